This is an optimization exercise on Yosys and OpenROAD, whose aim is small area, not a production implementation. In this exercise RTL edits were held to simulation tests only and were not proved equivalent to the original. Order is by start time. A run may have started before the one above it ended, and the first run may already hold edits. Not every run is shown, and edits may drop behaviour that the tests do not exercise. No activity file was given, so power comes from the tool's default toggle rates.

`design/flow/design.v`:
```
`timescale 1ns / 1ps
module temp_monitor(
    input         CLK100MHZ,         
    input         reset,             
    input         enable,            
    input  [12:0] manualSwitch,
    input         TMP_SDA_in,        
    output        TMP_SDA_out,       
    output        TMP_SDA_oe,        
    output        TMP_SCL,           
    output [6:0]  CA,                
    output [7:0]  AN,                
    output        dp,
    output        R,G,B,
    output [15:0] LED                
    );
    localparam [4:0] DASH  = 5'd16;
    localparam [4:0] BLANK = 5'd31;
    reg  [14:0] lfsr;
    wire        lz    = (lfsr[13:0] == 14'd0);
    wire        lzero = lz & ~lfsr[14];
    always @(posedge CLK100MHZ or posedge reset)
        if (reset) lfsr <= 15'd0;
        else       lfsr <= {lfsr[13:0], lfsr[14] ^ lfsr[13] ^ lz};
    reg  [2:0] pdig;                         
    wire [2:0] dig = pdig + {2'b00, lzero};   
    reg        started;
    always @(posedge CLK100MHZ or posedge reset)
        if (reset) begin
            pdig    <= 3'd7;
            started <= 1'b0;
        end else begin
            pdig    <= dig;
            started <= 1'b1;
        end
    localparam [8:0] PRE_FIRST = 9'd401;
    localparam [8:0] PRE_LAST  = 9'd456;
    reg  [8:0] pre;
    wire       tick = (pre == PRE_LAST);
    always @(posedge CLK100MHZ or posedge reset)
        if (reset) pre <= PRE_FIRST;
        else       pre <= {pre[7:0], ~(pre[8] ^ pre[4] ^ tick)};
    reg [2:0] sub;
    reg [6:0] ph;
    wire sub_end = (sub == 3'd4);
    always @(posedge CLK100MHZ or posedge reset)
        if (reset) begin
            sub <= 3'd0;
            ph  <= 7'd0;
        end else if (tick) begin
            sub <= sub_end ? 3'd0 : sub + 3'd1;
            if (sub_end)
                ph <= (ph == 7'd111) ? 7'd0 : ph + 7'd1;
        end
    assign TMP_SCL = ph[1];
    wire nack = (ph >= 7'd106);
    assign TMP_SDA_oe = (ph < 7'd34) | (ph >= 7'd70 && ph < 7'd74) | nack;
    reg obit;
    always @(*) begin
        if (ph[6])
            obit = ph[5];
        else if (ph == 7'd0)
            obit = 1'b1;
        else if (ph < 7'd3)
            obit = 1'b0;
        else if (ph < 7'd7)
            obit = 1'b1;
        else if (ph < 7'd15)
            obit = 1'b0;
        else if (ph < 7'd19)
            obit = 1'b1;
        else if (ph < 7'd23)
            obit = 1'b0;
        else
            obit = 1'b1;
    end
    assign TMP_SDA_out = obit;
    wire sample = tick & sub_end & (ph[1:0] == 2'b01) & (ph >= 7'd41) & (ph <= 7'd93) & (ph != 7'd73);
    reg [12:0] shreg;
    always @(posedge CLK100MHZ)
        if (sample) shreg <= {shreg[11:0], TMP_SDA_in};
    reg [12:0] T;
    reg        valid;
    wire       load = tick & nack;
    always @(posedge CLK100MHZ)
        if (load) T <= shreg;
    always @(posedge CLK100MHZ or posedge reset)
        if (reset)     valid <= 1'b0;
        else if (load) valid <= 1'b1;
    wire [12:0] V = ({13{enable & valid}} & T) | ({13{~enable}} & manualSwitch);
    assign LED = {V, 3'b000};
    reg [6:0] rc;
    reg       rgb;
    always @(posedge CLK100MHZ or posedge reset)
        if (reset) rc <= 7'd0;
        else       rc <= (rc == 7'd100) ? 7'd0 : rc + 7'd1;
    wire [7:0] TI = T[11:4];
    wire gt30  = (TI > 8'd30);
    wire hold  = ~valid | (~T[12] & ((TI == 8'd0) | (TI == 8'd30)));
    wire level = T[12] ? (rc < 7'd25) : gt30 ? (rc != 7'd100) : (rc < 7'd50);
    always @(posedge CLK100MHZ or posedge reset)
        if (reset)      rgb <= 1'b0;
        else if (!hold) rgb <= level;
    assign R = rgb;
    assign G = rgb;
    assign B = rgb;
    wire [4:0] code;
    tm_digit_code u_code(.enable(enable), .V(V), .dig(dig), .code(code));
    reg [4:0] ncode;
    always @(posedge CLK100MHZ or posedge reset)
        if (reset) ncode <= 5'd0;
        else       ncode <= ~code;
    wire [4:0] rcode = ~ncode;
    reg [6:0] seg;
    always @(*) begin
        case (rcode)
            5'd0 : seg = 7'b1000000;
            5'd1 : seg = 7'b1111001;
            5'd2 : seg = 7'b0100100;
            5'd3 : seg = 7'b0110000;
            5'd4 : seg = 7'b0011001;
            5'd5 : seg = 7'b0010010;
            5'd6 : seg = 7'b0000010;
            5'd7 : seg = 7'b1111000;
            5'd8 : seg = 7'b0000000;
            5'd9 : seg = 7'b0011000;
            5'd10: seg = 7'b0001000;
            5'd11: seg = 7'b0000011;
            5'd12: seg = 7'b1000110;
            5'd13: seg = 7'b0100001;
            5'd14: seg = 7'b0000110;
            5'd15: seg = 7'b0001110;
            5'd16: seg = 7'b0111111;
            default: seg = 7'b1111111;
        endcase
    end
    assign CA = seg;
    assign AN[0] = ~(pdig == 3'd0);
    assign AN[1] = ~(pdig == 3'd1);
    assign AN[2] = ~(pdig == 3'd2);
    assign AN[3] = ~(pdig == 3'd3);
    assign AN[4] = ~(pdig == 3'd4);
    assign AN[5] = ~(pdig == 3'd5);
    assign AN[6] = ~(started & pdig[2] & pdig[1]);
    assign AN[7] = 1'b1;
    assign dp    = ~(pdig == 3'd4);
endmodule
module tm_digit_code(
    input             enable,
    input      [12:0] V,
    input      [2:0]  dig,
    output reg [4:0]  code
    );
    localparam [4:0] DASH  = 5'd16;
    localparam [4:0] BLANK = 5'd31;
    wire        s   = V[12];
    wire [11:0] below;
    assign below[0] = 1'b0;
    genvar gi;
    generate for (gi = 1; gi < 12; gi = gi + 1) begin : g_neg
        assign below[gi] = below[gi-1] | V[gi-1];
    end endgenerate
    wire [11:0] mag = V[11:0] ^ ({12{s}} & below);
    wire [7:0]  I   = mag[11:4];
    wire [3:0]  F   = mag[3:0];
    wire [4:0] q;
    wire [2:0] r0, r1, r2, r3, r4;
    assign q[4] = I[7] & (I[6] | I[5]);
    assign r0 = {I[7] & ~I[6] & ~I[5], I[6] & (~I[7] | I[5]), (~I[7] & I[5]) | (I[7] & I[6] & ~I[5])};
    m5 s1(r0, I[4], q[3], r1);
    m5 s2(r1, I[3], q[2], r2);
    m5 s3(r2, I[2], q[1], r3);
    m5 s4(r3, I[1], q[0], r4);
    wire [3:0] r = {r4, I[0]};
    wire        ge100 = (q >= 5'd10);
    wire        ge10  = (q != 5'd0);
    wire [1:0]  hun   = {q >= 5'd20, ge100 & (q < 5'd20)};
    wire [3:0]  ten   = q - ((q >= 5'd20) ? 5'd20 : ge100 ? 5'd10 : 5'd0);
    reg [3:0] f1, f2, f3;
    always @(*) begin
        case (F[1:0])
            2'd0: f1 = 4'd0;
            2'd1: f1 = 4'd2;
            2'd2: f1 = 4'd5;
            default: f1 = 4'd7;
        endcase
        case (F[2:0])
            3'd0: f2 = 4'd0;
            3'd1: f2 = 4'd6;
            3'd2: f2 = 4'd2;
            3'd3: f2 = 4'd8;
            3'd4: f2 = 4'd5;
            3'd5: f2 = 4'd1;
            3'd6: f2 = 4'd7;
            default: f2 = 4'd3;
        endcase
        case (F)
            4'd0, 4'd1:   f3 = 4'd0;
            4'd2, 4'd3:   f3 = 4'd1;
            4'd4:         f3 = 4'd2;
            4'd5, 4'd6:   f3 = 4'd3;
            4'd7:         f3 = 4'd4;
            4'd8, 4'd9:   f3 = 4'd5;
            4'd10, 4'd11: f3 = 4'd6;
            4'd12:        f3 = 4'd7;
            4'd13, 4'd14: f3 = 4'd8;
            default:      f3 = 4'd9;
        endcase
    end
    always @(*) begin
        case (dig)
            3'd0: code = F[0] ? 5'd5 : 5'd0;
            3'd1: code = {1'b0, f1};
            3'd2: code = {1'b0, f2};
            3'd3: code = {1'b0, f3};
            3'd4: code = {1'b0, r};
            3'd5: code = enable ? q : ge10 ? {1'b0, ten} : (s ? DASH : BLANK);
            3'd6: code = enable ? (s ? DASH : BLANK) :
                         ge100 ? {3'b000, hun} : ((ge10 & s) ? DASH : BLANK);
            default: code = (~enable & s & ge100) ? DASH : BLANK;
        endcase
    end
endmodule
module m5(input [2:0] r, input b, output q, output [2:0] ro);
    assign q     = r[2] | (r[1] & (r[0] | b));
    assign ro[2] = (r[1] & ~r[0] & ~b) | (r[2] & b);
    assign ro[1] = (~r[1] & r[0]) | (r[1] & r[0] & b) | (r[2] & ~b);
    assign ro[0] = (~r[2] & ~r[1] & b) | (r[1] & r[0] & ~b) | (r[2] & ~b);
endmodule
```
`design/flow/run.sh`:
```
#!/bin/bash
# synth_recipe.tcl (not shown) runs the flow's synth.tcl, then flattens the netlist and writes it again
# the make line also repeats each setting of config.mk as NAME=value (left out here)
make -C /OpenROAD-flow-scripts/flow DESIGN_CONFIG=/design/flow/config.mk WORK_HOME=/design/flow/orfs CLKGATE_MAP_FILE= SYNTH_SCRIPT=/design/flow/synth_recipe.tcl finish
```
`design/flow/config.mk`:
```
export PLATFORM = sky130hd
export DESIGN_NAME = temp_monitor
export DESIGN_NICKNAME = temp_monitor
export VERILOG_FILES = /design/flow/design.v
export SDC_FILE = /design/flow/constraint.sdc
export NUM_CORES = 4
export LEC_CHECK = 0
export CAP_MARGIN = 20
export CORE_MARGIN = 2
export CORE_UTILIZATION = 40
export SLEW_MARGIN = 20
```
`design/flow/constraint.sdc`:
```
create_clock -name core_clock -period 10.0 [get_ports {CLK100MHZ}]
set_input_delay 2.0000 -clock core_clock [delete_from_list [all_inputs] [get_ports {CLK100MHZ}]]
set_output_delay 2.0000 -clock core_clock [all_outputs]
set_load 0.01 [all_outputs]
```
==> out/results.tsv, run 1 <==
metric	value	unit
syn-instance-count	560	
ys_warn_count	2	
clock_sinks	78	
synth_top_cell_area_share	0.214	
grt_max_degree	53	
p_total	865	uW
synthArstFlopShare	0.667	
synth_area	5260	um2
path_max_fanout	20	
core	12700	um2
grt.busiest_layer	met2	
critPathSlowestCell	clkdlybuf4s50_1	
hp-class	flop to flop	
finalHoldViolCount	0	
htreeDepth	3	
drive_gt1_frac	0.0883	
io_buffer_count	50	
clock-skew-final	7.84	ps
cp-end-kind	flop	
row_count	41	
fin_nets	633	
die_x	119	um
synth_common_cells	nor2_1 (52), dfrtp_1 (45), nand2_1 (40)	
die_height	119	um
grtUsageTotal	0.182	
fillers	1239	
postPlaceCellArea	5820	um2
critical_path_class	input port to flop	
ys_top_cells_by_area	dfrtp_1 (21%), edfxtp_1 (15%), ha_1 (4.8%)	
clockBufferDepth	2	
synth-seq-cells	78	
fin_area	6130	um2
worst-path-buf-inv	3	
grt_pass1_vias	4231	
ctsResizeCount	0	
grt_pass1_wl	20900	um
io_pins	55	
p_per_area	141	nW/um2
grt_overflow	0	
cts_hold_buf	0	
drtIter0Drc	360	
yosysMostFrequentCell	nor2_1	
first_pass_iters	5	
met3_usage	0.0367	
cts_tree	done	
vias_per_cell	5.72	
place_hpwl	9580	um
status	no timing/DRC/antenna violations	
cp.arrival	7480	ps
ir_worst_vdd	0.0859	mV
start_util	0.413	
wire_per_inst	16.2	um
rsz0062_at_grt	no	
stdcell_count	772	
slew_headroom	0.334	
maxCapViolCount	0	
crit_family	compound AO/OA/AOI/OAI gates	
die_area	14100	um2
remaining_drc_errors	0	
syn_avg_cell_area	9.39	um2
drv_slew	0	
holdWs	369	ps
setup_viol	0	
multi_input_area	2900	um2
tightest_slew	995	ps
fmax	138	MHz
timing.setup.tns	0	ps
finalCriticalPeriod	7260	ps
yosys_most_used_dff	dfrtp_1	
yosysSeqAreaShare	0.397	
path_cells	clkdlybuf4s50_1, inv_1, a22oi_1, inv_1, mux2i_1, a31oi_1, o311ai_1, o32ai_4, a2bb2oi_1, o31ai_1, nand2_1, ha_1, fa_1, mux2i_1, a21o_1, o41ai_1	
synth_edf_count	26	
use_met1	0.242	
antenna_cells	0	
seq_area	2090	um2
placed_cells	756	
ys_types	85	
use_met2	0.286	
cts.clk_slew.worst_paths	60	ps
synth_area_leader_cell	dfrtp_1	
cts_buffers	9	
cts_setup_buffers	0	
via_count	4413	
ant_nets	0	
antenna_found_initial	0	
routed_wl	12500	um
gp_congestion	0.892	
clock_latency	330	ps
syn2layout_area_growth	16.5	%
worstSetupStartpointType	input port	
timing.final.crit_share	0.726	
cp_data_required_time	10220	ps
clockRootBuffer	clkbuf_16	
cpPeakStageDelay	890	ps
leakage	0.00240	uW
## kinds of logic (layout without fill, tap and decap cells)
group	after synthesis	count (layout)	share of synthesized area
compound gates	170	170	0.233
fa+ha+maj	21	21	0.0514
other cells	2	5	0.00143
mux	9	9	0.0176
simple gates	192	192	0.190
xor+xnor	28	28	0.0545
buf+inv	60	97	0.0545
flops	78	78	0.397
## flip-flops by register name (all words and copies together), names as in the netlist
| register | cells |
|---|---|
| lfsr | 15 |
| valid | 1 |
| pdig | 3 |
| ph | 7 |
| sub | 3 |
| rc | 7 |
| shreg | 13 |
| rgb | 1 |
| pre | 9 |
| T | 13 |
| started | 1 |
| ncode | 5 |
## worst register-to-register path: stages (launching register included)
cell and delay, ps:
edfxtp_1 480, and2_1 250, a32o_2 330, or3_1 500, or3_4 460, xnor2_2 290
a311oi_1 140, o32ai_4 510, a2bb2oi_1 190, o31ai_1 470, nand2_1 150, ha_1 240
fa_1 480, mux2i_1 70, a21o_1 200, o41ai_1 220
## metrics by stage
| step | util | setup slack [ps] |
|---|---|---|
| final | 0.482 | 2740 |
| after floorplan | - | 3900 |
| after detailed placement | 0.458 | 2500 |
| after CTS | 0.481 | 2820 |
| after global routing | 0.482 | 2220 |
| after global placement | 0.458 | 2620 |
## worst paths after layout
check,endpoint,cells past startpoint,slack [ps],from
max,ncode[2],16,2740,enable
min,pre[8],0,370,pre[7]
max reg2reg,ncode[2],15,4930,T[12]
min reg2reg,pre[8],0,370,pre[7]
max in group asynchronous,lfsr[2],2,7360,reset
min in group asynchronous,ph[0],2,2140,reset
## routing by layer
metal,wire (um),up-vias,share of wire
met3,746,29,0.060
met2,5760,148,0.46
li1,-,2166,-
met1,5650,2070,0.45
met4,331,0,0.026
met5,0,-,0
## final cells by class
class,instances,share of cell area
Multi-Input combinational cell,425,0.473
Sequential cell,78,0.341
Timing Repair Buffer,52,0.0841
Clock buffer,12,0.0402
Tap cell,172,0.0351
Inverter,29,0.0180
Clock inverter,4,0.00878
## where the power goes
part / leakage, uW / internal (uW) / total [uW] / switching (uW)
clock network: 0.000148 / 202 / 321 / 120
registers: 0.000870 / 330 / 333 / 2.67
logic: 0.00138 / 88.5 / 211 / 122
## placed cells by master (no fill, tap or decap), drive strengths merged, types with 8 or more instances in the layout
cell           Yosys  final
a211oi             8      8
clkdlybuf4s50      0     50
or3               11     11
dfrtp             45     45
nand2             40     40
nand3             22     22
clkbuf            17     12
edfxtp            26     26
a21oi             26     26
o21ai             38     38
xnor2             24     24
ha                20     20
a22oi              9      9
a22o               8      8
nor3              21     21
nor2              53     53
inv               28     29
nand4              8      8
==> run 2, diff against run 1 <==
--- a/design/flow/config.mk
+++ b/design/flow/config.mk
@@ -7,5 +7,5 @@
 export LEC_CHECK = 0
 export CAP_MARGIN = 20
 export CORE_MARGIN = 2
-export CORE_UTILIZATION = 40
+export CORE_UTILIZATION = 70
 export SLEW_MARGIN = 20
==> out/results.tsv, run 2 <==
metric	value	unit	change
status	no timing/DRC/antenna violations		
cts_setup_buffers	0		unchanged
critPathSlowestCell	clkdlybuf4s50_1		
ys_warn_count	2		unchanged
tightest_slew	1030	ps	+31.2 ps
synth_edf_count	26		unchanged
fillers	440		-64%
hp-class	flop to flop		
grt_pass1_wl	22700	um	+8.6%
cp.arrival	7600	ps	+120 ps
layout_common_cells	nor2_1 (51), clkdlybuf4s50_1 (50), dfrtp_1 (45), nand2_1 (40), o21ai_0 (38)		
largest_register_ff_count	15		unchanged
use_met1	0.448		+0.207
grt_max_degree	53		unchanged
cts_hold_buf	0		unchanged
p_int	514	uW	-17%
ant_nets	0		unchanged
regMostFlops	lfsr		
ir_worst_vdd	0.138	mV	+61%
syn_avg_cell_area	9.39	um2	unchanged
core	7250	um2	-43%
drtIter0Drc	452		+26%
clock_latency	350	ps	+20 ps
cp-end-kind	flop		
die_x	90.7	um	-24%
synth_area_leader_cell	dfrtp_1		
crit_family	compound AO/OA/AOI/OAI gates		
cpPeakStageDelay	920	ps	+30 ps
row_count	31		-24%
holdWs	372	ps	+2.88 ps
place_hpwl	9870	um	+3.0%
finalHoldViolCount	0		unchanged
drv_slew	0		unchanged
layout_commonest_cell	nor2_1		
critical_path_class	input port to flop		
cts_tree	done		
use_met2	0.586		+0.300
p_comb_frac	0.280		+0.036
power_frac_seq	0.439		+0.054
grt_overflow	0		unchanged
first_pass_iters	6		+1
antenna_found_initial	0		unchanged
grt_pass1_vias	4393		+3.8%
start_util	0.725		+0.312
routed_wl	14000	um	+12%
remaining_drc_errors	0		unchanged
met3_usage	0.0543		+0.0176
die_area	8220	um2	-42%
gp_congestion	1.00		+12%
slew_headroom	0.313		-0.0209
drive_gt1_frac	0.0885		+0.000147
maxCapViolCount	0		unchanged
htreeDepth	3		unchanged
timing.setup.tns	0	ps	unchanged
cts.clk_slew.worst_paths	80	ps	+20 ps
cts_buffers	9		unchanged
ys_top_cells_by_area	dfrtp_1 (21%), edfxtp_1 (15%), ha_1 (4.8%)		
reg_top3	lfsr (15), T (13), shreg (13)		
syn-instance-count	560		unchanged
clock_sinks	78		unchanged
setup_viol	0		unchanged
rsz0062_at_grt	no		
fin_nets	632		-0.16%
io_buffer_count	50		unchanged
clockRootBuffer	clkbuf_8		
cp_data_required_time	10220	ps	about the same
switching_share	0.321		+0.0375
clockBufferDepth	2		unchanged
synthArstFlopShare	0.667		unchanged
synth_common_cells	nor2_1 (52), dfrtp_1 (45), nand2_1 (40)		
path_max_fanout	20		unchanged
vias_per_cell	6.87		+20%
switchingPower	243	uW	-0.84%
grt.busiest_layer	met2		
finalCriticalPeriod	7380	ps	+124 ps
yosys_most_used_dff	dfrtp_1		
yosysMostFrequentCell	nor2_1		
worstSetupStartpointType	input port		
io_pins	55		unchanged
via_count	4796		+8.7%
die_height	90.7	um	-24%
clock-skew-final	9.25	ps	+1.41 ps
path_cells	clkdlybuf4s50_1, inv_1, a22oi_1, inv_1, mux2i_1, a31oi_1, o311ai_1, o32ai_4, a2bb2oi_1, o31ai_1, nand2_1, ha_1, fa_1, mux2i_1, a21o_1, o41ai_1		
synth_top_cell_area_share	0.214		unchanged
synth-seq-cells	78		unchanged
timing.final.crit_share	0.738		+0.0124
p_per_area	128	nW/um2	-9.1%
syn2layout_area_growth	12.2	%	
fmax	135	MHz	-1.7%
worst-path-buf-inv	3		unchanged
grtUsageTotal	0.344		+0.162
ys_types	85		unchanged
synth_area	5260	um2	unchanged
leakage	0.00234	uW	-2.6%
yosysSeqAreaShare	0.397		unchanged
ctsResizeCount	0		unchanged
antenna_cells	0		unchanged
power.share.clock	0.282		-0.090
wire_per_inst	20.1	um	+24%
-- run 2: cell counts after synthesis --
No cell type changed its count.
-- run 2: worst reg2reg max path, cell delays in order, from the launching register on --
cell       delay [ps]
edfxtp_1          510
and2_1            280
a32o_2            350
nor3_2            620
a211oi_1          160
a31oi_1           460
o311ai_1          250
o32ai_4           450
a2bb2oi_1         190
o31ai_1           470
nand2_1           140
ha_1              220
fa_1              480
mux2i_1            70
a21o_1            200
o41ai_1           300
-- run 2: kinds of logic (layout without fill, tap and decap cells) --
| group | after synthesis | after routing | share of synthesized area |
|---|---|---|---|
| XOR/XNOR | 28 | 28 | 0.0545 |
| buffers and inverters | 60 | 96 | 0.0545 |
| AO/OA/AOI/OAI | 170 | 170 | 0.233 |
| adder cells (fa/ha/maj) | 21 | 21 | 0.0514 |
| other | 2 | 5 | 0.00143 |
| flip-flops | 78 | 78 | 0.397 |
| multiplexers | 9 | 9 | 0.0176 |
| AND/OR/NAND/NOR | 192 | 192 | 0.190 |
-- run 2: final timing paths --
path                            startpoint        to  slack (ps)  cells past startpoint
max in group asynchronous            reset   lfsr[4]        7320                      2
worst max-delay path                enable  ncode[2]        2620                     16
min in group asynchronous            reset     ph[6]        2170                      2
worst min-delay path                pre[7]    pre[8]         370                      0
worst min register to register      pre[7]    pre[8]         370                      0
worst max register to register       T[12]  ncode[2]        4750                     15
-- run 2: power groups by stage --
stage | Combinational [uW] | Sequential [uW] | Clock, uW
floorplan | 157 | 337 | 0
global placement | 200 | 338 | 0
detailed placement | 205 | 339 | 0
CTS | 207 | 332 | 215
global route | 227 | 332 | 229
finish | 212 | 332 | 213
-- run 2: final cells by class --
cell class | instances | area (um2) | share of cell area
Multi-Input combinational cell | 425 | 2900 | 0.491
Sequential cell | 78 | 2090 | 0.354
Timing Repair Buffer | 51 | 508 | 0.0861
Clock buffer | 11 | 141 | 0.0240
Tap cell | 99 | 124 | 0.0210
Inverter | 29 | 110 | 0.0187
Clock inverter | 5 | 32.5 | 0.00551
-- run 2: per-layer routing --
metal | vias up | routed length [um]
met5 | - | 0
met4 | 0 | 399
met3 | 47 | 1120
met2 | 312 | 7170
met1 | 2285 | 5350
li1 | 2152 | -
-- run 2: through the flow --
stage / std cells / cell area, um2 / setup slack, ps / util / total power (uW)
after detailed placement: 682 / 5730 / 2540 / 0.789 / 543
after floorplan: 563 / 5270 / 3900 / - / 495
final: 698 / 5900 / 2620 / 0.814 / 757
after global placement: 682 / 5730 / 2700 / 0.789 / 539
after global routing: 698 / 5900 / 2420 / 0.814 / 788
after CTS: 698 / 5900 / 2820 / 0.813 / 754
==> run 3, diff against run 2 <==
--- a/design/flow/config.mk
+++ b/design/flow/config.mk
@@ -5,7 +5,11 @@
 export SDC_FILE = /design/flow/constraint.sdc
 export NUM_CORES = 4
 export LEC_CHECK = 0
+export ABC_AREA = 1
 export CAP_MARGIN = 20
 export CORE_MARGIN = 2
-export CORE_UTILIZATION = 70
+export CORE_UTILIZATION = 85
+export CTS_BUF_LIST = sky130_fd_sc_hd__clkbuf_2
+export CTS_CLUSTER_SIZE = 20
+export PLACE_DENSITY_LB_ADDON = 0.05
 export SLEW_MARGIN = 20
==> out/results.tsv, run 3 <==
metric	value	unit	change
synth_area	4930	um2	-6.3%
synth_area_leader_cell	dfrtp_1		
die_height	80.2	um	-12%
ys_types	51		-40%
yosys_most_used_dff	dfrtp_1		
lastStage	global placement without I/O		
synth_edf_count	26		unchanged
start_util	0.890		+0.165
ys_warn_count	2		unchanged
syn-instance-count	599		+7.0%
yosysMostFrequentCell	nand2_1		
syn_avg_cell_area	8.23	um2	-12%
status	stopped before the end		
ys_top_cells_by_area	dfrtp_1 (23%), edfxtp_1 (16%), nand2_1 (8.6%)		
synth_top_cell_area_share	0.228		+0.0143
row_count	27		-13%
synthArstFlopShare	0.667		unchanged
yosysSeqAreaShare	0.424		+0.0266
die_x	80.2	um	-12%
synth-seq-cells	78		unchanged
stop_error	[ERROR FLW-0024] Place density exceeds 1.0 (current PLACE_DENSITY_LB_ADDON =  0.05). Please check if the value of  PLACE_DENSITY_LB_ADDON is between 0 and 0.99.		
synth_common_cells	nand2_1 (113), inv_1 (77), nor2_1 (50)		
## run 3: changes by cell type after synthesis, sizes merged, moves of 8 or more
cell    delta
a211oi     -8
a22oi      -9
clkbuf    -16
xnor2     -24
nor3       -8
inv       +55
nand3     +31
a22o       -8
or3       -11
nand2    +107
## run 3: logic make-up after synthesis
group / count (synthesis) / share of synthesized area
other: 2 / 0.00152
adders and majority gates: 21 / 0.0548
DFF: 78 / 0.424
buffers and inverters: 97 / 0.0832
AOI/OAI and AO/OA: 90 / 0.114
and+or+nand+nor: 302 / 0.301
xor gates and xnor gates: 9 / 0.0213
==> run 4, diff against run 3 <==
--- a/design/flow/config.mk
+++ b/design/flow/config.mk
@@ -8,8 +8,8 @@
 export ABC_AREA = 1
 export CAP_MARGIN = 20
 export CORE_MARGIN = 2
-export CORE_UTILIZATION = 85
-export CTS_BUF_LIST = sky130_fd_sc_hd__clkbuf_2
-export CTS_CLUSTER_SIZE = 20
-export PLACE_DENSITY_LB_ADDON = 0.05
+export CORE_UTILIZATION = 78
+export CTS_BUF_LIST = sky130_fd_sc_hd__clkbuf_8
+export CTS_CLUSTER_SIZE = 15
+export PLACE_DENSITY = 0.9
 export SLEW_MARGIN = 20
==> out/results.tsv, run 4 <==
metric	value	unit	change
min-delay-start	lfsr[6]		
regMostFlops	lfsr		
yosysSeqAreaShare	0.424		unchanged
die_x	83.5	um	+4.2%
critPathSlowestCell	clkdlybuf4s50_1		
cp.arrival	7460	ps	
htreeDepth	3		
ys_types	51		unchanged
ctsResizeCount	0		
worstSetupStartpointType	input port		
antenna_cells	0		
grt_pass1_wl	28300	um	
layout_common_cells	nand2_1 (113), inv_1 (76), clkdlybuf4s50_1 (50), nor2_1 (49), nand3_1 (46)		
clockBufferDepth	2		
critical_path_class	input port to flop		
met3_usage	0.192		
drtIter0Drc	1333		
cp_data_required_time	10250	ps	
crit_top_cell	nand2_2		
rr_worst_depth	30		
tightest_slew	1010	ps	
first_pass_iters	15		
holdPathEnd	lfsr[7]		
reg_top3	lfsr (15), T (13), shreg (13)		
clock-skew-final	14.6	ps	
grt_max_degree	53		
cpPeakStageDelay	980	ps	
cts_hold_buf	0		
fin_util	0.941		
rr_endpoint	ncode[3]		
largest_register_ff_count	15		
syn2layout_area_growth	15.0	%	
yosysMostFrequentCell	nand2_1		
cts_setup_buffers	0		
grtUsageTotal	0.523		
remaining_drc_errors	0		
use_met1	0.570		
antenna_found_initial	0		
synth_top_cell_area_share	0.228		unchanged
path_max_fanout	16		
syn_avg_cell_area	8.23	um2	unchanged
core	6030	um2	
cts_tree	done		
cts_buffers	9		
setup_viol	0		
fin_nets	688		
finalCriticalPeriod	7200	ps	
grt_pass1_vias	5459		
gp_congestion	0.970		
fillers	175		
io_buffer_count	50		
ir_worst_vdd	0.166	mV	
fin_area	5670	um2	
fmax	139	MHz	
routed_wl	18800	um	
holdWs	392	ps	
via_count	5652		
postPlaceCellArea	5440	um2	
yosys_most_used_dff	dfrtp_1		
wire_per_inst	25.8	um	
cts.clk_slew.worst_paths	90	ps	
synth_area_leader_cell	dfrtp_1		
synth_common_cells	nand2_1 (113), inv_1 (77), nor2_1 (50)		
hp-class	flop to flop		
synthArstFlopShare	0.667		unchanged
rrSetupSlack	5270	ps	
worstReg2RegStart	valid		
ys_warn_count	2		unchanged
finalHoldViolCount	0		
cp-end-kind	flop		
grt.busiest_layer	met2		
p_per_area	143	nW/um2	
rsz0062_at_grt	no		
clock_latency	370	ps	
die_area	6970	um2	
timing.setup.tns	0	ps	
place_hpwl	9910	um	
die_height	83.5	um	+4.2%
clockRootBuffer	clkbuf_8		
synth_area	4930	um2	unchanged
syn-instance-count	599		unchanged
maxCapViolCount	0		
leakage	0.00258	uW	
ant_nets	0		
start_util	0.818		-0.0717
status	no timing/DRC/antenna violations		
row_count	28		+3.7%
ys_top_cells_by_area	dfrtp_1 (23%), edfxtp_1 (16%), nand2_1 (8.6%)		
io_pins	55		
slew_headroom	0.324		
vias_per_cell	7.74		
timing.final.crit_share	0.720		
synth-seq-cells	78		unchanged
synth_edf_count	26		unchanged
grt_overflow	0		
use_met2	0.808		
whs_path_depth	0		
clock_sinks	78		
drive_gt1_frac	0.142		
drv_slew	0		
layout_commonest_cell	nand2_1		
[run 4: how the worst max path moves through the flow]
stage,startpoint,to,slack [ps],cells after the start
2_1_floorplan,enable,ncode[3],4830,31
3_3_place_gp,enable,ncode[3],3570,32
3_5_place_dp,enable,ncode[3],3310,32
4_1_cts,enable,ncode[3],3290,32
5_1_grt,enable,ncode[3],2700,32
6_report,enable,ncode[3],2800,32
[run 4: area by class of cell]
class,instances,area [um2],area share
flip-flops and latches,78,2090,0.369
repair buffers,50,500,0.0883
well taps,75,93.8,0.0165
clock inverters,7,103,0.0181
inverters,84,317,0.0558
clock buffers,9,124,0.0218
multi-input cells,427,2440,0.431
[run 4: logic make-up (layout without fill, tap and decap cells)]
group,count (synthesis),count (layout),share of synthesized area
other cells,2,5,0.00152
simple gates,302,302,0.301
fa+ha+maj,21,21,0.0548
flops,78,78,0.424
compound gates,90,90,0.114
xor+xnor,9,9,0.0213
buf+inv,97,150,0.0832
[run 4: critical path, delay by kind of cell]
family,cells,cell delay (ps)
adder cells (fa/ha/maj),2,600
AO/OA/AOI/OAI,1,200
AND/OR/NAND/NOR,21,2540
XOR/XNOR,1,360
buffers and inverters,7,1750
[run 4: metrics by stage]
step,power [uW],setup slack [ps],cells
global placement,498,3570,714
finish,812,2800,730
detailed placement,506,3310,714
floorplan,464,4830,602
CTS,784,3290,730
global route,828,2700,730
[run 4: layer usage]
layer,share of wire,vias up
met5,0,-
met4,0.13,0
met3,0.15,310
met2,0.42,787
met1,0.30,2465
li1,-,2090
[run 4: power by group]
part	total, uW	switching [uW]	internal (uW)	leakage (uW)
Combinational	194	131	62.8	0.00159
Clock	286	141	145	0.000117
Sequential	331	2.17	329	0.000870
==> run 5, diff against run 4 <==
==> design/flow/flow/run.sh (new file) <==
#!/bin/bash
# Own layout flow: the standard synthesis, then its combinational logic is
# re-mapped with a stronger ABC script (registers untouched), then the standard
# ORFS layout with the smallest buffer on the ports.
set -euo pipefail
W=$(pwd)
PLAT=$FLOW_HOME/platforms/$FLOW_PLATFORM
LIB=$PLAT/lib/sky130_fd_sc_hd__tt_025C_1v80.lib
RES=$W/orfs/results/$FLOW_PLATFORM/temp_monitor/base

# 1. standard synthesis (reference registers and names)
bash standard.sh synth > $W/log_1_standard_synth.txt 2>&1
cp $RES/1_2_yosys.v $W/std_1_2_yosys.v

# 2. re-map the combinational logic
python3 flow/cellmap.py $LIB > $W/cellmap.v
cat > $W/resyn.ys <<EOS
read_verilog $W/cellmap.v
read_liberty -lib -ignore_redef $LIB
read_verilog $W/std_1_2_yosys.v
hierarchy -top $FLOW_TOP
flatten
opt -purge
techmap
opt -fast -purge
read_liberty -lib -overwrite $LIB
abc -script $W/flow/resyn.abc -liberty $LIB -dont_use *probe* -dont_use *lpflow*
splitnets
opt_clean -purge
hilomap -singleton -hicell sky130_fd_sc_hd__conb_1 HI -locell sky130_fd_sc_hd__conb_1 LO
insbuf -buf sky130_fd_sc_hd__buf_1 A X
check -assert -mapped
tee -o $W/resyn_stat.txt stat -liberty $LIB
write_verilog -noattr -nohex -nodec $W/resyn.v
EOS
yosys -s $W/resyn.ys > $W/log_2_resyn.txt 2>&1
cp $W/resyn.v $RES/1_2_yosys.v
rm -f $RES/1_synth.odb $RES/1_synth.sdc

# 3. standard layout from the re-mapped netlist
export BUFFER_PORTS_ARGS="-buffer_cell sky130_fd_sc_hd__buf_1"
bash standard.sh > $W/log_3_layout.txt 2>&1
==> design/flow/flow/cellmap.py (new file) <==
#!/usr/bin/env python3
"""Write Verilog models (assign statements) of the combinational sky130hd cells."""
import re, sys
lib = sys.argv[1]
cells = {}
cell = None; pin = None; depth = 0; seq = set(); tri = set(); dirs = {}
for line in open(lib):
    m = re.match(r'\s*cell\s*\(\s*"?(\w+)"?\s*\)', line)
    if m:
        cell = m.group(1); cells[cell] = {}; dirs[cell] = {}; continue
    if cell is None: continue
    if re.match(r'\s*(ff|latch|statetable)\s*\(', line): seq.add(cell)
    if 'three_state' in line: tri.add(cell)
    m = re.match(r'\s*pin\s*\(\s*"?(\w+)"?\s*\)', line)
    if m: pin = m.group(1); continue
    m = re.match(r'\s*direction\s*:\s*"?(\w+)"?', line)
    if m and pin: dirs[cell][pin] = m.group(1)
    m = re.match(r'\s*function\s*:\s*"([^"]*)"', line)
    if m and pin: cells[cell][pin] = m.group(1)
out = []
for c, fs in cells.items():
    if c in seq or c in tri or not fs: continue
    ins = [p for p, d in dirs[c].items() if d == 'input']
    outs = [p for p in fs if dirs[c].get(p) == 'output']
    if not outs: continue
    out.append('module %s(%s);' % (c, ', '.join(ins + outs)))
    for p in ins: out.append('  input %s;' % p)
    for p in outs:
        out.append('  output %s;' % p)
        out.append('  assign %s = %s;' % (p, fs[p].replace('!', '~')))
    out.append('endmodule')
print('\n'.join(out))
==> design/flow/flow/resyn.abc (new file) <==
&get -n
&deepsyn -T 60
&put
dch -f
map -a
topo
==> design/flow/standard.sh (new file) <==
#!/bin/bash
# synth_recipe.tcl (not shown) runs the flow's synth.tcl, then flattens the netlist and writes it again
# the make line also repeats each setting of config.mk as NAME=value (left out here)
make -C /OpenROAD-flow-scripts/flow DESIGN_CONFIG=/design/flow/config.mk WORK_HOME=/design/flow/orfs CLKGATE_MAP_FILE= SYNTH_SCRIPT=/design/flow/synth_recipe.tcl "${@:-finish}"
--- a/design/flow/config.mk
+++ b/design/flow/config.mk
@@ -8,8 +8,5 @@
 export ABC_AREA = 1
 export CAP_MARGIN = 20
 export CORE_MARGIN = 2
-export CORE_UTILIZATION = 78
-export CTS_BUF_LIST = sky130_fd_sc_hd__clkbuf_8
-export CTS_CLUSTER_SIZE = 15
-export PLACE_DENSITY = 0.9
+export CORE_UTILIZATION = 70
 export SLEW_MARGIN = 20
removed: design/flow/run.sh
==> out/results.tsv, run 5 <==
metric	value	unit	change
status	no timing/DRC/antenna violations		
crit_top_cell	nor2_1		
critical_path_class	input port to flop		
timing.setup.tns	0	ps	unchanged
leakage	0.00172	uW	-33%
io_buffer_count	50		unchanged
ir_worst_vdd	0.144	mV	-13%
rr_worst_depth	46		+53%
clock_latency	360	ps	about the same
reg_top3	lfsr (15), T (13), shreg (13)		
timing.final.crit_share	0.888		+0.168
finalHoldViolCount	0		unchanged
use_met1	0.386		-0.185
finalCriticalPeriod	8880	ps	+1680 ps
start_util	0.735		-0.0828
vias_per_cell	5.75		-26%
syn-instance-count	517		-14%
rrSetupSlack	2710	ps	-2560 ps
hp-class	flop to flop		
cpPeakStageDelay	330	ps	-650 ps
use_met2	0.522		-0.286
antenna_found_initial	0		unchanged
clockRootBuffer	clkbuf_8		
whs_path_depth	0		unchanged
p_total	619	uW	-24%
cp.arrival	9140	ps	+1680 ps
drtIter0Drc	227		-83%
grt.busiest_layer	met2		
htreeDepth	3		unchanged
clock_sinks	78		unchanged
via_count	3601		-36%
syn_avg_cell_area	7.93	um2	-3.7%
tightest_slew	983	ps	-27.3 ps
layout_commonest_cell	nor2_1		
grt_max_degree	53		unchanged
cts_tree	done		
largest_register_ff_count	15		unchanged
cts_buffers	9		unchanged
antenna_cells	0		unchanged
ys_warn_count	2		unchanged
row_count	27		-3.6%
first_pass_iters	5		-10
clock-skew-final	10.3	ps	-4.33 ps
pre_cts_slack	588	ps	-2730 ps
regMostFlops	lfsr		
ant_nets	0		unchanged
synth_area	4100	um2	-17%
clockBufferDepth	2		unchanged
maxCapViolCount	0		unchanged
die_x	80.5	um	-3.6%
wire_per_inst	14.6	um	-43%
place_hpwl	6920	um	-30%
grtUsageTotal	0.315		-0.208
layout_setup_ws	1120	ps	-1680 ps
grt_overflow	0		unchanged
rsz0062_at_grt	no		
p_per_area	139	nW/um2	-2.9%
drv_slew	0		unchanged
remaining_drc_errors	0		unchanged
met3_usage	0.0764		-0.115
routed_wl	9150	um	-51%
drive_gt1_frac	0.0487		-0.0932
path_max_fanout	16		unchanged
grt_pass1_vias	3443		-37%
die_height	80.5	um	-3.6%
critPathSlowestCell	o21ai_0		
layout_common_cells	nor2_1 (94), clkinv_1 (81), nand2_1 (70), buf_1 (50), dfrtp_1 (45)		
grt_pass1_wl	15400	um	-46%
die_area	6480	um2	-7.0%
fillers	383		+120%
fmax	113	MHz	-19%
cts_setup_buffers	0		unchanged
worstSetupStartpointType	input port		
cp_data_required_time	10260	ps	about the same
core	5570	um2	-7.5%
io_pins	55		unchanged
syn2layout_area_growth	8.58	%	
setup_viol	0		unchanged
cp-end-kind	flop		
fin_nets	566		-18%
cts.clk_slew.worst_paths	80	ps	about the same
slew_headroom	0.342		+0.0183
gp_congestion	0.924		-4.8%
## run 5: cell types whose count changed in the layout (fill, tap and decap cells not counted), moves of 27 or more
cell	previous run	this run
nor2_1	49	94
clkdlybuf4s50_1	50	0
clkinv_1	1	81
buf_1	0	50
nand3_1	46	19
inv_1	76	0
nand2_2	31	0
nand2_1	113	70
## run 5: area by class of cell
cell class                      instances  area, um2  area share
Multi-Input combinational cell        328       1600       0.360
Tap cell                               72       90.1      0.0202
Timing Repair Buffer                   51        195      0.0439
Sequential cell                        78       2090       0.470
Clock buffer                           11        131      0.0295
Clock inverter                          5       33.8     0.00759
Inverter                               81        305      0.0686
## run 5: worst max-delay path: cells and delay by family
family / cells / cell delay, ps
compound gates: 14 / 2720
simple gates: 22 / 2700
buf+inv: 10 / 1500
xor+xnor: 1 / 230
## run 5: timing repair
item	in CTS	in global routing
resized for setup	0	4
endpoints found under the setup margin	0	5
hold buffers	0	0
## run 5: path summary, 6_finish.rpt
kind                             start        to
worst max-delay path            enable  ncode[2]
worst min-delay path            pre[7]    pre[8]
worst max register to register   valid  ncode[2]
worst min register to register  pre[7]    pre[8]
max in group asynchronous        reset    sub[2]
min in group asynchronous        reset  lfsr[13]
## run 5: metal layers
| layer | vias up | part of all wire |
|---|---|---|
| met3 | 30 | 0.062 |
| met4 | 0 | 0.031 |
| met1 | 1661 | 0.42 |
| li1 | 1758 | - |
| met5 | - | 0 |
| met2 | 152 | 0.49 |
## run 5: stage by stage
| stage | area [um2] | hold slack [ps] | cells | utilization |
|---|---|---|---|---|
| after global placement | 4270 | 355 | 610 | 0.766 |
| final | 4450 | 375 | 626 | 0.798 |
| after global routing | 4450 | 380 | 626 | 0.798 |
| after detailed placement | 4270 | 362 | 610 | 0.766 |
| after floorplan | 4110 | 345 | 520 | - |
| after CTS | 4440 | 374 | 626 | 0.796 |
## run 5: where the power goes
part	total, uW	leakage (uW)	internal, uW	switching (uW)
clock	202	0.0000779	90.3	112
combinational	86.1	0.000771	25.5	60.6
sequential	330	0.000870	329	1.24
==> run 6, diff against run 5 <==
--- a/design/flow/design.v
+++ b/design/flow/design.v
@@ -75,29 +75,35 @@
             obit = 1'b1;
     end
     assign TMP_SDA_out = obit;
-    wire sample = tick & sub_end & (ph[1:0] == 2'b01) & (ph >= 7'd41) & (ph <= 7'd93) & (ph != 7'd73);
-    reg [12:0] shreg;
+    wire step_end = tick & sub_end;
+    wire sample   = step_end & (ph[1:0] == 2'b01) & (ph >= 7'd41) & (ph <= 7'd89) & (ph != 7'd73);
+    wire sample_l = step_end & (ph == 7'd93);
+    reg [12:0] ring;
     always @(posedge CLK100MHZ)
-        if (sample) shreg <= {shreg[11:0], TMP_SDA_in};
+        ring <= {ring[11:0], sample ? TMP_SDA_in : ring[12]};
+    reg lsb3;
+    always @(posedge CLK100MHZ)
+        if (sample_l) lsb3 <= TMP_SDA_in;
     reg [12:0] T;
     reg        valid;
-    wire       load = tick & nack;
+    wire       load = tick & (sub == 3'd0) & (ph == 7'd106);
     always @(posedge CLK100MHZ)
-        if (load) T <= shreg;
+        if (load) T <= {ring[1], ring[11], ring[8], ring[5], ring[2], ring[12], ring[9],
+                        ring[6], ring[0], ring[10], ring[7], ring[4], lsb3};
     always @(posedge CLK100MHZ or posedge reset)
         if (reset)     valid <= 1'b0;
         else if (load) valid <= 1'b1;
     wire [12:0] V = ({13{enable & valid}} & T) | ({13{~enable}} & manualSwitch);
     assign LED = {V, 3'b000};
-    reg [6:0] rc;
+    reg [6:0] rc;    
     reg       rgb;
     always @(posedge CLK100MHZ or posedge reset)
-        if (reset) rc <= 7'd0;
-        else       rc <= (rc == 7'd100) ? 7'd0 : rc + 7'd1;
+        if (reset) rc <= 7'd100;
+        else       rc <= (rc == 7'd0) ? 7'd100 : rc - 7'd1;
     wire [7:0] TI = T[11:4];
     wire gt30  = (TI > 8'd30);
     wire hold  = ~valid | (~T[12] & ((TI == 8'd0) | (TI == 8'd30)));
-    wire level = T[12] ? (rc < 7'd25) : gt30 ? (rc != 7'd100) : (rc < 7'd50);
+    wire level = T[12] ? (rc > 7'd75) : gt30 ? (rc != 7'd0) : (rc > 7'd50);
     always @(posedge CLK100MHZ or posedge reset)
         if (reset)      rgb <= 1'b0;
         else if (!hold) rgb <= level;
==> design/flow/flow/resyn.abc (replaced) <==
&get -n
&deepsyn -T 60
&put
dch -f
amap -F 50 -A 50
topo
--- a/design/flow/config.mk
+++ b/design/flow/config.mk
@@ -9,4 +9,6 @@
 export CAP_MARGIN = 20
 export CORE_MARGIN = 2
 export CORE_UTILIZATION = 70
+export CTS_BUF_LIST = sky130_fd_sc_hd__clkbuf_8
+export CTS_CLUSTER_SIZE = 15
 export SLEW_MARGIN = 20
==> out/results.tsv, run 6 <==
metric	value	unit	change
status	no timing/DRC/antenna violations		
vias_per_cell	5.98		+3.9%
htreeDepth	3		unchanged
clock_sinks	79		+1.3%
io_pins	55		unchanged
tightest_slew	1010	ps	+29.7 ps
crit_family	simple AND/OR/NAND/NOR gates		
switching_share	0.274		-0.00672
p_comb_frac	0.124		-0.015
fin_area	4270	um2	-4.0%
whs_path_depth	0		unchanged
cts_buffers	9		unchanged
die_area	6140	um2	-5.2%
finalHoldViolCount	0		unchanged
fin_nets	514		-9.2%
setup_viol	0		unchanged
crit_top_cell	nor2_1		
clock-skew-final	14.4	ps	+4.13 ps
largest_register_ff_count	15		unchanged
die_x	78.4	um	-2.6%
row_count	27		unchanged
critPathSlowestCell	or3b_1		
pre_cts_slack	270	ps	-318 ps
power_frac_seq	0.508		-0.026
placed_cells	556		-8.9%
grt_pass1_vias	3066		-11%
via_count	3430		-4.7%
drv_slew	0		unchanged
cpPeakStageDelay	360	ps	+30 ps
grt_overflow	0		unchanged
cp_num_cells	48		+2.1%
drive_gt1_frac	0.0637		+0.0150
timing.final.crit_share	0.912		+0.0243
remaining_drc_errors	0		unchanged
reg_top3	lfsr (15), T (13), ring (13)		
cp-end-kind	flop		
start_util	0.712		-0.0231
clockRootBuffer	clkbuf_8		
fin_util	0.785		-0.0131
clock_latency	350	ps	about the same
finalCriticalPeriod	9120	ps	+243 ps
cts_hold_buf	0		unchanged
grt_max_degree	53		unchanged
syn_avg_cell_area	8.37	um2	+5.5%
cts_tree	done		
ant_nets	0		unchanged
core	5440	um2	-2.4%
layout_setup_ws	880	ps	-243 ps
gp_congestion	1.04		+13%
syn2layout_area_growth	10.3	%	
routed_wl	8350	um	-8.7%
postPlaceCellArea	4050	um2	-5.2%
clockBufferDepth	2		unchanged
synth_area	3870	um2	-5.5%
drtIter0Drc	355		+56%
ys_warn_count	2		unchanged
wire_per_inst	14.5	um	-0.47%
place_hpwl	5920	um	-15%
critical_path_class	input port to flop		
cp_data_required_time	10250	ps	about the same
die_height	78.4	um	-2.6%
cts.clk_slew.worst_paths	90	ps	about the same
p_per_area	151	nW/um2	+8.6%
grtUsageTotal	0.286		-0.0295
use_met2	0.455		-0.0665
cp.arrival	9370	ps	+230 ps
path_max_fanout	14		-2
p_int	468	uW	+5.2%
first_pass_iters	5		unchanged
power.share.clock	0.368		+0.041
switchingPower	177	uW	+1.8%
antenna_found_initial	0		unchanged
worstSetupStartpointType	input port		
layout_common_cells	nor2_1 (86), clkinv_1 (53), buf_1 (50), dfrtp_1 (42), a21oi_1 (34)		
hp-class	flop to flop		
leakage	0.00163	uW	-5.3%
stdcell_count	574		-8.3%
regMostFlops	lfsr		
met3_usage	0.0529		-0.0235
io_buffer_count	50		unchanged
timing.setup.tns	0	ps	unchanged
syn-instance-count	463		-10%
layout_commonest_cell	nor2_1		
worst-path-buf-inv	7		-3
grt.busiest_layer	met2		
antenna_cells	0		unchanged
grt_pass1_wl	13900	um	-9.6%
fmax	110	MHz	-2.7%
ir_worst_vdd	0.208	mV	+44%
maxCapViolCount	0		unchanged
rr_worst_depth	47		+2.2%
use_met1	0.395		+0.00890
slew_headroom	0.322		-0.0203
## run 6: layout make-up
cell class                      count  area [um2]
Clock buffer                        9         124
Clock inverter                      7        71.3
Fill cell                         384        1170
Inverter                           55         211
Multi-Input combinational cell    299        1570
Sequential cell                    79        1990
Tap cell                           72        90.1
Timing Repair Buffer               53         210
## run 6: layer usage
layer	wire length (um)	up-vias
met1	3670	1581
met5	0	-
met4	218	0
li1	-	1669
met2	3930	151
met3	529	29
## run 6: worst paths after layout
check,start,end,slack (ps)
worst max-delay path,enable,ncode[1],880
min in group asynchronous,reset,lfsr[7],1770
worst min register to register,ring[3],ring[4],330
worst max register to register,valid,ncode[1],2270
max in group asynchronous,reset,pre[6],7720
worst min-delay path,ring[3],ring[4],330
## run 6: power groups by stage
stage | sequential [uW] | clock [uW] | combinational [uW]
5_1_grt | 328 | 251 | 90.2
2_1_floorplan | 334 | 0 | 61.4
3_3_place_gp | 334 | 0 | 74.8
4_1_cts | 328 | 239 | 77.0
6_report | 328 | 238 | 79.9
3_5_place_dp | 334 | 0 | 76.6
## run 6: timing repair
item,4_1_cts,5_1_grt
setup endpoints to repair,0,5
resized for setup,0,6
setup buffers,0,2
## run 6: through the flow
stage | hold WS, ps | power, uW
final | 331 | 645
after floorplan | 310 | 395
after global placement | 311 | 409
after CTS | 332 | 644
after detailed placement | 313 | 411
after global routing | 337 | 669
## run 6: worst reg2reg max path, delay by kind of cell (launching register included)
kind | cells | cell delay, ps
simple gates | 27 | 3510
flops | 1 | 440
buf+inv | 6 | 950
compound gates | 14 | 2720
==> run 7, diff against run 6 <==
--- a/design/flow/flow/run.sh
+++ b/design/flow/flow/run.sh
@@ -39,4 +39,5 @@
 
 # 3. standard layout from the re-mapped netlist
 export BUFFER_PORTS_ARGS="-buffer_cell sky130_fd_sc_hd__buf_1"
+export CTS_ARGS="-sink_clustering_enable -repair_clock_nets -sink_clustering_size 40 -buf_list sky130_fd_sc_hd__clkbuf_8 -dont_use_dummy_load"
 bash standard.sh > $W/log_3_layout.txt 2>&1
==> out/results.tsv, run 7 <==
metric	value	unit	change
rrSetupSlack	2330	ps	+60 ps
fmax	110	MHz	+0.19%
core	5440	um2	unchanged
tightest_slew	987	ps	-25.7 ps
vias_per_cell	6.00		+0.44%
gp_congestion	1.04		unchanged
cts.clk_slew.worst_paths	70	ps	-20 ps
grt_pass1_wl	13500	um	-2.7%
io_buffer_count	50		unchanged
largest_register_ff_count	15		unchanged
hp-class	flop to flop		
clock_latency	350	ps	about the same
grt_max_degree	53		unchanged
antenna_cells	0		unchanged
layout_setup_ws	897	ps	+17.2 ps
clockRootBuffer	clkbuf_8		
die_x	78.4	um	unchanged
layout_commonest_cell	nor2_1		
status	no timing/DRC/antenna violations		
slew_headroom	0.339		+0.0172
cpPeakStageDelay	360	ps	about the same
wire_per_inst	14.4	um	-1.3%
maxCapViolCount	0		unchanged
drv_slew	0		unchanged
grt.busiest_layer	met2		
use_met1	0.381		-0.0133
via_count	3403		-0.79%
die_area	6140	um2	unchanged
regMostFlops	lfsr		
clock-skew-final	22.0	ps	+7.61 ps
synth_area	3870	um2	unchanged
grtUsageTotal	0.281		-0.00427
grt_overflow	0		unchanged
place_hpwl	5920	um	unchanged
ir_worst_vdd	0.151	mV	-28%
critPathSlowestCell	or3b_1		
die_height	78.4	um	unchanged
start_util	0.712		unchanged
stdcell_count	567		-1.2%
pre_cts_slack	270	ps	unchanged
cp_num_cells	48		unchanged
remaining_drc_errors	0		unchanged
crit_family	simple AND/OR/NAND/NOR gates		
finalHoldViolCount	0		unchanged
worstSetupStartpointType	input port		
critical_path_class	input port to flop		
cts_hold_buf	0		unchanged
path_max_fanout	14		unchanged
finalCriticalPeriod	9100	ps	-17.2 ps
io_pins	55		unchanged
antenna_found_initial	0		unchanged
worst-path-buf-inv	7		unchanged
cts_tree	done		
met3_usage	0.0747		+0.0218
placed_cells	556		unchanged
cts_buffers	9		unchanged
htreeDepth	3		unchanged
whs_path_depth	0		unchanged
rr_worst_depth	47		unchanged
clock_sinks	79		unchanged
syn2layout_area_growth	8.43	%	
cp-end-kind	flop		
fin_nets	514		unchanged
timing.setup.tns	0	ps	unchanged
grt_pass1_vias	3024		-1.4%
layout_common_cells	nor2_1 (86), clkinv_1 (53), buf_1 (50), dfrtp_1 (42), a21oi_1 (34)		
leakage	0.00159	uW	-2.3%
drtIter0Drc	353		-0.56%
first_pass_iters	5		unchanged
cp.arrival	9340	ps	-30 ps
reg_top3	lfsr (15), T (13), ring (13)		
cp_data_required_time	10240	ps	about the same
row_count	27		unchanged
use_met2	0.439		-0.0164
p_per_area	140	nW/um2	-7.0%
clockBufferDepth	2		unchanged
syn_avg_cell_area	8.37	um2	unchanged
drive_gt1_frac	0.0525		-0.0112
fin_area	4200	um2	-1.7%
ant_nets	0		unchanged
timing.final.crit_share	0.910		-0.00172
syn-instance-count	463		unchanged
setup_viol	0		unchanged
crit_top_cell	nor2_1		
postPlaceCellArea	4050	um2	unchanged
p_total	590	uW	-8.6%
ys_warn_count	2		unchanged
routed_wl	8140	um	-2.5%
==> run 7: where the power goes <==
group / internal [uW] / leakage (uW) / switching, uW / total [uW]
Sequential: 327 / 0.000833 / 1.04 / 328
Clock: 80.5 / 0.0000647 / 102 / 182
Combinational: 25.8 / 0.000693 / 54.0 / 79.8
Total: 433 / 0.00159 / 157 / 590
==> run 7: layer usage <==
metal  vias to the layer above  wire (um)
met4                         0        168
met3                        24        470
met5                         -          0
met1                      1592       3680
met2                       120       3820
li1                       1667          -
==> run 7: area by class of cell <==
class	instances	area, um2
Sequential cell	79	1990
Clock buffer	9	124
Timing Repair Buffer	53	210
Tap cell	72	90.1
Multi-Input combinational cell	299	1570
Fill cell	392	1240
Inverter	55	211
==> run 7: final timing paths <==
check | start | endpoint
max in group asynchronous | reset | rc[1]
worst min register to register | ring[3] | ring[4]
worst max register to register | valid | ncode[1]
worst max-delay path | enable | ncode[1]
min in group asynchronous | reset | lfsr[12]
worst min-delay path | ring[3] | ring[4]
==> run 7: timing repair <==
item	4_1_cts	5_1_grt
endpoints found under the hold margin	0	0
resized for setup	0	6
setup endpoints to repair	0	5
buffers inserted	0	2
==> run 7: worst reg2reg max path, delay by kind of cell, from the launching register on <==
family | cells | cell delay [ps]
and+or+nand+nor | 27 | 3480
buffers and inverters | 6 | 960
DFF | 1 | 410
AOI/OAI and AO/OA | 14 | 2710
==> run 7: through the flow <==
stage | hold WS [ps] | utilization
6_report | 335 | 0.772
5_1_grt | 332 | 0.772
4_1_cts | 328 | 0.768
3_5_place_dp | 313 | 0.745
3_3_place_gp | 311 | 0.745
2_1_floorplan | 310 | -
==> run 8, diff against run 7 <==
--- a/design/flow/flow/run.sh
+++ b/design/flow/flow/run.sh
@@ -39,5 +39,5 @@
 
 # 3. standard layout from the re-mapped netlist
 export BUFFER_PORTS_ARGS="-buffer_cell sky130_fd_sc_hd__buf_1"
-export CTS_ARGS="-sink_clustering_enable -repair_clock_nets -sink_clustering_size 40 -buf_list sky130_fd_sc_hd__clkbuf_8 -dont_use_dummy_load"
+export CTS_ARGS="-sink_clustering_enable -repair_clock_nets -sink_clustering_size 20 -buf_list sky130_fd_sc_hd__clkbuf_8 -dont_use_dummy_load"
 bash standard.sh > $W/log_3_layout.txt 2>&1
==> out/results.tsv, run 8 <==
metric	value	unit	change
worstReg2RegStart	valid		
ys_warn_count	2		unchanged
row_count	27		unchanged
p_per_area	140	nW/um2	unchanged
pre_cts_slack	270	ps	unchanged
syn_avg_cell_area	8.37	um2	unchanged
layout_setup_ws	897	ps	unchanged
use_met1	0.381		unchanged
critPathSlowestCell	or3b_1		
grt_pass1_vias	3024		unchanged
met3_usage	0.0747		unchanged
fmax	110	MHz	unchanged
path_max_fanout	14		unchanged
cp_data_required_time	10240	ps	about the same
min-delay-start	ring[3]		
grt_max_degree	53		unchanged
holdPathEnd	ring[4]		
rrSetupSlack	2330	ps	about the same
fillers	392		unchanged
leakage	0.00159	uW	unchanged
worstSetupStartpointType	input port		
via_count	3403		unchanged
cp-end-kind	flop		
grt.busiest_layer	met2		
rr_worst_depth	47		unchanged
status	no timing/DRC/antenna violations		
first_pass_iters	5		unchanged
finalCriticalPeriod	9100	ps	unchanged
whs_path_depth	0		unchanged
maxCapViolCount	0		unchanged
grt_overflow	0		unchanged
grtUsageTotal	0.281		unchanged
clockBufferDepth	2		unchanged
start_util	0.712		unchanged
cts_buffers	9		unchanged
setup_viol	0		unchanged
cp.arrival	9340	ps	about the same
cts.clk_slew.worst_paths	70	ps	about the same
tightest_slew	987	ps	unchanged
synth_area	3870	um2	unchanged
grt_pass1_wl	13500	um	unchanged
antenna_found_initial	0		unchanged
fin_nets	514		unchanged
io_buffer_count	50		unchanged
seq_area	1990	um2	unchanged
die_height	78.4	um	unchanged
cts_tree	done		
multi_input_area	1570	um2	unchanged
drive_gt1_frac	0.0525		unchanged
clockRootBuffer	clkbuf_8		
crit_family	simple AND/OR/NAND/NOR gates		
vias_per_cell	6.00		unchanged
wire_per_inst	14.4	um	unchanged
syn2layout_area_growth	8.43	%	unchanged
die_x	78.4	um	unchanged
cts_hold_buf	0		unchanged
routed_wl	8140	um	unchanged
finalHoldViolCount	0		unchanged
regMostFlops	lfsr		
core	5440	um2	unchanged
io_pins	55		unchanged
rr_endpoint	ncode[1]		
worst-path-buf-inv	7		unchanged
clock_latency	350	ps	about the same
drv_slew	0		unchanged
cpPeakStageDelay	360	ps	about the same
drtIter0Drc	353		unchanged
timing.final.crit_share	0.910		unchanged
reg_top3	lfsr (15), T (13), ring (13)		
clock-skew-final	22.0	ps	unchanged
antenna_cells	0		unchanged
ir_worst_vdd	0.151	mV	unchanged
layout_common_cells	nor2_1 (86), clkinv_1 (53), buf_1 (50), dfrtp_1 (42), a21oi_1 (34)		
syn-instance-count	463		unchanged
layout_commonest_cell	nor2_1		
hp-class	flop to flop		
remaining_drc_errors	0		unchanged
fin_util	0.772		unchanged
gp_congestion	1.04		unchanged
die_area	6140	um2	unchanged
htreeDepth	3		unchanged
place_hpwl	5920	um	unchanged
largest_register_ff_count	15		unchanged
critical_path_class	input port to flop		
clock_sinks	79		unchanged
crit_top_cell	nor2_1		
slew_headroom	0.339		unchanged
use_met2	0.439		unchanged
ant_nets	0		unchanged
## run 8: layer usage
layer,vias to the layer above,share of wire
met3,24,0.058
met5,-,0
li1,1667,-
met1,1592,0.45
met2,120,0.47
met4,0,0.021
## run 8: power by group
group | total, uW | switching (uW) | internal [uW]
registers | 328 | 1.04 | 327
logic | 79.8 | 54.0 | 25.8
clock network | 182 | 102 | 80.5
total | 590 | 157 | 433
## run 8: worst max-delay path by stage
stage,start,endpoint,slack (ps),cells after the start
finish,enable,ncode[1],900,48
global route,enable,ncode[1],-70,48
CTS,enable,ncode[1],550,48
detailed placement,enable,ncode[1],270,48
global placement,enable,ncode[1],770,48
floorplan,enable,ncode[1],1520,47
## run 8: area by class of cell
cell class,count,area share
clock buffer,9,0.0295
inverter,55,0.0503
multi-input combinational,299,0.374
sequential,79,0.475
tap,72,0.0214
timing repair buffer,53,0.0500
## run 8: through the flow
stage | total power (uW) | hold WS, ps | cells | instance area, um2 | TNS, ps
2_1_floorplan | 395 | 310 | 466 | 3880 | 0
3_3_place_gp | 409 | 311 | 556 | 4050 | 0
3_5_place_dp | 411 | 313 | 556 | 4050 | 0
4_1_cts | 588 | 328 | 565 | 4180 | 0
5_1_grt | 614 | 332 | 567 | 4200 | -68.5
6_report | 590 | 335 | 567 | 4200 | 0
## run 8: what timing repair did
action                                  CTS  global route
endpoints found under the setup margin    0             5
buffers inserted                          0             2
resized for setup                         0             6
==> run 9, diff against run 8 <==
--- a/design/flow/design.v
+++ b/design/flow/design.v
@@ -22,24 +22,26 @@
     always @(posedge CLK100MHZ or posedge reset)
         if (reset) lfsr <= 15'd0;
         else       lfsr <= {lfsr[13:0], lfsr[14] ^ lfsr[13] ^ lz};
-    reg  [2:0] pdig;                         
+    reg  [2:0] npdig;                        
+    wire [2:0] pdig = ~npdig;
     wire [2:0] dig = pdig + {2'b00, lzero};   
     reg        started;
     always @(posedge CLK100MHZ or posedge reset)
         if (reset) begin
-            pdig    <= 3'd7;
+            npdig   <= 3'd0;
             started <= 1'b0;
         end else begin
-            pdig    <= dig;
+            npdig   <= ~dig;
             started <= 1'b1;
         end
     localparam [8:0] PRE_FIRST = 9'd401;
     localparam [8:0] PRE_LAST  = 9'd456;
-    reg  [8:0] pre;
+    reg  [8:0] prex;                         
+    wire [8:0] pre  = prex ^ PRE_FIRST;
     wire       tick = (pre == PRE_LAST);
     always @(posedge CLK100MHZ or posedge reset)
-        if (reset) pre <= PRE_FIRST;
-        else       pre <= {pre[7:0], ~(pre[8] ^ pre[4] ^ tick)};
+        if (reset) prex <= 9'd0;
+        else       prex <= {pre[7:0], ~(pre[8] ^ pre[4] ^ tick)} ^ PRE_FIRST;
     reg [2:0] sub;
     reg [6:0] ph;
     wire sub_end = (sub == 3'd4);
@@ -80,26 +82,24 @@
     wire sample_l = step_end & (ph == 7'd93);
     reg [12:0] ring;
     always @(posedge CLK100MHZ)
-        ring <= {ring[11:0], sample ? TMP_SDA_in : ring[12]};
-    reg lsb3;
-    always @(posedge CLK100MHZ)
-        if (sample_l) lsb3 <= TMP_SDA_in;
+        ring <= {ring[11:2], sample_l ? TMP_SDA_in : ring[1], ring[0], sample ? TMP_SDA_in : ring[12]};
     reg [12:0] T;
     reg        valid;
     wire       load = tick & (sub == 3'd0) & (ph == 7'd106);
     always @(posedge CLK100MHZ)
         if (load) T <= {ring[1], ring[11], ring[8], ring[5], ring[2], ring[12], ring[9],
-                        ring[6], ring[0], ring[10], ring[7], ring[4], lsb3};
+                        ring[6], ring[0], ring[10], ring[7], ring[4], ring[3]};
     always @(posedge CLK100MHZ or posedge reset)
         if (reset)     valid <= 1'b0;
         else if (load) valid <= 1'b1;
     wire [12:0] V = ({13{enable & valid}} & T) | ({13{~enable}} & manualSwitch);
     assign LED = {V, 3'b000};
-    reg [6:0] rc;    
-    reg       rgb;
-    always @(posedge CLK100MHZ or posedge reset)
-        if (reset) rc <= 7'd100;
-        else       rc <= (rc == 7'd0) ? 7'd100 : rc - 7'd1;
+    reg  [6:0] rcx;   
+    wire [6:0] rc = rcx ^ 7'd100;    
+    reg        rgb;
+    always @(posedge CLK100MHZ or posedge reset)
+        if (reset) rcx <= 7'd0;
+        else       rcx <= ((rc == 7'd0) ? 7'd100 : rc - 7'd1) ^ 7'd100;
     wire [7:0] TI = T[11:4];
     wire gt30  = (TI > 8'd30);
     wire hold  = ~valid | (~T[12] & ((TI == 8'd0) | (TI == 8'd30)));
--- a/design/flow/flow/run.sh
+++ b/design/flow/flow/run.sh
@@ -12,9 +12,12 @@
 bash standard.sh synth > $W/log_1_standard_synth.txt 2>&1
 cp $RES/1_2_yosys.v $W/std_1_2_yosys.v
 
-# 2. re-map the combinational logic
+# 2. re-map the combinational logic: four ABC runs with different seeds,
+#    keep the smallest
 python3 flow/cellmap.py $LIB > $W/cellmap.v
-cat > $W/resyn.ys <<EOS
+for S in 1 2 3 4; do
+  sed "s/@SEED@/$S/" flow/resyn.abc > $W/resyn_$S.abc
+  cat > $W/resyn_$S.ys <<EOS
 read_verilog $W/cellmap.v
 read_liberty -lib -ignore_redef $LIB
 read_verilog $W/std_1_2_yosys.v
@@ -24,17 +27,26 @@
 techmap
 opt -fast -purge
 read_liberty -lib -overwrite $LIB
-abc -script $W/flow/resyn.abc -liberty $LIB -dont_use *probe* -dont_use *lpflow*
+abc -script $W/resyn_$S.abc -liberty $LIB -dont_use *probe* -dont_use *lpflow*
 splitnets
 opt_clean -purge
 hilomap -singleton -hicell sky130_fd_sc_hd__conb_1 HI -locell sky130_fd_sc_hd__conb_1 LO
 insbuf -buf sky130_fd_sc_hd__buf_1 A X
 check -assert -mapped
-tee -o $W/resyn_stat.txt stat -liberty $LIB
-write_verilog -noattr -nohex -nodec $W/resyn.v
+tee -o $W/resyn_stat_$S.txt stat -liberty $LIB
+write_verilog -noattr -nohex -nodec $W/resyn_$S.v
 EOS
-yosys -s $W/resyn.ys > $W/log_2_resyn.txt 2>&1
-cp $W/resyn.v $RES/1_2_yosys.v
+  yosys -s $W/resyn_$S.ys > $W/log_2_resyn_$S.txt 2>&1 &
+done
+wait
+BEST=$(for S in 1 2 3 4; do
+  if [[ -s $W/resyn_$S.v ]]; then
+    echo "$(awk '/Chip area/ {print $NF}' $W/resyn_stat_$S.txt) $S"
+  fi
+done | sort -g | head -1 | awk '{print $2}')
+echo "best resynthesis: seed $BEST" > $W/log_2_resyn_best.txt
+cat $W/resyn_stat_*.txt >> $W/log_2_resyn_best.txt
+cp $W/resyn_$BEST.v $RES/1_2_yosys.v
 rm -f $RES/1_synth.odb $RES/1_synth.sdc
 
 # 3. standard layout from the re-mapped netlist
==> design/flow/flow/resyn.abc (replaced) <==
&get -n
&deepsyn -T 60 -S @SEED@
&put
dch -f
amap -F 50 -A 50
topo
==> out/results.tsv, run 9 <==
metric	value	unit	change
hp-class	flop to flop		
pre_cts_slack	-84.8	ps	-355 ps
place_hpwl	5930	um	+0.17%
gp_congestion	0.898		-14%
htreeDepth	3		unchanged
critPathSlowestCell	a211oi_2		
cp-end-kind	flop		
slew_headroom	0.304		-0.0351
cts_hold_buf	0		unchanged
cp_num_cells	54		+13%
grt_overflow	0		unchanged
status	no timing/DRC/antenna violations		
fin_nets	506		-1.6%
finalCriticalPeriod	9180	ps	+72.7 ps
first_pass_iters	5		unchanged
row_count	26		-3.7%
finalHoldViolCount	0		unchanged
io_buffer_count	50		unchanged
leakage	0.00154	uW	-3.2%
ys_warn_count	2		unchanged
power.share.clock	0.299		-0.010
timing.setup.tns	0	ps	unchanged
tightest_slew	1040	ps	+51.3 ps
p_int	429	uW	-0.93%
rr_worst_depth	51		+8.5%
critical_path_class	input port to flop		
die_x	77.9	um	-0.59%
syn2layout_area_growth	10.3	%	
path_max_fanout	14		unchanged
crit_family	simple AND/OR/NAND/NOR gates		
whs_path_depth	0		unchanged
clockRootBuffer	clkbuf_8		
layout_common_cells	nor2_1 (78), dfrtp_1 (52), clkinv_1 (51), buf_1 (50), nand2_1 (32)		
p_per_area	137	nW/um2	-2.4%
cpPeakStageDelay	300	ps	-60 ps
grt_pass1_vias	3043		+0.63%
cts_tree	done		
grt_max_degree	53		unchanged
ir_worst_vdd	0.124	mV	-18%
regMostFlops	lfsr		
synth_area	3830	um2	-1.2%
syn-instance-count	455		-1.7%
syn_avg_cell_area	8.41	um2	+0.51%
via_count	3279		-3.6%
maxCapViolCount	0		unchanged
power_frac_seq	0.557		about the same
ctsResizeCount	0		unchanged
clock_sinks	78		-1.3%
setup_viol	0		unchanged
fillers	341		-13%
wire_per_inst	14.3	um	-0.16%
ant_nets	0		unchanged
cts_buffers	9		unchanged
grtUsageTotal	0.282		+0.000584
cp.arrival	9360	ps	+20 ps
switchingPower	150	uW	-4.6%
clock_latency	340	ps	about the same
cp_data_required_time	10180	ps	-60 ps
switching_share	0.259		-0.00730
layout_setup_ws	824	ps	-72.7 ps
grt_pass1_wl	13500	um	-0.16%
drv_slew	0		unchanged
start_util	0.735		+0.0229
io_pins	55		unchanged
remaining_drc_errors	0		unchanged
p_comb_frac	0.144		+0.009
layout_commonest_cell	nor2_1		
timing.final.crit_share	0.918		+0.00727
worstSetupStartpointType	input port		
worst-path-buf-inv	10		+3
routed_wl	7980	um	-1.9%
reg_top3	lfsr (15), T (13), ring (13)		
antenna_found_initial	0		unchanged
clock-skew-final	27.8	ps	+5.75 ps
clockBufferDepth	2		unchanged
antenna_cells	0		unchanged
fmax	109	MHz	-0.79%
largest_register_ff_count	15		unchanged
cts.clk_slew.worst_paths	70	ps	about the same
vias_per_cell	5.89		-1.9%
cts_setup_buffers	0		unchanged
core	5200	um2	-4.3%
die_area	6070	um2	-1.2%
drtIter0Drc	285		-19%
drive_gt1_frac	0.0575		+0.00497
crit_top_cell	nor2_1		
die_height	77.9	um	-0.59%
## run 9: path summary, 6_finish.rpt
path                               start       end  slack [ps]
max in group asynchronous          reset  ncode[1]        7680
worst max-delay path              enable  ncode[2]         820
worst max register to register     valid  ncode[2]        2080
worst min-delay path            ring[11]  ring[12]         350
worst min register to register  ring[11]  ring[12]         350
min in group asynchronous          reset   prex[2]        1780
## run 9: cell type report
type	count	area [um2]	area share
timing repair buffer	53	214	0.0507
clock buffer	9	124	0.0293
sequential	78	1950	0.462
multi-input combinational	292	1630	0.387
tap	70	87.6	0.0207
inverter	55	211	0.0501
## run 9: through the flow
step / instance area (um2) / instances / total power (uW) / utilization / hold slack, ps
global route: 4220 / 557 / 603 / 0.811 / 356
CTS: 4140 / 557 / 572 / 0.795 / 350
floorplan: 3840 / 458 / 387 / - / 327
detailed placement: 4020 / 548 / 403 / 0.772 / 337
global placement: 4020 / 548 / 401 / 0.772 / 332
finish: 4220 / 557 / 579 / 0.811 / 352
## run 9: power by group through the flow
stage | clock, uW | combinational (uW) | sequential (uW)
5_1_grt | 188 | 93.5 | 322
4_1_cts | 174 | 75.4 | 322
6_report | 173 | 83.4 | 322
3_5_place_dp | 0 | 74.5 | 329
2_1_floorplan | 0 | 58.4 | 328
3_3_place_gp | 0 | 73.0 | 329
## run 9: layer usage
layer,track usage,vias up,wire [um]
met4,0.0982,0,163
met1,0.359,1497,3450
met2,0.473,122,3900
li1,-,1641,-
met3,0.0686,19,464
met5,0,-,0
## run 9: worst reg2reg max path: cells and delay by family, from the launching register on
kind | cells | cell delay [ps]
and+or+nand+nor | 30 | 3700
AOI/OAI and AO/OA | 14 | 2490
buffers and inverters | 7 | 920
DFF | 1 | 690
==> run 10, diff against run 9 <==
==> design/flow/flow/resyn.abc (replaced) <==
&get -n
&deepsyn -T 60 -S @SEED@
&put
dch -f
amap -F 50 -A 50
topo
upsize -D 6000
dnsize -D 6000
==> out/results.tsv, run 10 <==
metric	value	unit	change
rrSetupSlack	2290	ps	+210 ps
slew_headroom	0.417		+0.113
grt_overflow	0		unchanged
grtUsageTotal	0.311		+0.0293
wire_per_inst	16.3	um	+14%
worstSetupStartpointType	input port		
seq_area	1950	um2	unchanged
clock-skew-final	43.2	ps	+15.4 ps
setup_viol	0		unchanged
cts_setup_buffers	0		unchanged
start_util	0.736		about the same
clockBufferDepth	2		unchanged
ctsResizeCount	0		unchanged
reg_top3	lfsr (15), T (13), ring (13)		
fillers	347		+1.8%
drv_slew	0		unchanged
htreeDepth	3		unchanged
worstReg2RegStart	valid		
ant_nets	0		unchanged
routed_wl	9050	um	+13%
fmax	111	MHz	+1.8%
path_max_fanout	7		-7
cp-end-kind	flop		
crit_top_cell	nor2_1		
io_pins	55		unchanged
status	no timing/DRC/antenna violations		
rr_endpoint	ncode[0]		
cp_data_required_time	10210	ps	+30 ps
layout_commonest_cell	nor2_1		
place_hpwl	6690	um	+13%
regMostFlops	lfsr		
synth_area	3830	um2	about the same
leakage	0.00152	uW	-1.4%
die_height	78.0	um	about the same
antenna_found_initial	0		unchanged
remaining_drc_errors	0		unchanged
fin_nets	505		-0.20%
clock_latency	370	ps	+30 ps
timing.setup.tns	0	ps	unchanged
cpPeakStageDelay	470	ps	+170 ps
vias_per_cell	6.25		+6.2%
antenna_cells	0		unchanged
critical_path_class	input port to flop		
via_count	3477		+6.0%
cp-startpoint	enable		
cts.clk_slew.worst_paths	100	ps	+30 ps
rsz0062_at_grt	no		
grt_pass1_vias	3291		+8.1%
endpoint	ncode[0]		
die_x	78.0	um	about the same
p_per_area	138	nW/um2	+0.90%
largest_register_ff_count	15		unchanged
row_count	26		unchanged
syn_avg_cell_area	8.44	um2	+0.32%
cts_hold_buf	0		unchanged
clockRootBuffer	clkbuf_8		
first_pass_iters	5		unchanged
gp_congestion	0.926		+3.1%
multi_input_area	1570	um2	-3.7%
timing.final.crit_share	0.901		-0.0165
hp-class	flop to flop		
cp.arrival	9220	ps	-140 ps
cts_buffers	9		unchanged
rr_worst_depth	45		-12%
syn-instance-count	454		-0.22%
clock_sinks	78		unchanged
pre_cts_slack	558	ps	+643 ps
finalCriticalPeriod	9010	ps	-165 ps
critPathSlowestCell	a211oi_1		
layout_setup_ws	989	ps	+165 ps
grt_pass1_wl	14800	um	+9.7%
io_buffer_count	50		unchanged
layout_common_cells	nor2_1 (81), clkinv_1 (55), dfrtp_1 (52), buf_1 (50), a21oi_1 (30)		
drive_gt1_frac	0.0350		-0.0225
drtIter0Drc	237		-17%
finalHoldViolCount	0		unchanged
syn2layout_area_growth	8.66	%	
cts_tree	done		
ir_worst_vdd	0.141	mV	+14%
die_area	6080	um2	+0.10%
maxCapViolCount	0		unchanged
ys_warn_count	2		unchanged
core	5200	um2	unchanged
grt_max_degree	53		unchanged
tightest_slew	873	ps	-165 ps
run 10: worst min-delay path by stage:
| stage | from | cells past startpoint | slack [ps] | to |
|---|---|---|---|---|
| after global routing | ring[4] | 0 | 330 | ring[5] |
| final | ring[4] | 0 | 330 | ring[5] |
| after floorplan | ring[9] | 0 | 330 | ring[10] |
| after CTS | ring[4] | 0 | 330 | ring[5] |
| after global placement | ring[2] | 0 | 330 | ring[3] |
| after detailed placement | ring[7] | 0 | 340 | ring[8] |
run 10: stage by stage:
step / total power [uW] / utilization / cells / cell area (um2) / hold slack, ps
2_1_floorplan: 384 / - / 457 / 3840 / 327
6_report: 576 / 0.800 / 556 / 4160 / 332
5_1_grt: 597 / 0.800 / 556 / 4160 / 333
3_5_place_dp: 400 / 0.773 / 547 / 4020 / 345
4_1_cts: 575 / 0.796 / 556 / 4150 / 330
3_3_place_gp: 397 / 0.773 / 547 / 4020 / 329
run 10: area by class of cell:
class / count / share of cell area
timing repair buffer: 53 / 0.0505
sequential: 78 / 0.469
tap: 70 / 0.0210
inverter: 57 / 0.0517
clock buffer: 9 / 0.0298
multi-input combinational: 289 / 0.378
run 10: report_power, final:
| part | total, uW | internal [uW] | switching, uW | leakage, uW |
|---|---|---|---|---|
| sequential | 322 | 322 | 0.543 | 0.000836 |
| clock | 179 | 80.3 | 99.0 | 0.0000647 |
| combinational | 74.0 | 22.8 | 51.2 | 0.000617 |
run 10: per-layer routing:
metal / GRT usage / share of wire / routed length [um]
met1: 0.394 / 0.41 / 3750
met2: 0.514 / 0.50 / 4540
met3: 0.0791 / 0.062 / 562
met4: 0.126 / 0.023 / 208
met5: 0 / 0 / 0
run 10: worst max-delay path, delay by kind of cell:
| family | cells | cell delay (ps) |
|---|---|---|
| compound gates | 13 | 3080 |
| simple gates | 27 | 3180 |
| buf+inv | 6 | 960 |
==> run 11, diff against run 10 <==
--- a/design/flow/flow/run.sh
+++ b/design/flow/flow/run.sh
@@ -12,10 +12,10 @@
 bash standard.sh synth > $W/log_1_standard_synth.txt 2>&1
 cp $RES/1_2_yosys.v $W/std_1_2_yosys.v
 
-# 2. re-map the combinational logic: four ABC runs with different seeds,
+# 2. re-map the combinational logic: eight ABC runs with different seeds,
 #    keep the smallest
 python3 flow/cellmap.py $LIB > $W/cellmap.v
-for S in 1 2 3 4; do
+for S in 1 2 3 4 5 6 7 8; do
   sed "s/@SEED@/$S/" flow/resyn.abc > $W/resyn_$S.abc
   cat > $W/resyn_$S.ys <<EOS
 read_verilog $W/cellmap.v
@@ -37,9 +37,10 @@
 write_verilog -noattr -nohex -nodec $W/resyn_$S.v
 EOS
   yosys -s $W/resyn_$S.ys > $W/log_2_resyn_$S.txt 2>&1 &
+  if [[ $S == 4 ]]; then wait; fi
 done
 wait
-BEST=$(for S in 1 2 3 4; do
+BEST=$(for S in 1 2 3 4 5 6 7 8; do
   if [[ -s $W/resyn_$S.v ]]; then
     echo "$(awk '/Chip area/ {print $NF}' $W/resyn_stat_$S.txt) $S"
   fi
==> out/results.tsv, run 11 <==
metric	value	unit	change
largest_register_ff_count	15		unchanged
wire_per_inst	16.3	um	unchanged
hp-class	flop to flop		
path_max_fanout	7		unchanged
via_count	3477		unchanged
syn2layout_area_growth	8.66	%	unchanged
finalHoldViolCount	0		unchanged
layout_commonest_cell	nor2_1		
drtIter0Drc	237		unchanged
die_x	78.0	um	unchanged
maxCapViolCount	0		unchanged
leakage	0.00152	uW	unchanged
slew_headroom	0.417		unchanged
ys_warn_count	2		unchanged
cts_tree	done		
cpPeakStageDelay	470	ps	about the same
drv_slew	0		unchanged
htreeDepth	3		unchanged
p_per_area	138	nW/um2	unchanged
drive_gt1_frac	0.0350		unchanged
io_pins	55		unchanged
die_height	78.0	um	unchanged
io_buffer_count	50		unchanged
setup_viol	0		unchanged
grt_overflow	0		unchanged
timing.final.crit_share	0.901		unchanged
critical_path_class	input port to flop		
place_hpwl	6690	um	unchanged
row_count	26		unchanged
clockRootBuffer	clkbuf_8		
worstSetupStartpointType	input port		
rrSetupSlack	2290	ps	about the same
fmax	111	MHz	unchanged
clock-skew-final	43.2	ps	unchanged
p_total	576	uW	unchanged
fin_nets	505		unchanged
routed_wl	9050	um	unchanged
grt_max_degree	53		unchanged
ir_worst_vdd	0.141	mV	unchanged
syn-instance-count	454		unchanged
grtUsageTotal	0.311		unchanged
synth_area	3830	um2	unchanged
cts_buffers	9		unchanged
grt_pass1_wl	14800	um	unchanged
die_area	6080	um2	unchanged
timing.setup.tns	0	ps	unchanged
vias_per_cell	6.25		unchanged
status	no timing/DRC/antenna violations		
cp_data_required_time	10210	ps	about the same
critPathSlowestCell	a211oi_1		
gp_congestion	0.926		unchanged
clockBufferDepth	2		unchanged
clock_sinks	78		unchanged
regMostFlops	lfsr		
remaining_drc_errors	0		unchanged
rsz0062_at_grt	no		
grt_pass1_vias	3291		unchanged
cp-end-kind	flop		
syn_avg_cell_area	8.44	um2	unchanged
clock_latency	370	ps	about the same
tightest_slew	873	ps	unchanged
cts.clk_slew.worst_paths	100	ps	about the same
crit_top_cell	nor2_1		
finalCriticalPeriod	9010	ps	unchanged
cp.arrival	9220	ps	about the same
layout_common_cells	nor2_1 (81), clkinv_1 (55), dfrtp_1 (52), buf_1 (50), a21oi_1 (30)		
antenna_cells	0		unchanged
antenna_found_initial	0		unchanged
core	5200	um2	unchanged
ant_nets	0		unchanged
start_util	0.736		unchanged
first_pass_iters	5		unchanged
reg_top3	lfsr (15), T (13), ring (13)		
[run 11: worst paths after layout]
path                          from       end  cells past startpoint
max                         enable  ncode[0]                     46
min                        ring[4]   ring[5]                      0
max reg2reg                  valid  ncode[0]                     45
min reg2reg                ring[4]   ring[5]                      0
max in group asynchronous    reset  ncode[3]                      2
min in group asynchronous    reset     ph[5]                      2
[run 11: power by group]
part	total, uW	internal (uW)	leakage, uW	switching (uW)
Sequential	322	322	0.000836	0.543
Clock	179	80.3	0.0000647	99.0
Combinational	74.0	22.8	0.000617	51.2
[run 11: what timing repair did]
action	4_1_cts	5_1_grt
setup buffers	0	0
hold buffers	0	0
endpoints found under the setup margin	0	4
resized for setup	0	4
[run 11: per-stage QoR]
step	hold WS, ps	util	instances	setup WS, ps	cell area [um2]
3_3_place_gp	329	0.773	547	1260	4020
4_1_cts	330	0.796	556	867	4150
6_report	332	0.800	556	989	4160
5_1_grt	333	0.800	556	40.6	4160
3_5_place_dp	345	0.773	547	558	4020
2_1_floorplan	327	-	457	1860	3840
[run 11: final cells by class]
class / count / area (um2)
well taps: 70 / 87.6
clock buffers: 9 / 124
multi-input cells: 289 / 1570
flip-flops and latches: 78 / 1950
inverters: 57 / 215
fillers: 347 / 1040
repair buffers: 53 / 210
[run 11: per-layer routing]
layer / vias to the layer above / wire length [um] / track usage
li1: 1654 / - / -
met1: 1622 / 3750 / 0.394
met2: 171 / 4540 / 0.514
met3: 30 / 562 / 0.0791
met4: 0 / 208 / 0.126
met5: - / 0 / 0
[run 11: worst max-delay path, delay by kind of cell]
kind,cells,cell delay (ps)
buffers and inverters,6,960
and+or+nand+nor,27,3180
AOI/OAI and AO/OA,13,3080
==> run 12, diff against run 11 <==
--- a/design/flow/flow/run.sh
+++ b/design/flow/flow/run.sh
@@ -12,10 +12,10 @@
 bash standard.sh synth > $W/log_1_standard_synth.txt 2>&1
 cp $RES/1_2_yosys.v $W/std_1_2_yosys.v
 
-# 2. re-map the combinational logic: eight ABC runs with different seeds,
+# 2. re-map the combinational logic: four ABC runs with different seeds,
 #    keep the smallest
 python3 flow/cellmap.py $LIB > $W/cellmap.v
-for S in 1 2 3 4 5 6 7 8; do
+for S in 1 2 3 4; do
   sed "s/@SEED@/$S/" flow/resyn.abc > $W/resyn_$S.abc
   cat > $W/resyn_$S.ys <<EOS
 read_verilog $W/cellmap.v
@@ -37,10 +37,9 @@
 write_verilog -noattr -nohex -nodec $W/resyn_$S.v
 EOS
   yosys -s $W/resyn_$S.ys > $W/log_2_resyn_$S.txt 2>&1 &
-  if [[ $S == 4 ]]; then wait; fi
 done
 wait
-BEST=$(for S in 1 2 3 4 5 6 7 8; do
+BEST=$(for S in 1 2 3 4; do
   if [[ -s $W/resyn_$S.v ]]; then
     echo "$(awk '/Chip area/ {print $NF}' $W/resyn_stat_$S.txt) $S"
   fi
--- a/design/flow/config.mk
+++ b/design/flow/config.mk
@@ -8,7 +8,7 @@
 export ABC_AREA = 1
 export CAP_MARGIN = 20
 export CORE_MARGIN = 2
-export CORE_UTILIZATION = 70
+export CORE_UTILIZATION = 55
 export CTS_BUF_LIST = sky130_fd_sc_hd__clkbuf_8
 export CTS_CLUSTER_SIZE = 15
 export SLEW_MARGIN = 20
==> out/results.tsv, run 12 <==
metric	value	unit	change
io_buffer_count	50		unchanged
status	no timing/DRC/antenna violations		
first_pass_iters	7		+2
timing.setup.tns	0	ps	unchanged
path_max_fanout	9		+2
cts_hold_buf	0		unchanged
grt_overflow	0		unchanged
drive_gt1_frac	0.0288		-0.00617
syn2layout_area_growth	8.59	%	about the same
regMostFlops	lfsr		
cts_tree	done		
die_x	87.4	um	+12%
grt_pass1_vias	2889		-12%
ir_worst_vdd	0.103	mV	-27%
grt_max_degree	53		unchanged
finalHoldViolCount	0		unchanged
fin_nets	505		unchanged
rsz0062_at_grt	no		
io_pins	55		unchanged
place_hpwl	5890	um	-12%
cp.arrival	9080	ps	-140 ps
slew_headroom	0.427		+0.00984
fillers	634		+83%
hp-class	flop to flop		
ant_nets	0		unchanged
clock_sinks	78		unchanged
layout_commonest_cell	nor2_1		
setup_viol	0		unchanged
core	6760	um2	+30%
grtUsageTotal	0.214		-0.0972
rrSetupSlack	2420	ps	+130 ps
critical_path_class	input port to flop		
leakage	0.00151	uW	-0.22%
vias_per_cell	5.73		-8.4%
crit_family	simple AND/OR/NAND/NOR gates		
layout_common_cells	nor2_1 (81), clkinv_1 (56), dfrtp_1 (52), buf_1 (50), a21oi_1 (30)		
htreeDepth	3		unchanged
maxCapViolCount	0		unchanged
worst-path-buf-inv	6		unchanged
start_util	0.567		-0.169
die_area	7650	um2	+26%
routed_wl	7780	um	-14%
finalCriticalPeriod	8860	ps	-149 ps
die_height	87.4	um	+12%
syn-instance-count	454		unchanged
cts.clk_slew.worst_paths	70	ps	-30 ps
critPathSlowestCell	a211oi_1		
p_total	568	uW	-1.3%
cts_buffers	9		unchanged
row_count	30		+15%
cp_data_required_time	10210	ps	about the same
crit_top_cell	nor2_1		
timing.final.crit_share	0.886		-0.0149
via_count	3242		-6.8%
drv_slew	0		unchanged
clockRootBuffer	clkbuf_8		
rr_endpoint	ncode[3]		
worstReg2RegStart	valid		
antenna_found_initial	0		unchanged
largest_register_ff_count	15		unchanged
remaining_drc_errors	0		unchanged
ys_warn_count	2		unchanged
cpPeakStageDelay	390	ps	-80 ps
fmax	113	MHz	+1.7%
rr_worst_depth	45		unchanged
tightest_slew	858	ps	-14.7 ps
p_per_area	137	nW/um2	-1.3%
clock-skew-final	32.7	ps	-10.5 ps
worstSetupStartpointType	input port		
clockBufferDepth	2		unchanged
min-delay-start	ring[11]		
grt_pass1_wl	12800	um	-14%
synth_area	3830	um2	unchanged
clock_latency	350	ps	-20 ps
drtIter0Drc	186		-22%
syn_avg_cell_area	8.44	um2	unchanged
reg_top3	lfsr (15), T (13), ring (13)		
gp_congestion	0.834		-9.9%
cp-end-kind	flop		
holdPathEnd	ring[12]		
wire_per_inst	13.7	um	-16%
antenna_cells	0		unchanged
whs_path_depth	0		unchanged
-- run 12: power by group --
group	total [uW]	internal [uW]	switching (uW)	leakage, uW
Sequential	322	322	0.496	0.000836
Combinational	71.0	22.6	48.4	0.000614
Clock	175	80.4	94.2	0.0000647
Total	568	425	143	0.00151
-- run 12: routing by layer --
metal  part of all wire  vias to the layer above  wire, um  global-route usage
met3              0.045                        5       347              0.0474
met5                  0                        -         0                   0
li1                   -                     1646         -                   -
met2               0.47                       82      3690               0.343
met4             0.0081                        0        63              0.0503
met1               0.47                     1509      3680               0.298
-- run 12: timing repair --
| action | in CTS | in global routing |
|---|---|---|
| endpoints found under the setup margin | 0 | 4 |
| gates resized for setup | 0 | 2 |
| buffers inserted | 0 | 0 |
-- run 12: final cells by class --
class	instances	area (um2)	area share
sequential	78	1950	0.469
clock buffer	9	124	0.0298
multi-input combinational	289	1560	0.375
inverter	57	215	0.0517
tap	80	100	0.0241
timing repair buffer	53	210	0.0505
-- run 12: per-stage QoR --
stage,instance area [um2],hold slack (ps),cells,setup WS (ps),util
floorplan,3840,327,457,1860,-
detailed placement,4030,335,557,639,0.597
finish,4160,334,566,1140,0.616
global placement,4030,335,557,961,0.597
CTS,4160,341,566,951,0.615
global route,4160,353,566,116,0.616
-- run 12: how the worst max path moves through the flow --
stage                           from       end  slack [ps]  cells after the start
floorplan                     enable  ncode[3]        1860                     45
global placement    manualSwitch[12]  ncode[3]         960                     46
detailed placement  manualSwitch[12]  ncode[3]         640                     46
CTS                 manualSwitch[12]  ncode[3]         950                     46
global route                  enable  ncode[3]         120                     48
finish                        enable  ncode[3]        1140                     46
==> run 13, diff against run 12 <==
--- a/design/flow/config.mk
+++ b/design/flow/config.mk
@@ -8,7 +8,7 @@
 export ABC_AREA = 1
 export CAP_MARGIN = 20
 export CORE_MARGIN = 2
-export CORE_UTILIZATION = 55
+export CORE_UTILIZATION = 45
 export CTS_BUF_LIST = sky130_fd_sc_hd__clkbuf_8
 export CTS_CLUSTER_SIZE = 15
 export SLEW_MARGIN = 20
==> out/results.tsv, run 13 <==
metric	value	unit	change
status	no timing/DRC/antenna violations		
start_util	0.466		-0.101
fin_area	4190	um2	+0.75%
ir_worst_vdd	0.0891	mV	-14%
power.share.clock	0.304		-0.004
p_int	425	uW	about the same
cts_buffers	9		unchanged
htreeDepth	3		unchanged
critical_path_class	input port to flop		
drv_slew	0		unchanged
clockBufferDepth	2		unchanged
row_count	33		+10%
vias_per_cell	5.45		-4.9%
grt_pass1_vias	2966		+2.7%
layout_common_cells	nor2_1 (81), clkinv_1 (56), dfrtp_1 (52), buf_1 (50), a21oi_1 (30)		
clock_latency	340	ps	about the same
worstSetupStartpointType	input port		
switching_share	0.250		-0.00248
via_count	3219		-0.71%
wire_per_inst	13.7	um	-0.55%
grtUsageTotal	0.186		-0.0278
io_buffer_count	50		unchanged
antenna_found_initial	0		unchanged
path_max_fanout	9		unchanged
die_height	96.3	um	+10%
multi_input_area	1560	um2	unchanged
drive_gt1_frac	0.0288		unchanged
drtIter0Drc	170		-8.6%
core	8220	um2	+22%
finalHoldViolCount	0		unchanged
synth_area	3830	um2	unchanged
syn_avg_cell_area	8.44	um2	unchanged
rr_worst_depth	45		unchanged
p_per_area	135	nW/um2	-1.1%
ant_nets	0		unchanged
layout_commonest_cell	nor2_1		
clockRootBuffer	clkbuf_8		
cts_setup_buffers	0		unchanged
fin_util	0.510		-0.106
crit_top_cell	nor2_1		
remaining_drc_errors	0		unchanged
ys_warn_count	2		unchanged
critPathSlowestCell	a211oi_1		
routed_wl	8080	um	+3.8%
fillers	805		+27%
syn2layout_area_growth	9.41	%	
die_x	96.3	um	+10%
cp_data_required_time	10200	ps	about the same
grt_pass1_wl	13300	um	+4.1%
gp_congestion	0.871		+4.4%
leakage	0.00151	uW	about the same
postPlaceCellArea	4070	um2	+0.78%
holdWs	339	ps	+5.34 ps
tightest_slew	863	ps	+4.41 ps
cp.arrival	9250	ps	+170 ps
timing.final.crit_share	0.905		+0.0187
cpPeakStageDelay	370	ps	-20 ps
p_comb_frac	0.126		about the same
grt_overflow	0		unchanged
cts_tree	done		
hp-class	flop to flop		
power_frac_seq	0.569		+0.002
switchingPower	141	uW	-1.3%
p_total	566	uW	-0.35%
fin_nets	505		unchanged
io_pins	55		unchanged
clock-skew-final	28.2	ps	-4.46 ps
clock_sinks	78		unchanged
cp-end-kind	flop		
place_hpwl	6250	um	+6.1%
setup_viol	0		unchanged
seq_area	1950	um2	unchanged
grt_max_degree	53		unchanged
regMostFlops	lfsr		
whs_path_depth	0		unchanged
fmax	110	MHz	-2.1%
slew_headroom	0.424		-0.00295
first_pass_iters	4		-3
timing.setup.tns	0	ps	unchanged
antenna_cells	0		unchanged
syn-instance-count	454		unchanged
die_area	9270	um2	+21%
largest_register_ff_count	15		unchanged
rsz0062_at_grt	no		
cts.clk_slew.worst_paths	70	ps	about the same
maxCapViolCount	0		unchanged
reg_top3	lfsr (15), T (13), ring (13)		
finalCriticalPeriod	9050	ps	+187 ps
run 13: power by group through the flow:
| stage | clock, uW | combinational [uW] | sequential [uW] |
|---|---|---|---|
| detailed placement | 0 | 70.9 | 328 |
| floorplan | 0 | 55.2 | 328 |
| CTS | 181 | 71.3 | 322 |
| global route | 193 | 81.4 | 322 |
| finish | 172 | 71.5 | 322 |
| global placement | 0 | 70.2 | 328 |
run 13: critical path: cells and delay by family:
kind	cells	cell delay [ps]
AND/OR/NAND/NOR	27	3290
buffers and inverters	6	1140
AO/OA/AOI/OAI	13	2810
run 13: metal layers:
metal	vias to the layer above	part of all wire	GRT usage
met3	2	0.045	0.0509
met1	1511	0.48	0.248
met2	63	0.47	0.302
met4	0	0.0033	0.0452
li1	1643	-	-
met5	-	0	0
run 13: worst paths after layout:
check | start | to | slack [ps]
max | enable | ncode[3] | 950
min | ring[11] | ring[12] | 340
max reg2reg | valid | ncode[3] | 2350
min reg2reg | ring[11] | ring[12] | 340
max in group asynchronous | reset | ncode[3] | 7670
min in group asynchronous | reset | prex[6] | 1780
run 13: cell type report:
| type | count | share of cell area |
|---|---|---|
| repair buffers | 53 | 0.0502 |
| well taps | 105 | 0.0314 |
| multi-input cells | 289 | 0.372 |
| inverters | 57 | 0.0514 |
| flip-flops and latches | 78 | 0.466 |
| clock buffers | 9 | 0.0296 |
run 13: timing repair:
item | 4_1_cts | 5_1_grt
gates resized for setup | 0 | 1
hold buffers | 0 | 0
endpoints found under the hold margin | 0 | 0
setup endpoints to repair | 0 | 4
run 13: through the flow:
step                setup slack [ps]  std cells
detailed placement               563        582
floorplan                       1860        457
CTS                              866        591
global route                    74.0        591
global placement                 924        582
finish                           950        591
==> run 14, diff against run 13 <==
--- a/design/flow/config.mk
+++ b/design/flow/config.mk
@@ -8,7 +8,7 @@
 export ABC_AREA = 1
 export CAP_MARGIN = 20
 export CORE_MARGIN = 2
-export CORE_UTILIZATION = 45
+export CORE_UTILIZATION = 80
 export CTS_BUF_LIST = sky130_fd_sc_hd__clkbuf_8
 export CTS_CLUSTER_SIZE = 15
 export SLEW_MARGIN = 20
==> out/results.tsv, run 14 <==
metric	value	unit	change
grt_max_degree	53		unchanged
ant_nets	0		unchanged
grt_overflow	0		unchanged
p_per_area	139	nW/um2	+3.1%
grtUsageTotal	0.369		+0.183
drive_gt1_frac	0.0289		+0.0000594
placed_cells	530		-8.9%
syn-instance-count	454		unchanged
slew_headroom	0.427		+0.00298
reg_top3	lfsr (15), T (13), ring (13)		
p_comb_frac	0.126		about the same
first_pass_iters	8		+4
timing.setup.tns	0	ps	unchanged
io_pins	55		unchanged
tightest_slew	858	ps	-4.46 ps
die_x	73.2	um	-24%
layout_common_cells	nor2_1 (81), clkinv_1 (56), dfrtp_1 (52), buf_1 (49), a21oi_1 (30)		
syn_avg_cell_area	8.44	um2	unchanged
rrSetupSlack	2150	ps	-200 ps
hp-class	flop to flop		
holdPathEnd	ring[9]		
postPlaceCellArea	3990	um2	-1.8%
largest_register_ff_count	15		unchanged
syn2layout_area_growth	7.58	%	
io_buffer_count	50		unchanged
maxCapViolCount	0		unchanged
power_frac_seq	0.562		-0.007
critical_path_class	input port to flop		
antenna_cells	0		unchanged
worstSetupStartpointType	input port		
cp.arrival	9390	ps	+140 ps
setup_viol	0		unchanged
drv_slew	0		unchanged
start_util	0.822		+0.356
cpPeakStageDelay	400	ps	+30 ps
path_max_fanout	18		+9
stdcell_count	539		-8.8%
worstReg2RegStart	valid		
switching_share	0.260		+0.0106
timing.final.crit_share	0.917		+0.0121
grt_pass1_vias	3203		+8.0%
fin_area	4120	um2	-1.7%
pre_cts_slack	236	ps	-327 ps
die_height	73.2	um	-24%
synth_area	3830	um2	unchanged
p_int	424	uW	about the same
finalCriticalPeriod	9170	ps	+121 ps
grt_pass1_wl	14700	um	+10%
worst-path-buf-inv	6		unchanged
regMostFlops	lfsr		
clock-skew-final	29.5	ps	+1.30 ps
critPathSlowestCell	clkinv_1		
layout_setup_ws	829	ps	-121 ps
switchingPower	149	uW	+5.7%
min-delay-start	ring[8]		
rsz0062_at_grt	no		
gp_congestion	0.996		+14%
cts_buffers	9		unchanged
whs_path_depth	0		unchanged
routed_wl	9270	um	+15%
cts.clk_slew.worst_paths	90	ps	+20 ps
clock_latency	360	ps	+20 ps
fin_nets	504		-0.20%
remaining_drc_errors	0		unchanged
fmax	109	MHz	-1.3%
vias_per_cell	6.60		+21%
layout_commonest_cell	nor2_1		
wire_per_inst	17.2	um	+26%
row_count	25		-24%
status	no timing/DRC/antenna violations		
antenna_found_initial	0		unchanged
rr_endpoint	ncode[2]		
crit_top_cell	nor2_1		
finalHoldViolCount	0		unchanged
cts_tree	done		
cp-end-kind	flop		
rr_worst_depth	45		unchanged
via_count	3557		+11%
clock_sinks	78		unchanged
leakage	0.00151	uW	-0.12%
cts_hold_buf	0		unchanged
crit_family	simple AND/OR/NAND/NOR gates		
core	4660	um2	-43%
clockRootBuffer	clkbuf_8		
drtIter0Drc	451		+170%
power.share.clock	0.313		+0.009
ir_worst_vdd	0.0983	mV	+10%
place_hpwl	6690	um	+7.1%
cp_data_required_time	10220	ps	+20 ps
htreeDepth	3		unchanged
die_area	5360	um2	-42%
ys_warn_count	2		unchanged
clockBufferDepth	2		unchanged
==> run 14: power by group through the flow <==
stage               Clock (uW)  Sequential, uW  Combinational, uW
global route               191             322               80.5
floorplan                    0             328               55.2
finish                     179             322               72.1
global placement             0             328               67.3
detailed placement           0             329               69.8
CTS                        179             322               70.3
==> run 14: cell type report <==
class / instances / area [um2]
clock buffer: 9 / 124
multi-input combinational: 289 / 1560
timing repair buffer: 52 / 204
fill: 242 / 541
tap: 54 / 67.6
sequential: 78 / 1950
inverter: 57 / 215
==> run 14: how the worst max path moves through the flow <==
stage | cells past startpoint | slack, ps | startpoint | endpoint
after floorplan | 45 | 1860 | enable | ncode[3]
after global placement | 46 | 730 | enable | ncode[3]
after detailed placement | 46 | 240 | enable | ncode[2]
after CTS | 46 | 560 | enable | ncode[2]
after global routing | 46 | 10 | enable | ncode[2]
final | 46 | 830 | enable | ncode[2]
==> run 14: stage by stage <==
stage / power (uW) / utilization / hold WS (ps)
2_1_floorplan: 384 / - / 327
3_3_place_gp: 396 / 0.857 / 329
3_5_place_dp: 398 / 0.857 / 342
4_1_cts: 571 / 0.883 / 347
5_1_grt: 593 / 0.884 / 348
6_report: 574 / 0.884 / 346
==> run 14: timing repair <==
| item | 4_1_cts | 5_1_grt |
|---|---|---|
| setup endpoints to repair | 0 | 4 |
| hold endpoints to repair | 0 | 0 |
| setup buffers | 0 | 0 |
| gates resized for setup | 0 | 2 |
==> run 14: metal layers <==
| metal | part of all wire | track usage | up-vias |
|---|---|---|---|
| met5 | 0 | 0 | - |
| met4 | 0.037 | 0.193 | 0 |
| met3 | 0.078 | 0.0939 | 48 |
| met2 | 0.50 | 0.605 | 221 |
| met1 | 0.39 | 0.449 | 1645 |
| li1 | - | - | 1643 |

what the ideal ports hide:
The results above use ideal ports. As a check the final layouts listed here were re-extracted and re-timed, cells and wires unchanged.
Step 1 (the two cells are an assumption about what drives the block):
set clk [get_ports {CLK100MHZ}]
set_driving_cell -lib_cell sky130_fd_sc_hd__clkbuf_16 $clk
set_driving_cell -lib_cell sky130_fd_sc_hd__buf_2 [delete_from_list [all_inputs] $clk]
Step 2 also shifts input and output timing later by t, the mid clock arrival at the registers, as if the neighbouring blocks saw the same clock.
Slacks: no drivers / after step 1 / after step 2; pairs: no drivers / after step 1.
run	t, ns	setup slack, ns	worst hold slack (ns)	worst setup path at the end	worst register clock-pin slew, ns
run 1	0.361	2.742 / 2.719 / 2.358	0.369 / 0.369 / 0.369	input to register	0.06 / 0.06
run 2	0.382	2.618 / 2.623 / 2.241	0.372 / 0.372 / 0.372	input to register	0.08 / 0.08
run 4	0.399	2.799 / 2.794 / 2.394	0.392 / 0.392 / 0.392	input to register	0.10 / 0.10
run 5	0.383	1.122 / 1.129 / 0.746	0.375 / 0.375 / 0.375	input to register	0.08 / 0.08
run 6	0.368	0.880 / 0.889 / 0.520	0.331 / 0.331 / 0.331	input to register	0.09 / 0.09
run 7	0.371	0.897 / 0.905 / 0.534	0.335 / 0.335 / 0.335	input to register	0.08 / 0.08
run 8	0.371	0.897 / 0.905 / 0.534	0.335 / 0.335 / 0.335	input to register	0.08 / 0.08
run 9	0.357	0.824 / 0.825 / 0.468	0.352 / 0.352 / 0.352	input to register	0.07 / 0.07
run 10	0.373	0.989 / 0.995 / 0.622	0.332 / 0.332 / 0.332	input to register	0.10 / 0.10
run 11	0.373	0.989 / 0.995 / 0.622	0.332 / 0.332 / 0.332	input to register	0.10 / 0.10
run 12	0.360	1.137 / 1.146 / 0.786	0.334 / 0.334 / 0.334	input to register	0.09 / 0.09
run 13	0.352	0.950 / 0.952 / 0.601	0.339 / 0.339 / 0.339	input to register	0.08 / 0.08
run 14	0.373	0.829 / 0.838 / 0.464	0.346 / 0.346 / 0.346	input to register	0.09 / 0.09
After both steps every run listed still meets setup and hold. The setup slack of run 4, which loses most, moves by -0.005 ns with the drivers and by -0.405 ns with both steps.
